This design comes from an exercise in tuning for small area on the open sky130 flow, not from production work. At most, simulation tests tie the RTL to the original design; equivalence was not proved. Order is by start time. A run may have started before the one above it ended, and the first run may already hold edits. Some runs may be left out. An edit can pass the tests and still lose a function that they never use. The RTL of run 4 was laid out without a check of its function.

==> flow/design.v <==
`timescale 1ns / 1ps
module vga_sync(
  input  clk,
  input  reset,
  output oHS,
  output oVS,
  output visible,
  output p_tick,
  output [9:0] pixel_x,
  output [9:0] pixel_y
  );
localparam HD = 640, HF = 16, HS = 96, HB = 48;
localparam VD = 480, VF = 10, VS = 2,  VB = 33;
reg       mod2;
reg [9:0] h_count, v_count;
reg       h_sync_reg, v_sync_reg;
wire h_end = (h_count == HD + HF + HS + HB - 1);
wire v_end = (v_count == VD + VF + VS + VB - 1);
wire [9:0] h_next = ~mod2 ? h_count : (h_end ? 10'd0 : h_count + 10'd1);
wire [9:0] v_next = (~mod2 | ~h_end) ? v_count : (v_end ? 10'd0 : v_count + 10'd1);
wire h_sync_next = (h_next >= HD + HF) && (h_next <= HD + HF + HS - 1);
wire v_sync_next = (v_next >= VD + VF) && (v_next <= VD + VF + VS - 1);
always @(posedge clk) begin
  if (reset) begin
    mod2       <= 1'b0;
    h_count    <= 10'd0;
    v_count    <= 10'd0;
    h_sync_reg <= 1'b0;
    v_sync_reg <= 1'b0;
  end else begin
    mod2       <= ~mod2;
    h_count    <= h_next;
    v_count    <= v_next;
    h_sync_reg <= h_sync_next;
    v_sync_reg <= v_sync_next;
  end
end
assign p_tick  = mod2;
assign oHS     = ~h_sync_reg;
assign oVS     = ~v_sync_reg;
assign visible = (h_count < HD) && (v_count < VD);
assign pixel_x = h_count;
assign pixel_y = v_count;
endmodule
`timescale 1ns / 1ps
module Rotation_direction(
    input  CLK,
    input  reset,
    input  ROT_A,
    input  ROT_B,
    output reg rotary_event,
    output reg rotary_right
    );
reg [1:0] rot_in;
reg       rot_q1, rot_q2, rot_q1_d;
always @(posedge CLK) begin
  if (reset) begin
    rot_in <= 2'b00;
    rot_q1 <= 1'b0;
    rot_q2 <= 1'b0;
  end else begin
    rot_in <= {ROT_B, ROT_A};
    case (rot_in)
      2'b00: rot_q1 <= 1'b0;
      2'b01: rot_q2 <= 1'b0;
      2'b10: rot_q2 <= 1'b1;
      2'b11: rot_q1 <= 1'b1;
    endcase
  end
end
always @(posedge CLK) begin
  if (reset) begin
    rot_q1_d     <= 1'b0;
    rotary_event <= 1'b0;
    rotary_right <= 1'b0;
  end else begin
    rot_q1_d <= rot_q1;
    if (rot_q1 && !rot_q1_d) begin
      rotary_event <= 1'b1;
      rotary_right <= rot_q2;
    end else
      rotary_event <= 1'b0;
  end
end
endmodule
`timescale 1ns / 1ps
module GP(
	input clk,
	input reset,
	input [9:0]midx,
	input [9:0]midy,
	input [9:0]x,
	input [9:0]y,
	output reg [2:0]rgb,
	output reg gp_valid
    );
	wire [9:0] x_;
	wire [9:0] y_;
	reg [25:0] cnt;
	assign x_ = x > midx ? x - midx : midx - x;
	assign y_ = y > midy ? y - midy : midy - y;
	localparam MOUTH = 25000, PERIOD = 50000;
	always@(*)begin
		rgb <= 3'b110;
		gp_valid <= 0;
		if(  ((x_*x_) + (y_*y_) <= 16*16))begin
			gp_valid <= 1;
			if(cnt <= MOUTH)begin
				if((x+y > midx+midy) ||(x+midy < y+midx))begin
					rgb <= 3'b110;
					gp_valid <= 1;
				end
				else
					gp_valid <= 0;
			end
			else if(cnt <= PERIOD)begin
				rgb <= 3'b110;
				gp_valid <= 1;
			end
		end
		else 
			gp_valid <= 0;
	end
	always@(posedge clk)begin
		if(reset)
			cnt <= 0;
		else if(cnt >=PERIOD)
			cnt <= 0;
		else
			cnt <= cnt + 1 ;
	end
endmodule
`timescale 1ns / 1ps
module TP(
	input clk,
	input show,
	input [1:0]id,
	input [9:0]midx,
	input [9:0]midy,
	input [9:0]x,
	input [9:0]y,
	output reg [2:0]rgb,
	output reg tp_valid
    );
	wire [9:0] x_;
	wire [9:0] y_;
	assign x_ = x > midx ? x - midx : midx - x;
	assign y_ = y > midy ? y - midy : midy - y;
	always@(*)begin
		rgb <= 3'b000;
		tp_valid <= 0;
		if(show)begin
			case(id)
			0:begin
				if(x <= midx+8 && x >= midx-8 && y <= midy+8 && y >= midy-8)begin
					rgb <= 3'b001;
					tp_valid <= 1;
				end
				else tp_valid <=0;
			end
			1:begin
				if(y <= midy+20 && 2*x+midy < y+2*midx && 2*x+y > 2*midx+midy)begin
					rgb <= 3'b010;
					tp_valid <= 1;
				end
				else tp_valid <=0;
			end
			2:begin
				if( x_*x_ + y_*y_ <= 10*10)begin
					rgb <= 3'b100;
					tp_valid <= 1;
				end
				else tp_valid <=0;
			end
			3:begin
				if( x_*x_ + y_*y_ <= 10*10)begin
					rgb <= 3'b101;
					tp_valid <= 1;
				end
				else tp_valid <=0;
			end
			default:
				tp_valid <= 0;
         endcase
		end
		else
			tp_valid <= 0;
	end
endmodule
`timescale 1ns / 1ps
module status_board(
	input [9:0]x,
	input [9:0]y,
	input [3:0]id,
	output reg [2:0]rgb,
	output reg stbd_valid
	 );
	always@(*)begin
		rgb <= 3'b000;
		stbd_valid <= 0;
		if(x > 520 && y < 75)begin
			case(id)
			10:
				if((x > 555 && x < 565 && y > 10 && y < 60 ) || ((x >580 && x < 610 && y> 10 && y <60) && !( x >590 && x < 600 && y > 20 && y<50)))begin
					rgb <= 3'b110;
					stbd_valid <= 1;
				end
				else begin
					rgb <= 3'b011;
					stbd_valid <= 1;
				end
			9:
				if( ((x > 580 && x <610 && y >10  && y <40) && !( x >590 &&  x <600 && y >20  && y < 30)) || (x >580 && x <610 && y >50 && y <60) || (x >600 && x<610 && y >=40 && y<60))begin
					rgb <= 3'b110;
					stbd_valid <= 1;
				end
				else begin
					rgb <= 3'b011;
					stbd_valid <= 1;
				end
			8:
				if( (x > 580 && x <610 && y >10 && y <60) && !(x >590 && x < 600 && ( (y> 20 && y <30) || (y> 40 && y <50))) )begin
					rgb <= 3'b110;
					stbd_valid <= 1;
				end
				else begin
					rgb <= 3'b011;
					stbd_valid <= 1;
				end
			7:
				if(  (x>580 && x <590 && y >10 && y<35) || (x >=590 && x <600 &&y>10 && y <20) || (x >=600 && x <610 && y >10 && y<60))begin
					rgb <= 3'b110;
					stbd_valid <= 1;
				end
				else begin
					rgb <= 3'b011;
					stbd_valid <= 1;
				end
			6:
				if( ((x > 580 && x <610 && y >10 && y <60) && !(x >590 && x < 600 && ( (y> 20 && y <30) || (y> 40 && y <50)))) && !(x >= 600 && x <610 && y>20 && y <30) )begin
					rgb <= 3'b110;
					stbd_valid <= 1;
				end
				else begin
					rgb <= 3'b011;
					stbd_valid <= 1;
				end
			5:
				if( ((x > 580 && x <610 && y >10 && y <60) && !(x >590 && x < 600 && ( (y> 20 && y <30) || (y> 40 && y <50)))) && !((x >= 600 && x <610 && y>20 && y <30) || (x >580 && x <=590 &&y >40 && y <50)) )begin
					rgb <= 3'b110;
					stbd_valid <= 1;
				end
				else begin
					rgb <= 3'b011;
					stbd_valid <= 1;
				end
			4:
				if( (x >580 && x < 590 && y >10 && y < 40) || ( x >= 590 && x <= 600 && y > 30 && y <40) || ( x > 600 && x <610 && y >10 && y <60))begin
					rgb <= 3'b110;
					stbd_valid <= 1;
				end
				else begin
					rgb <= 3'b011;
					stbd_valid <= 1;
				end
			3:
				if( ((x > 580 && x <610 && y >10 && y <60) && !(x >590 && x < 600 && ( (y> 20 && y <30) || (y> 40 && y <50)))) && !( (x>580 && x <= 590) && ( (y >20 && y <30) || (y >40 && y <50)))  )begin
					rgb <= 3'b110;
					stbd_valid <= 1;
				end
				else begin
					rgb <= 3'b011;
					stbd_valid <= 1;
				end
			2:
				if( ((x > 580 && x <610 && y >10 && y <60) && !(x >590 && x < 600 && ( (y> 20 && y <30) || (y> 40 && y <50)))) && !( (x>580 && x <= 590 && y >20 && y <30) || (x>=600 && x <610 && y>40 && y <50)) )begin
					rgb <= 3'b110;
					stbd_valid <= 1;
				end
				else begin
					rgb <= 3'b011;
					stbd_valid <= 1;
				end
			1:
				if( x > 600 && x <610 && y >10 && y < 60)begin
					rgb <= 3'b110;
					stbd_valid <= 1;
				end
				else begin
					rgb <= 3'b011;
					stbd_valid <= 1;
				end
			0:
				if( (x > 580 && x <610 && y >10 && y <60) && !(x>590 && x <600 && y>20 && y <50))begin
					rgb <= 3'b110;
					stbd_valid <= 1;
				end
				else begin
					rgb <= 3'b011;
					stbd_valid <= 1;
				end
			endcase
		end
		else stbd_valid <= 0;
	end
endmodule
`timescale 1ns / 1ps
module final_pro(
    input  clk,
    input  reset,
    input start,
	 input ROT_A,
	 input ROT_B,
	 output reg [7:0] led,
    output HSYNC,
    output VSYNC,
    output VGA_RED,
    output VGA_GREEN,
    output VGA_BLUE
	);
wire video_on;       
wire pixel_tick;     
wire [9:0] pixel_x;  
wire [9:0] pixel_y;  
reg [2:0] rgb_reg;   
reg [2:0] rgb_next;  
wire [2:0] current_rgb;  
reg start_b;
reg [9:0]gp_pos_x;
reg [9:0]gp_pos_y;
reg [9:0]tp_pos_x;
reg [9:0]tp_pos_y;
reg tp_show;
reg [3:0]tp_cnt;
reg [1:0]tp_id;
reg fb_show;
reg [2:0]score;
wire [2:0] rgb_gp;
wire [2:0] rgb_stbd;
wire [2:0] rgb_tp;
wire [2:0] rgb_fb;
reg [3:0]score_0;
reg [3:0]score_1;
reg [3:0]score_2;
reg [3:0]score_3;
reg led_valid;
reg catch;
localparam init_s = 3'b000 , set_s = 3'b001,fall_s = 3'b010 , dsap_s = 3'b011 , over_s = 3'b100;
reg [2:0]S_cur,S_next;
localparam TICK = 5000;
reg [19:0] cnt;
reg [25:0]rand_cnt;
wire stbd_valid;
wire gp_valid;
wire tp_valid;
wire fb_valid;
wire ro_event;
wire ro_dir;
vga_sync vs0(
  .clk(clk), .reset(reset), .oHS(HSYNC), .oVS(VSYNC),
  .visible(video_on), .p_tick(pixel_tick),
  .pixel_x(pixel_x), .pixel_y(pixel_y)
  );
GP gp(
	.clk(clk),
	.reset(reset),
	.midx(gp_pos_x),
	.midy(gp_pos_y),
	.x(pixel_x),
	.y(pixel_y),
	.rgb(rgb_gp),
	.gp_valid(gp_valid)
    );
TP tp(
	.clk(clk),
	.show(tp_show),
	.id(tp_id),
	.midx(tp_pos_x),
	.midy(tp_pos_y),
	.x(pixel_x),
	.y(pixel_y),
	.rgb(rgb_tp),
	.tp_valid(tp_valid)
    );
status_board sta_bd(
	.x(pixel_x),
	.y(pixel_y),
	.id(tp_cnt),
	.rgb(rgb_stbd),
	.stbd_valid(stbd_valid)
    );
Rotation_direction rd(
    .CLK(clk),
    .reset(reset),
    .ROT_A(ROT_A),
    .ROT_B(ROT_B),
    .rotary_event(ro_event),
    .rotary_right(ro_dir)
    );
assign rgb_fb = 3'b000;
assign fb_valid = 1'b0;
assign {VGA_RED, VGA_GREEN, VGA_BLUE} = rgb_reg;
always@(posedge clk)begin
   if(reset)
      start_b <= 0;
   else if(start)
      start_b <= 1;
   else 
      start_b <= 0;
end
always@(posedge clk)begin
   if(reset || start_b)
      S_cur <= init_s;
   else begin
      S_cur <= S_next;
   end
end
always@(posedge clk)begin
   if(reset)
      S_next <= init_s;
   else
   case(S_cur)
   init_s:
      S_next <= set_s;
   set_s:
      S_next <= fall_s;
   fall_s:
      if(catch || tp_pos_y >= 470)
         S_next <= dsap_s;
      else
         S_next <= fall_s;
   dsap_s:
      if(tp_cnt == 0)
         S_next <= over_s;
      else 
         S_next <= set_s;
   over_s:
      S_next <= over_s;
   endcase
end
always @(posedge clk) begin
  if (reset)
    rgb_reg <= 3'b000;
  else if (pixel_tick)
    rgb_reg <= rgb_next;
  else
    rgb_reg <= rgb_reg;
end
always @(*) begin
  if (~video_on)
    rgb_next = 3'b000;  
  else
    rgb_next = current_rgb;  
end
assign current_rgb = stbd_valid ? rgb_stbd: gp_valid ? rgb_gp : tp_valid ? rgb_tp : fb_valid ? rgb_fb : 111;
always@(posedge clk)begin
	if(reset || S_cur == init_s)begin
		gp_pos_x <= 319;
		gp_pos_y <= 463;
	end
	else if(ro_event)begin
		if(ro_dir)begin			 
			if(gp_pos_x <= 619)
				gp_pos_x <= gp_pos_x + 20 ;
			else
				gp_pos_x <= 639;
		end
		else begin					 
			if(gp_pos_x >= 20)
				gp_pos_x <= gp_pos_x - 20;
			else
				gp_pos_x <= 0;
		end
	end 
end
always@(posedge clk)begin
	if(reset)begin
		tp_pos_x <= 319;
		tp_pos_y <= 10;
		tp_show <= 0;
		tp_id <= 0;
	end
	else if(S_cur == init_s || S_cur == set_s)begin
		tp_pos_x <= 0 + 30 *(rand_cnt % 16);
		tp_pos_y <= 10 + 10 * (rand_cnt % 8);
		tp_show <= 1;
		tp_id <= rand_cnt % 4;
	end
	else if(S_cur == fall_s)
      if(cnt == TICK)begin
         if(tp_pos_y < 479)begin
            tp_pos_y <= tp_pos_y + 4;
            tp_show <= 1;
         end
         else
            tp_show <= 0;
      end
end
always@(posedge clk)begin
	if(reset)
		tp_cnt <= 0;
	else if(S_cur == init_s)
		tp_cnt <= 10;
   else if(S_cur == set_s && S_next == fall_s)
      tp_cnt <= tp_cnt -1;
end
always@(posedge clk)begin
   if(reset)
		cnt <= 0;
   else if(cnt < TICK)  
		cnt <= cnt + 1;
	else
		cnt <=0;
end
always@(posedge clk)begin
   if(reset)
      rand_cnt <= 0;
   else if(rand_cnt < 1500000)
      rand_cnt <= rand_cnt + 1;
   else 
      rand_cnt <= 0;
end
always@(posedge clk)begin
	if(reset || S_cur == init_s)begin
      catch <=0;
	end
	else if(S_cur == fall_s)begin
				if(tp_pos_x <= gp_pos_x+10 && tp_pos_x >= gp_pos_x-10 && tp_pos_y <= gp_pos_y+10 && tp_pos_y >= gp_pos_y-10)begin
               catch <= 1;
				end		
			end
         else if(S_cur == dsap_s)
            catch <=0;
end
always@(posedge clk)begin
   if(reset || S_cur == init_s)begin
      led <= 0;
      score_0 <= 0;
      score_1 <= 0;
      score_2 <= 0;
      score_3 <= 0;
   end
   else if(catch && led_valid)
      led <= led + 1;
      case(tp_id)
      0:score_0 <= score_0+1;
      1:score_1 <= score_1+1;
      2:score_2 <= score_2+1;
      3:score_3 <= score_3+1;
      endcase
end
always@(posedge clk)begin
   if(reset)
      led_valid <= 0;
   else if(S_cur == set_s)begin
      led_valid <= 1;
   end
   else if(catch)
      led_valid <= 0;
end
always@(posedge clk)begin
   if(reset)
      fb_show <= 0;
   else if(S_cur == over_s)begin
      fb_show <= 1;
   end
   else
      fb_show <= 0;
end
endmodule
==> flow/run.sh <==
#!/bin/bash
# synth_recipe.tcl (not shown) runs the flow's synth.tcl, then flattens the netlist and writes it again
# the make line also repeats each setting of config.mk as NAME=value (left out here)
make -C /OpenROAD-flow-scripts/flow DESIGN_CONFIG=/design/flow/config.mk WORK_HOME=/design/flow/orfs CLKGATE_MAP_FILE= SYNTH_SCRIPT=/design/flow/synth_recipe.tcl finish
==> flow/config.mk <==
export PLATFORM = sky130hd
export DESIGN_NAME = final_pro
export DESIGN_NICKNAME = final_pro
export VERILOG_FILES = /design/flow/design.v
export SDC_FILE = /design/flow/constraint.sdc
export NUM_CORES = 4
export LEC_CHECK = 0
export CAP_MARGIN = 20
export CORE_MARGIN = 2
export CORE_UTILIZATION = 40
export SLEW_MARGIN = 20
==> flow/constraint.sdc <==
create_clock -name core_clock -period 12.0 [get_ports {clk}]
set_input_delay 2.4000 -clock core_clock [delete_from_list [all_inputs] [get_ports {clk}]]
set_output_delay 2.4000 -clock core_clock [all_outputs]
set_load 0.01 [all_outputs]
==> reports/metrics.csv, run 1 <==
stage;metric;value;unit
outcome;status;no timing/DRC/antenna violations;
cts;post-CTS setup buffers;0;
final_layout;Util after Layout;43.4;%
cts;CTS Sinks;156;
die;Die H;271;um
critical_path;CP max stage cell;dfxtp_1;
final_layout;register area;3120;um2
critical_path;Reg2Reg Setup Slack;0.95;ns
detailed_routing;DR WL/cell;16.7;um
die;I/O pin cnt;18;
synth;Syn Area/Cell;7.98;um2
critical_path;Worst R2R Start;vs0.h_count[0];
die;die extent in x;271;um
global_route;global route overflow;0;
cts;Clock transition at path regs;0.07;ns
detailed_routing;vias per cell;5.45;
timing;Period Utilization, post-route;92.1;%
timing;Setup Viol. Count Final;0;
final_layout;layout cells sized above 1;4.69;%
cts;post_cts resized;0;
final_layout;Largest regs;gp.cnt: 26 flops, rand_cnt: 26 flops, cnt: 20 flops;
global_route;initial antenna violation count;0;
die;Cell Rows;97;
final_layout;commonest non-fill, non-tap cell in the layout;ha_1;
cts;CTS tree;yes;
global_route;vias in the first global route;23600;
die;area of the die;73200;um2
placed_design;HPWL after DPL;60.0;mm
final_layout;# fillers;7208;
detailed_routing;antenna-violating nets left;0;
timing;Tightest Pin Transition;1.04;ns
critical_path;Most Frequent Cell on Critical Path;inv_1;
detailed_routing;drt first pass iters;6;
final_layout;Net count, final;4255;
timing;fmax;90.5;MHz
synth;Synth async-reset ratio;0;%
cts;H-tree depth;4;
global_route;global-route wire length before repair;124;mm
critical_path;CP Data Required Time;12.35;ns
detailed_routing;Routed WL;75.6;mm
cts;clock tree buffer depth;2;
cts;Num CTS Buffers;17;
critical_path;Worst setup EP type;flip-flop;
detailed_routing;drt drc;0;
synth;register bit total from synthesis;156;
synth;number of synthesized flops with an enable pin;0;
job;Max-Cap Viols;0;
die;initial core utilization;40.5;%
cts;Hold-fix buffers, CTS;0;
synth;synthesized area;28400;um2
synth;ys flop type;dfxtp_1;
global_route;pin count of the biggest net entering global routing;60;
final_layout;footprint of the multi-input gates;23300;um2
timing;RSZ-0062 raised after global routing;false;
timing;worst hold margin;0.420;ns
final_layout;n_diodes;0;
final_layout;Area Overhead vs Synth;7.05;%
die;Placeable Area;70100;um2
synth;sequential-to-total area share from yosys stat;11.0;%
critical_path;worst reg-to-reg path cell count;39;
critical_path;crit path max fanout;14;
critical_path;Critical Path Source Type;flip-flop;
critical_path;critical path type;reg -> reg;
final_layout;most frequent cells in the layout;ha_1 (472), inv_1 (427), nor2_1 (382), nand2_1 (231), xnor2_1 (210);
detailed_routing;Initial DRC Count;1944;
critical_path;beginning of the critical path;vs0.h_count[0];
cts;clock tree root buffer cell;clkbuf_16;
synth;Cells after Synth;3563;
timing;Clock Skews;0.0105;ns
global_route;Tot GR Track Use;20.6;%
timing;setup_tns;0;ns
placed_design;placer congestion estimate;0.922;
critical_path;Crit path largest cell delay;0.71;ns
critical_path;Critical Path Sink;rgb_reg[0];
hold_path;worst hold-check path type;reg -> reg;
placed_design;IO Port Bufs;17;
cts;clock network latency to the later pin of the worst-skew pair;0.46;ns
timing;Final Max Slew Viols;0;
critical_path;Worst EP arrival;11.40;ns
critical_path;Reg2Reg Capture Point;rgb_reg[0];
synth;yosys warns;6;
timing;slew margin rel.;29.9;%
timing;Fin. Hold Viols;0;
timing;Final Critical Period;11.05;ns
synth;Netlist cell types;103;
detailed_routing;DR vias;24700;
cell type report:
type	instances	share of cell area, %
Clock buffer	18	1.44
Clock inverter	12	0.465
Inverter	440	5.43
Multi-Input combinational cell	2879	76.5
Sequential cell	156	10.3
Tap cell	940	3.86
Timing Repair Buffer	76	2.00
worst min path at each step:
stage          cells past startpoint         endpoint   startpoint
3_3_place_gp                       1  rd.rotary_event  rd.rot_q1_d
5_1_grt                            1  rd.rotary_event  rd.rot_q1_d
4_1_cts                            1  rd.rotary_event  rd.rot_q1_d
3_5_place_dp                       1  rd.rotary_event  rd.rot_q1_d
6_report                           1  rd.rotary_event  rd.rot_q1_d
2_1_floorplan                      1  rd.rotary_event  rd.rot_q1_d
routing by layer:
layer,track usage (%),share of wire (%),wire length (um)
met1,29.3,49,36900
met2,33.0,44,33200
met3,1.96,4.8,3640
met4,6.37,2.6,1930
met5,0,0,0
cell usage after synthesis (22+ instances only):
cell type / count / area share, %
a211oi_1: 24 / 0.63
a21o_1: 70 / 1.8
a21oi_1: 198 / 3.5
a31oi_1: 32 / 0.70
and2_1: 29 / 0.64
and3_1: 29 / 0.64
clkbuf_1: 83 / 1.1
dfxtp_1: 156 / 11
fa_1: 208 / 15
ha_1: 472 / 21
inv_1: 427 / 5.6
nand2_1: 231 / 3.0
nand2b_1: 36 / 0.79
nand3_1: 91 / 1.6
nand4_1: 48 / 1.1
nor2_1: 382 / 5.0
nor2b_1: 42 / 0.92
nor3_1: 67 / 1.2
nor4_1: 38 / 0.84
o21a_1: 47 / 1.2
o21ai_0: 152 / 2.7
o21bai_1: 32 / 0.84
or2_2: 27 / 0.59
or3_1: 22 / 0.48
xnor2_1: 210 / 6.5
xor2_1: 75 / 2.3
through the flow:
stage | cell area, um2 | setup slack, ns | std cells
finish | 30400 | 0.949 | 4521
global route | 30400 | 0.0708 | 4521
CTS | 30400 | 1.05 | 4521
detailed placement | 29900 | 1.08 | 4491
global placement | 29900 | 1.17 | 4491
floorplan | 28500 | 2.11 | 3585
critical path, delay by kind of cell (launching register included):
family / cells / cell delay, ns
buffers and inverters: 7 / 0.87
flip-flops: 1 / 0.71
AO/OA/AOI/OAI: 15 / 3.85
XOR/XNOR: 1 / 0.54
adder cells (fa/ha/maj): 8 / 3.36
AND/OR/NAND/NOR: 8 / 1.60
kinds of logic after synthesis:
logic type	count (synthesis)	share of synthesized area (%)
adders and majority gates	680	35.4
AOI/OAI and AO/OA	760	17.6
other	1	0.0132
DFF	156	11.0
and+or+nand+nor	1104	18.8
xor gates and xnor gates	286	8.84
buffers and inverters	550	7.39
muxes	26	0.959
Power of run 1 is not shown: the default activity estimate is doubtful for this run.
==> inputs of run 2 (changes only) <==
==> flow/design.v (replaced) <==
`timescale 1ns / 1ps
module vga_sync(
  input  clk,
  input  reset,
  output oHS,
  output oVS,
  output visible,
  output p_tick,
  output reg [5:0] hq,
  output reg [4:0] hr,
  output reg [9:0] pixel_y
  );
reg mod2;
wire hr_end = hr[4] & hr[1] & hr[0];                     
wire hq_end = hq[5] & hq[2] & hq[1] & hq[0];             
wire v_end  = pixel_y[9] & pixel_y[3] & pixel_y[2];      
always @(posedge clk) begin
  if (reset) begin
    mod2    <= 1'b0;
    hr      <= 5'd0;
    hq      <= 6'd0;
    pixel_y <= 10'd0;
  end else begin
    mod2 <= ~mod2;
    if (mod2) begin
      hr <= hr_end ? 5'd0 : hr + 5'd1;
      if (hr_end) begin
        hq <= hq_end ? 6'd0 : hq + 6'd1;
        if (hq_end)
          pixel_y <= v_end ? 10'd0 : pixel_y + 10'd1;
      end
    end
  end
end
wire hs = (hq == 6'd32 && hr >= 5'd16) || (hq >= 6'd33 && hq <= 6'd36) ||
          (hq == 6'd37 && hr <= 5'd11);
wire vs = (pixel_y[9:1] == 9'd245);
assign p_tick  = mod2;
assign oHS     = ~hs;
assign oVS     = ~vs;
assign visible = (hq < 6'd32) && (pixel_y < 10'd480);
endmodule
`timescale 1ns / 1ps
module Rotation_direction(
    input  CLK,
    input  reset,
    input  ROT_A,
    input  ROT_B,
    output reg rotary_event,
    output reg rotary_right
    );
reg [1:0] rot_in;
reg       rot_q1, rot_q2, rot_q1_d;
always @(posedge CLK) begin
  if (reset) begin
    rot_in <= 2'b00;
    rot_q1 <= 1'b0;
    rot_q2 <= 1'b0;
  end else begin
    rot_in <= {ROT_B, ROT_A};
    case (rot_in)
      2'b00: rot_q1 <= 1'b0;
      2'b01: rot_q2 <= 1'b0;
      2'b10: rot_q2 <= 1'b1;
      2'b11: rot_q1 <= 1'b1;
    endcase
  end
end
always @(posedge CLK) begin
  if (reset) begin
    rot_q1_d     <= 1'b0;
    rotary_event <= 1'b0;
  end else begin
    rot_q1_d     <= rot_q1;
    rotary_event <= rot_q1 && !rot_q1_d;
  end
end
always @(posedge CLK)
  rotary_right <= rot_q2;
endmodule
`timescale 1ns / 1ps
module GP(
	input clk,
	input reset,
	input [4:0] m,
	input e,
	input [5:0] hq,
	input [4:0] hr,
	input [9:0] y,
	output gp_valid
    );
	localparam MOUTH = 25000, PERIOD = 50000;
	reg [15:0] cnt;
	wire cnt_end = cnt[15] & cnt[14] & cnt[9] & cnt[8] & cnt[6] & cnt[4];
	always@(posedge clk)begin
		if(reset || cnt_end)
			cnt <= 0;
		else
			cnt <= cnt + 1'b1;
	end
	wire mouth_en = (cnt <= MOUTH);
	wire q0 = (hq == {1'b0, m});
	wire qp = (hq == {1'b0, m} + 6'd1);
	wire qn = (hq + 6'd1 == {1'b0, m});
	reg hx;
	reg signed [5:0] dx;
	always @(*) begin
		hx = 1'b0;
		dx = 6'sd0;
		if (!e) begin
			if (q0 && hr <= 5'd16) begin hx = 1'b1; dx = {1'b0, hr}; end
			if (qn && hr >= 5'd4)  begin hx = 1'b1; dx = {1'b0, hr} - 6'sd20; end
		end else begin
			if (q0 && hr >= 5'd3)  begin hx = 1'b1; dx = {1'b0, hr} - 6'sd19; end
			if (qp && hr <= 5'd15) begin hx = 1'b1; dx = {1'b0, hr} + 6'sd1; end
		end
	end
	wire hy = (y >= 10'd447) && (y <= 10'd479);
	wire signed [5:0] dy = y[5:0] - 6'd15;       
	wire [4:0] ax = dx[5] ? -dx[4:0] : dx[4:0];
	wire [4:0] ay = dy[5] ? -dy[4:0] : dy[4:0];
	reg [4:0] w;
	always @(*) begin
		case (ay)
		5'd0: w = 16; 5'd1: w = 15; 5'd2: w = 15; 5'd3: w = 15;
		5'd4: w = 15; 5'd5: w = 15; 5'd6: w = 14; 5'd7: w = 14;
		5'd8: w = 13; 5'd9: w = 13; 5'd10: w = 12; 5'd11: w = 11;
		5'd12: w = 10; 5'd13: w = 9; 5'd14: w = 7; 5'd15: w = 5;
		5'd16: w = 0; default: w = 0;
		endcase
	end
	wire disc = hx && hy && (ax <= w);
	wire signed [6:0] t1 = dx + dy;
	wire lt = dx < dy;
	reg mouth;
	always @(*) begin
		case ({m, e})
		{5'd26, 1'b1}: mouth = (t1 > 0 && t1 < 22) || lt;            
		{5'd27, 1'b0}: mouth = (t1 > 0 && t1 < 21) || lt;            
		{5'd27, 1'b1}: mouth = (t1 == 1) ||                           
			(((dx >= 2) == (dy >= 2)) ? lt : (dx >= 2));
		{5'd28, 1'b0}: mouth =                                        
			(((dx >= 1) == (dy >= 1)) ? lt : (dx >= 1));
		{5'd28, 1'b1}: mouth = t1 > 0 || t1 < -18 || lt;             
		{5'd29, 1'b0}: mouth = t1 > 0 || t1 < -19 || lt;             
		default:       mouth = (dy > 0) || (ax > ay);
		endcase
	end
	assign gp_valid = disc && (!mouth_en || mouth);
endmodule
`timescale 1ns / 1ps
module TP(
	input show,
	input [1:0] id,
	input [3:0] k,
	input [7:0] ty2,
	input [5:0] hq,
	input [4:0] hr,
	input [9:0] y,
	output reg [2:0] rgb,
	output tp_valid
    );
	wire [5:0] qd = hq - ({2'b0, k} + {3'b0, k[3:1]});
	wire q0 = (qd == 6'd0);
	wire qp = (qd == 6'd1);
	wire qn = (qd == 6'h3f);
	reg hx;
	reg signed [4:0] dx;      
	always @(*) begin
		hx = 1'b0;
		dx = 5'sd0;
		if (!k[0]) begin
			if (q0 && hr <= 5'd10) begin hx = 1'b1; dx = hr; end
			if (qn && hr >= 5'd10) begin hx = 1'b1; dx = hr - 5'd20; end
		end else begin
			if (q0)                begin hx = 1'b1; dx = hr - 5'd10; end
			if (qp && hr == 5'd0)  begin hx = 1'b1; dx = 5'sd10; end
		end
	end
	wire signed [8:0] dh = y[9:1] - {1'b0, ty2};
	wire hy = (dh >= -9'sd5) && (dh <= 9'sd10);
	wire signed [5:0] dy = {dh[4:0], y[0]};
	wire [4:0] ax = dx[4] ? -dx : dx;
	wire [4:0] ay = dy[5] ? -dy[4:0] : dy[4:0];
	reg [3:0] w;
	reg wok;
	always @(*) begin
		wok = 1'b1;
		case (ay)
		5'd0: w = 10; 5'd1: w = 9; 5'd2: w = 9; 5'd3: w = 9;
		5'd4: w = 9; 5'd5: w = 8; 5'd6: w = 8; 5'd7: w = 7;
		5'd8: w = 6; 5'd9: w = 4; 5'd10: w = 0;
		default: begin w = 0; wok = 1'b0; end
		endcase
	end
	reg v;
	always @(*) begin
		case (id)
		2'd0: begin v = (k != 4'd0) && (ax <= 8) && (ay <= 8); rgb = 3'b001; end
		2'd1: begin v = !dy[5] && (dy <= 20) && ({ax, 1'b0} < dy); rgb = 3'b010; end
		2'd2: begin v = wok && (ax <= w); rgb = 3'b100; end
		default: begin v = wok && (ax <= w); rgb = 3'b101; end
		endcase
	end
	assign tp_valid = show && hx && hy && v;
endmodule
`timescale 1ns / 1ps
module status_board(
	input [5:0]hq,
	input [4:0]hr,
	input [9:0]y,
	input [3:0]id,
	output [2:0]rgb,
	output stbd_valid
	 );
	function xg(input [5:0] cq, input [4:0] cr);
		xg = (hq > cq) || (hq == cq && hr > cr);
	endfunction
	function xl(input [5:0] cq, input [4:0] cr);
		xl = (hq < cq) || (hq == cq && hr < cr);
	endfunction
	reg pix;
	always@(*)begin
		case(id)
		4'd10: pix = (xg(27,15) && xl(28,5) && y > 10 && y < 60 ) || ((xg(29,0) && xl(30,10) && y> 10 && y <60) && !( xg(29,10) && xl(30,0) && y > 20 && y<50));
		4'd9: pix = ((xg(29,0) && xl(30,10) && y >10  && y <40) && !( xg(29,10) &&  xl(30,0) && y >20  && y < 30)) || (xg(29,0) && xl(30,10) && y >50 && y <60) || (xg(30,0) && xl(30,10) && y >=40 && y<60);
		4'd8: pix = (xg(29,0) && xl(30,10) && y >10 && y <60) && !(xg(29,10) && xl(30,0) && ( (y> 20 && y <30) || (y> 40 && y <50)));
		4'd7: pix = (xg(29,0) && xl(29,10) && y >10 && y<35) || (!xl(29,10) && xl(30,0) &&y>10 && y <20) || (!xl(30,0) && xl(30,10) && y >10 && y<60);
		4'd6: pix = ((xg(29,0) && xl(30,10) && y >10 && y <60) && !(xg(29,10) && xl(30,0) && ( (y> 20 && y <30) || (y> 40 && y <50)))) && !(!xl(30,0) && xl(30,10) && y>20 && y <30);
		4'd5: pix = ((xg(29,0) && xl(30,10) && y >10 && y <60) && !(xg(29,10) && xl(30,0) && ( (y> 20 && y <30) || (y> 40 && y <50)))) && !((!xl(30,0) && xl(30,10) && y>20 && y <30) || (xg(29,0) && !xg(29,10) &&y >40 && y <50));
		4'd4: pix = (xg(29,0) && xl(29,10) && y >10 && y < 40) || ( !xl(29,10) && !xg(30,0) && y > 30 && y <40) || ( xg(30,0) && xl(30,10) && y >10 && y <60);
		4'd3: pix = ((xg(29,0) && xl(30,10) && y >10 && y <60) && !(xg(29,10) && xl(30,0) && ( (y> 20 && y <30) || (y> 40 && y <50)))) && !( (xg(29,0) && !xg(29,10)) && ( (y >20 && y <30) || (y >40 && y <50)));
		4'd2: pix = ((xg(29,0) && xl(30,10) && y >10 && y <60) && !(xg(29,10) && xl(30,0) && ( (y> 20 && y <30) || (y> 40 && y <50)))) && !( (xg(29,0) && !xg(29,10) && y >20 && y <30) || (!xl(30,0) && xl(30,10) && y>40 && y <50));
		4'd1: pix = xg(30,0) && xl(30,10) && y >10 && y < 60;
		4'd0: pix = (xg(29,0) && xl(30,10) && y >10 && y <60) && !(xg(29,10) && xl(30,0) && y>20 && y <50);
		default: pix = 1'b0;
		endcase
	end
	assign stbd_valid = xg(26,0) && y < 75 && id <= 4'd10;
	assign rgb = pix ? 3'b110 : 3'b011;
endmodule
`timescale 1ns / 1ps
module final_pro(
    input  clk,
    input  reset,
    input start,
	 input ROT_A,
	 input ROT_B,
	 output reg [7:0] led,
    output HSYNC,
    output VSYNC,
    output VGA_RED,
    output VGA_GREEN,
    output VGA_BLUE
	);
wire video_on;
wire pixel_tick;
wire [5:0] hq;
wire [4:0] hr;
wire [9:0] pixel_y;
reg [2:0] rgb_reg;
reg start_b;
reg [4:0] gm;
reg       ge;
reg [3:0] tk;
reg [7:0] ty2;
reg tp_show;
reg [3:0] tp_cnt;
reg [1:0] tp_id;
reg led_valid;
reg catch;
localparam init_s = 3'b000 , set_s = 3'b001,fall_s = 3'b010 , dsap_s = 3'b011 , over_s = 3'b100;
reg [2:0] S_cur, S_next;
localparam TICK = 5000;
reg [12:0] cnt;
reg [20:0] rand_cnt;
wire stbd_valid;
wire gp_valid;
wire tp_valid;
wire [2:0] rgb_stbd;
wire [2:0] rgb_tp;
wire ro_event;
wire ro_dir;
vga_sync vs0(
  .clk(clk), .reset(reset), .oHS(HSYNC), .oVS(VSYNC),
  .visible(video_on), .p_tick(pixel_tick),
  .hq(hq), .hr(hr), .pixel_y(pixel_y)
  );
GP gp(
	.clk(clk),
	.reset(reset),
	.m(gm),
	.e(ge),
	.hq(hq),
	.hr(hr),
	.y(pixel_y),
	.gp_valid(gp_valid)
    );
TP tp(
	.show(tp_show),
	.id(tp_id),
	.k(tk),
	.ty2(ty2),
	.hq(hq),
	.hr(hr),
	.y(pixel_y),
	.rgb(rgb_tp),
	.tp_valid(tp_valid)
    );
status_board sta_bd(
	.hq(hq),
	.hr(hr),
	.y(pixel_y),
	.id(tp_cnt),
	.rgb(rgb_stbd),
	.stbd_valid(stbd_valid)
    );
Rotation_direction rd(
    .CLK(clk),
    .reset(reset),
    .ROT_A(ROT_A),
    .ROT_B(ROT_B),
    .rotary_event(ro_event),
    .rotary_right(ro_dir)
    );
assign {VGA_RED, VGA_GREEN, VGA_BLUE} = rgb_reg;
always@(posedge clk)begin
   if(reset)
      start_b <= 0;
   else
      start_b <= start;
end
always@(posedge clk)begin
   if(reset || start_b)
      S_cur <= init_s;
   else
      S_cur <= S_next;
end
wire cnt_end = cnt[12] & cnt[9] & cnt[8] & cnt[7] & cnt[3];    
wire ty_ge470 = (ty2 >= 8'd235);
wire ty_lt479 = (ty2 < 8'd240);
always@(posedge clk)begin
   if(reset)
      S_next <= init_s;
   else
   case(S_cur)
   init_s:
      S_next <= set_s;
   set_s:
      S_next <= fall_s;
   fall_s:
      if(catch || ty_ge470)
         S_next <= dsap_s;
      else
         S_next <= fall_s;
   dsap_s:
      if(tp_cnt == 0)
         S_next <= over_s;
      else
         S_next <= set_s;
   over_s:
      S_next <= over_s;
   default:
      S_next <= S_next;
   endcase
end
wire [2:0] current_rgb = stbd_valid ? rgb_stbd : gp_valid ? 3'b110 : tp_valid ? rgb_tp : 3'b111;
always @(posedge clk) begin
  if (reset)
    rgb_reg <= 3'b000;
  else if (pixel_tick)
    rgb_reg <= video_on ? current_rgb : 3'b000;
end
always@(posedge clk)begin
	if(reset || S_cur == init_s)begin
		gm <= 5'd15;             
		ge <= 1'b1;
	end
	else if(ro_event)begin
		if(ro_dir)begin          
			if(gm != 5'd31)
				gm <= gm + 1'b1;     
			else
				ge <= 1'b1;          
		end
		else begin               
			if(gm != 5'd0)
				gm <= gm - 1'b1;     
			else
				ge <= 1'b0;          
		end
	end
end
always@(posedge clk)begin
	if(reset)
		tp_show <= 0;
	else if(S_cur == init_s || S_cur == set_s)
		tp_show <= 1;
	else if(S_cur == fall_s && cnt_end && !ty_lt479)
		tp_show <= 0;
end
always@(posedge clk)begin
	if(S_cur == init_s || S_cur == set_s)begin
		tk <= rand_cnt[3:0];
		ty2 <= 8'd5 + 8'd5 * rand_cnt[2:0];
		tp_id <= rand_cnt[1:0];
	end
	else if(S_cur == fall_s && cnt_end && ty_lt479)
		ty2 <= ty2 + 8'd2;
end
always@(posedge clk)begin
	if(reset)
		tp_cnt <= 0;
	else if(S_cur == init_s)
		tp_cnt <= 10;
	else if(S_cur == set_s && S_next == fall_s)
		tp_cnt <= tp_cnt - 1'b1;
end
always@(posedge clk)begin
	if(reset || cnt_end)
		cnt <= 0;
	else
		cnt <= cnt + 1'b1;
end
wire rand_end = rand_cnt[20] & rand_cnt[18] & rand_cnt[17] & rand_cnt[15] &
                rand_cnt[14] & rand_cnt[13] & rand_cnt[9] & rand_cnt[8] &
                rand_cnt[6] & rand_cnt[5];
always@(posedge clk)begin
	if(reset || rand_end)
		rand_cnt <= 0;
	else
		rand_cnt <= rand_cnt + 1'b1;
end
wire signed [7:0] j = {2'b0, tk, 1'b0} + {4'b0, tk} - {2'b0, gm, 1'b0};
wire hit_x = ge ? (j == 8'sd1 || j == 8'sd2)
                : ((j == 8'sd0 || j == 8'sd1 || j == -8'sd1) && gm != 5'd0);
wire hit_y = (ty2 >= 8'd227) && (ty2 <= 8'd236);
always@(posedge clk)begin
	if(reset || S_cur == init_s)
		catch <= 0;
	else if(S_cur == fall_s)begin
		if(hit_x && hit_y)
			catch <= 1;
	end
	else if(S_cur == dsap_s)
		catch <= 0;
end
always@(posedge clk)begin
   if(reset || S_cur == init_s)
      led <= 0;
   else if(catch && led_valid)
      led <= led + 1'b1;
end
always@(posedge clk)begin
   if(reset)
      led_valid <= 0;
   else if(S_cur == set_s)
      led_valid <= 1;
   else if(catch)
      led_valid <= 0;
end
endmodule
==> reports/metrics.csv, run 2 <==
stage;metric;value;unit
outcome;status;no timing/DRC/antenna violations;
final_layout;Largest Register;rand_cnt;
critical_path;Worst R2R Start;vs0.hr[4];
global_route;vias in the first global route;8460;
timing;fmax;163;MHz
global_route;initial antenna violation count;0;
synth;ys flop type;dfxtp_1;
cts;CTS tree;yes;
synth;number of synthesized flops with an enable pin;12;
cts;clock tree root buffer cell;clkbuf_16;
global_route;pin count of the biggest net entering global routing;36;
global_route;global route overflow;0;
detailed_routing;DR WL/cell;16.0;um
synth;top cells by area, synth;dfxtp_1 (21%), ha_1 (13%), xnor2_1 (5.0%);
detailed_routing;drt drc;0;
detailed_routing;Routed WL;26.6;mm
timing;RSZ-0062 raised after global routing;false;
synth;yosys warns;6;
die;Placeable Area;25800;um2
synth;Cells after Synth;1326;
timing;Period Utilization, post-route;51.1;%
critical_path;CP max stage cell;dfxtp_1;
synth;register bit total from synthesis;122;
timing;Tightest Pin Transition;1.12;ns
final_layout;commonest non-fill, non-tap cell in the layout;nor2_1;
synth;Synth area leader;dfxtp_1;
cts;clock tree buffer depth;2;
cts;post_cts resized;0;
synth;Syn Area/Cell;7.85;um2
critical_path;CP Data Required Time;12.30;ns
detailed_routing;drt first pass iters;5;
final_layout;Net count, final;1435;
timing;slew margin rel.;23.1;%
job;Max-Cap Viols;0;
critical_path;Worst EP arrival;6.43;ns
timing;setup_tns;0;ns
detailed_routing;Initial DRC Count;794;
die;initial core utilization;40.3;%
die;die extent in x;165;um
final_layout;Area Overhead vs Synth;9.47;%
final_layout;# fillers;2600;
detailed_routing;DR vias;9381;
detailed_routing;antenna-violating nets left;0;
hold_path;Hold Path Sink;rd.rotary_right;
final_layout;most frequent cells in the layout;nor2_1 (136), dfxtp_1 (110), ha_1 (109), nand2_1 (98), inv_1 (83);
final_layout;n_diodes;0;
cts;Hold-fix buffers, CTS;0;
synth;top-count cell post-synth;nor2_1;
placed_design;placer congestion estimate;0.915;
timing;Fin. Hold Viols;0;
synth;Yosys top cell area share;21.1;%
final_layout;max reg flops;21;
critical_path;critical path buffer and inverter count;3;
synth;Netlist cell types;81;
hold_path;hold path depth;0;
synth;synthesized area;10400;um2
cts;CTS Sinks;122;
placed_design;HPWL after DPL;20.1;mm
synth;Synth top cells by count;nor2_1 (136), dfxtp_1 (110), ha_1 (109);
global_route;Tot GR Track Use;19.6;%
critical_path;crit path max fanout;21;
detailed_routing;vias per cell;5.65;
timing;Clock Skews;0.0209;ns
synth;sequential-to-total area share from yosys stat;24.6;%
die;area of the die;27300;um2
cts;H-tree depth;4;
die;I/O pin cnt;18;
synth;Synth async-reset ratio;0;%
timing;Final Max Slew Viols;0;
critical_path;worst-path cell chain;clkinv_1 > ha_1 > o2111a_1 > nand3_2 > o21ai_1 > and2_1 > mux2i_1 > inv_1 > ha_1 > inv_1 > fa_1 > nor2b_1 > o21a_1 > o21ai_0 > a211o_1 > o32a_1 > nand2_1 > or4_1 > a221o_1 > or4b_1 > a2bb2oi_1;
cts;Num CTS Buffers;17;
die;Die H;165;um
die;Cell Rows;59;
global_route;global-route wire length before repair;43.0;mm
cts;post-CTS setup buffers;0;
critical_path;worst reg-to-reg path cell count;21;
final_layout;Largest regs;rand_cnt: 21 flops, gp.cnt: 16 flops, cnt: 13 flops;
final_layout;layout cells sized above 1;4.68;%
critical_path;Critical Path Source Type;flip-flop;
critical_path;Reg2Reg Capture Point;rgb_reg[1];
hold_path;hold path startpoint;rd.rot_q2;
timing;Setup Viol. Count Final;0;
timing;Final Critical Period;6.13;ns
cts;clock network latency to the later pin of the worst-skew pair;0.43;ns
placed_design;IO Port Bufs;17;
cts;Clock transition at path regs;0.07;ns
hold_path;worst hold-check path type;reg -> reg;
critical_path;Reg2Reg Setup Slack;5.87;ns
critical_path;Worst setup EP type;flip-flop;
critical_path;critical path type;reg -> reg;
critical_path;kind of cell adding the most delay to the critical path;compound AO/OA/AOI/OAI gates;
critical_path;Crit path largest cell delay;0.77;ns
-- run 2: cell families (layout without fill, tap and decap cells) --
kind of cell	Yosys count	count (layout)	share of synthesized area, %
flops	122	122	24.6
buf+inv	143	142	5.33
mux	13	13	1.29
simple gates	495	495	24.0
fa+ha+maj	118	118	14.8
xor+xnor	115	115	9.82
compound gates	320	320	20.1
-- run 2: worst max-delay path by stage --
stage	slack, ns	from	to	depth (start not counted)
global placement	6.17	vs0.hr[4]	rgb_reg[1]	21
global route	5.43	vs0.hr[4]	rgb_reg[1]	21
CTS	5.94	vs0.hr[4]	rgb_reg[1]	21
floorplan	6.85	tk[0]	rgb_reg[0]	22
detailed placement	5.98	vs0.hr[4]	rgb_reg[1]	21
finish	5.87	vs0.hr[4]	rgb_reg[1]	21
-- run 2: cell type report --
| type | count | area [um2] | share of cell area, % |
|---|---|---|---|
| timing repair buffer | 26 | 238 | 2.09 |
| sequential | 122 | 2560 | 22.5 |
| clock buffer | 18 | 429 | 3.76 |
| tap | 335 | 419 | 3.68 |
| clock inverter | 14 | 136 | 1.20 |
| inverter | 84 | 315 | 2.77 |
| multi-input combinational | 1061 | 7300 | 64.0 |
-- run 2: per-layer routing --
| metal | global-route usage (%) | up-vias | wire length (um) | share of wire, % |
|---|---|---|---|---|
| met5 | 0 | - | 0 | 0 |
| met4 | 8.74 | 0 | 897 | 3.4 |
| met3 | 2.85 | 50 | 1220 | 4.6 |
| met2 | 29.8 | 238 | 11300 | 42 |
| met1 | 27.6 | 4381 | 13200 | 50 |
| li1 | - | 4712 | - | - |
-- run 2: metrics by stage --
stage	cell area (um2)	cells	util, %	hold WS (ns)	worst slack [ns]
after floorplan	10400	1326	-	0.331	6.85
after detailed placement	10800	1628	41.9	0.351	5.98
final	11400	1660	44.1	0.358	5.87
after CTS	11400	1660	44.1	0.360	5.94
after global routing	11400	1660	44.1	0.371	5.43
after global placement	10800	1627	41.9	0.351	6.17
Power of run 2 is not shown: the default activity estimate is doubtful for this run.
==> inputs of run 3 (changes only) <==
--- a/flow/config.mk
+++ b/flow/config.mk
@@ -8,4 +8,4 @@
 export CAP_MARGIN = 20
 export CORE_MARGIN = 2
-export CORE_UTILIZATION = 40
+export CORE_UTILIZATION = 70
 export SLEW_MARGIN = 20
==> reports/metrics.csv, run 3 <==
stage;metric;value;unit
final_layout;n_diodes;0;
detailed_routing;drt first pass iters;5;
synth;Synth async-reset ratio;0;%
die;Cell Rows;44;
synth;synthesized area;10400;um2
critical_path;Reg2Reg Capture Point;rgb_reg[1];
timing;Clock Skews;0.0162;ns
cts;CTS tree;yes;
synth;top cells by area, synth;dfxtp_1 (21%), ha_1 (13%), xnor2_1 (5.0%);
global_route;grt peak-use layer;met2;
outcome;status;no timing/DRC/antenna violations;
final_layout;Net count, final;1433;
synth;register bit total from synthesis;122;
hold_path;hold path startpoint;rd.rot_q2;
cts;CTS Sinks;122;
synth;Synth area leader;dfxtp_1;
cts;clock tree buffer depth;2;
die;initial core utilization;71.7;%
synth;Syn Area/Cell;7.85;um2
cts;clock tree root buffer cell;clkbuf_16;
die;die extent in x;126;um
final_layout;# fillers;1067;
cts;Num CTS Buffers;17;
job;Max-Cap Viols;0;
timing;fmax;164;MHz
detailed_routing;DR vias;9726;
timing;RSZ-0062 raised after global routing;false;
timing;Tightest Pin Transition;1.04;ns
cts;Clock transition at path regs;0.06;ns
critical_path;CP max stage cell;dfxtp_1;
detailed_routing;vias per cell;6.45;
critical_path;crit path max fanout;21;
critical_path;CP Data Required Time;12.31;ns
global_route;met3 usage;6.71;%
global_route;global-route wire length before repair;43.5;mm
cts;post-CTS setup buffers;0;
synth;Cells after Synth;1326;
critical_path;Worst EP arrival;6.39;ns
die;Die H;126;um
placed_design;IO Port Bufs;17;
synth;Synth top cells by count;nor2_1 (136), dfxtp_1 (110), ha_1 (109);
timing;Final Max Slew Viols;0;
cts;clock network latency to the later pin of the worst-skew pair;0.43;ns
critical_path;Crit path largest cell delay;0.76;ns
synth;number of synthesized flops with an enable pin;12;
global_route;Tot GR Track Use;33.2;%
hold_path;hold path depth;0;
cts;Hold-fix buffers, CTS;0;
critical_path;Critical Path Source Type;flip-flop;
final_layout;layout cells sized above 1;4.54;%
final_layout;Largest regs;rand_cnt: 21 flops, gp.cnt: 16 flops, cnt: 13 flops;
final_layout;Largest Register;rand_cnt;
critical_path;critical path type;reg -> reg;
detailed_routing;DR WL/cell;17.6;um
synth;yosys warns;6;
critical_path;Worst setup EP type;flip-flop;
hold_path;Hold Path Sink;rd.rotary_right;
die;Placeable Area;14500;um2
detailed_routing;antenna-violating nets left;0;
synth;top-count cell post-synth;nor2_1;
critical_path;worst-path cell chain;clkinv_1 > ha_1 > o2111a_1 > nand3_2 > o21ai_1 > and2_1 > mux2i_1 > inv_1 > ha_1 > inv_1 > fa_1 > nor2b_1 > o21a_1 > o21ai_0 > a211o_1 > o32a_1 > nand2_1 > or4_1 > a221o_1 > or4b_1 > a2bb2oi_1;
timing;Final Critical Period;6.08;ns
synth;ys flop type;dfxtp_1;
cts;post_cts resized;0;
placed_design;placer congestion estimate;0.989;
final_layout;commonest non-fill, non-tap cell in the layout;nor2_1;
global_route;grt met2 use;54.9;%
detailed_routing;Routed WL;26.5;mm
final_layout;max reg flops;21;
detailed_routing;Initial DRC Count;1001;
die;area of the die;15900;um2
global_route;vias in the first global route;9077;
cts;H-tree depth;4;
synth;Netlist cell types;81;
final_layout;most frequent cells in the layout;nor2_1 (136), dfxtp_1 (110), ha_1 (109), nand2_1 (98), inv_1 (83);
synth;sequential-to-total area share from yosys stat;24.6;%
critical_path;Reg2Reg Setup Slack;5.92;ns
hold_path;worst hold-check path type;reg -> reg;
global_route;GRT met1 Usage;43.1;%
placed_design;HPWL after DPL;19.5;mm
critical_path;worst reg-to-reg path cell count;21;
synth;Yosys top cell area share;21.1;%
final_layout;Area Overhead vs Synth;7.75;%
critical_path;Worst R2R Start;vs0.hr[4];
timing;slew margin rel.;28.8;%
global_route;pin count of the biggest net entering global routing;36;
die;I/O pin cnt;18;
detailed_routing;drt drc;0;
global_route;global route overflow;0;
global_route;initial antenna violation count;0;
timing;setup_tns;0;ns
timing;Fin. Hold Viols;0;
timing;Period Utilization, post-route;50.7;%
timing;Setup Viol. Count Final;0;
critical_path;beginning of the critical path;vs0.hr[4];
==> run 3: cell counts after synthesis <==
No cell type changed its count.
==> run 3: final cells by class <==
class / instances / area [um2] / area share, %
Clock buffer: 18 / 429 / 3.82
Inverter: 84 / 315 / 2.81
Clock inverter: 14 / 161 / 1.44
Multi-Input combinational cell: 1061 / 7300 / 65.1
Timing Repair Buffer: 24 / 223 / 1.98
Tap cell: 184 / 230 / 2.05
Sequential cell: 122 / 2560 / 22.8
==> run 3: worst max-delay path by stage <==
stage            endpoint  cells past startpoint
3_3_place_gp   rgb_reg[1]                     21
4_1_cts        rgb_reg[1]                     21
3_5_place_dp   rgb_reg[1]                     21
5_1_grt        rgb_reg[1]                     21
6_report       rgb_reg[1]                     21
2_1_floorplan  rgb_reg[0]                     22
==> run 3: cell families after synthesis <==
| family | synth area share, % |
|---|---|
| fa+ha+maj | 14.8 |
| flops | 24.6 |
| buf+inv | 5.33 |
| compound gates | 20.1 |
| simple gates | 24.0 |
| mux | 1.29 |
| xor+xnor | 9.82 |
==> run 3: metal layers <==
layer / wire length [um] / share of wire [%]
met1: 11300 / 43
met2: 12300 / 46
met3: 1990 / 7.5
met4: 874 / 3.3
met5: 0 / 0
==> run 3: per-stage QoR <==
step           hold slack (ns)  cells  util, %  worst slack (ns)  instance area (um2)
2_1_floorplan            0.331   1326        -              6.85                10400
3_3_place_gp             0.340   1475     73.1              6.27                10600
3_5_place_dp             0.356   1475     73.1              6.01                10600
4_1_cts                  0.359   1507     77.2              6.02                11200
5_1_grt                  0.367   1507     77.2              5.65                11200
6_report                 0.354   1507     77.2              5.92                11200
==> run 3: worst max-delay path: cells and delay by family (launching register included) <==
family	cells	cell delay [ns]
muxes	1	0.45
adders and majority gates	3	0.77
and+or+nand+nor	6	1.33
DFF	1	0.76
buffers and inverters	3	0.65
AOI/OAI and AO/OA	8	2.01
Power of run 3 is not shown: the default activity estimate is doubtful for this run.
==> inputs of run 4 (changes only) <==
--- a/flow/design.v
+++ b/flow/design.v
@@ -8,4 +8,5 @@
   output p_tick,
   output reg [5:0] hq,
+  output [5:0] hq_inc,
   output reg [4:0] hr,
   output reg [9:0] pixel_y
@@ -15,4 +16,5 @@
 wire hq_end = hq[5] & hq[2] & hq[1] & hq[0];             
 wire v_end  = pixel_y[9] & pixel_y[3] & pixel_y[2];      
+assign hq_inc = hq + 6'd1;
 always @(posedge clk) begin
   if (reset) begin
@@ -26,5 +28,5 @@
       hr <= hr_end ? 5'd0 : hr + 5'd1;
       if (hr_end) begin
-        hq <= hq_end ? 6'd0 : hq + 6'd1;
+        hq <= hq_end ? 6'd0 : hq_inc;
         if (hq_end)
           pixel_y <= v_end ? 10'd0 : pixel_y + 10'd1;
@@ -33,11 +35,11 @@
   end
 end
-wire hs = (hq == 6'd32 && hr >= 5'd16) || (hq >= 6'd33 && hq <= 6'd36) ||
-          (hq == 6'd37 && hr <= 5'd11);
+wire hs = (hq == 6'd32 && hr[4]) || (hq[5] && (hq[2:0] == 3'd1 || hq[2:1] == 2'd1 || hq[2:0] == 3'd4)) ||
+          (hq == 6'd37 && !(hr[4] || (hr[3] && hr[2])));
 wire vs = (pixel_y[9:1] == 9'd245);
 assign p_tick  = mod2;
 assign oHS     = ~hs;
 assign oVS     = ~vs;
-assign visible = (hq < 6'd32) && (pixel_y < 10'd480);
+assign visible = !hq[5] && !pixel_y[9] && !(pixel_y[8] && pixel_y[7] && pixel_y[6] && pixel_y[5]);
 endmodule
 `timescale 1ns / 1ps
@@ -83,7 +85,8 @@
 	input clk,
 	input reset,
-	input [4:0] m,
+	input [5:0] gc,
 	input e,
 	input [5:0] hq,
+	input [5:0] hq_inc,
 	input [4:0] hr,
 	input [9:0] y,
@@ -99,50 +102,263 @@
 			cnt <= cnt + 1'b1;
 	end
-	wire mouth_en = (cnt <= MOUTH);
-	wire q0 = (hq == {1'b0, m});
-	wire qp = (hq == {1'b0, m} + 6'd1);
-	wire qn = (hq + 6'd1 == {1'b0, m});
-	reg hx;
-	reg signed [5:0] dx;
-	always @(*) begin
-		hx = 1'b0;
-		dx = 6'sd0;
-		if (!e) begin
-			if (q0 && hr <= 5'd16) begin hx = 1'b1; dx = {1'b0, hr}; end
-			if (qn && hr >= 5'd4)  begin hx = 1'b1; dx = {1'b0, hr} - 6'sd20; end
-		end else begin
-			if (q0 && hr >= 5'd3)  begin hx = 1'b1; dx = {1'b0, hr} - 6'sd19; end
-			if (qp && hr <= 5'd15) begin hx = 1'b1; dx = {1'b0, hr} + 6'sd1; end
+	function lt5(input [4:0] a, input [4:0] b);
+		integer i;
+		reg r;
+		begin
+			r = 1'b0;
+			for (i = 0; i < 5; i = i + 1)
+				r = (~a[i] & b[i]) | (~(a[i] ^ b[i]) & r);
+			lt5 = r;
+		end
+	endfunction
+	function lt16(input [15:0] a, input [15:0] b);
+		integer i;
+		reg r;
+		begin
+			r = 1'b0;
+			for (i = 0; i < 16; i = i + 1)
+				r = (~a[i] & b[i]) | (~(a[i] ^ b[i]) & r);
+			lt16 = r;
 		end
+	endfunction
+	wire mouth_en = lt16(cnt, MOUTH + 1);
+	wire sel = (hq == gc);
+	wire qn = (hq_inc == gc);
+	reg hx, sx;
+	reg [4:0] ax;
+	always @(*) begin
+		case ({e, sel, hr})
+		7'd4: {hx, sx, ax} = {1'b1, 1'b1, 5'd16};
+		7'd5: {hx, sx, ax} = {1'b1, 1'b1, 5'd15};
+		7'd6: {hx, sx, ax} = {1'b1, 1'b1, 5'd14};
+		7'd7: {hx, sx, ax} = {1'b1, 1'b1, 5'd13};
+		7'd8: {hx, sx, ax} = {1'b1, 1'b1, 5'd12};
+		7'd9: {hx, sx, ax} = {1'b1, 1'b1, 5'd11};
+		7'd10: {hx, sx, ax} = {1'b1, 1'b1, 5'd10};
+		7'd11: {hx, sx, ax} = {1'b1, 1'b1, 5'd9};
+		7'd12: {hx, sx, ax} = {1'b1, 1'b1, 5'd8};
+		7'd13: {hx, sx, ax} = {1'b1, 1'b1, 5'd7};
+		7'd14: {hx, sx, ax} = {1'b1, 1'b1, 5'd6};
+		7'd15: {hx, sx, ax} = {1'b1, 1'b1, 5'd5};
+		7'd16: {hx, sx, ax} = {1'b1, 1'b1, 5'd4};
+		7'd17: {hx, sx, ax} = {1'b1, 1'b1, 5'd3};
+		7'd18: {hx, sx, ax} = {1'b1, 1'b1, 5'd2};
+		7'd19: {hx, sx, ax} = {1'b1, 1'b1, 5'd1};
+		7'd32: {hx, sx, ax} = {1'b1, 1'b0, 5'd0};
+		7'd33: {hx, sx, ax} = {1'b1, 1'b0, 5'd1};
+		7'd34: {hx, sx, ax} = {1'b1, 1'b0, 5'd2};
+		7'd35: {hx, sx, ax} = {1'b1, 1'b0, 5'd3};
+		7'd36: {hx, sx, ax} = {1'b1, 1'b0, 5'd4};
+		7'd37: {hx, sx, ax} = {1'b1, 1'b0, 5'd5};
+		7'd38: {hx, sx, ax} = {1'b1, 1'b0, 5'd6};
+		7'd39: {hx, sx, ax} = {1'b1, 1'b0, 5'd7};
+		7'd40: {hx, sx, ax} = {1'b1, 1'b0, 5'd8};
+		7'd41: {hx, sx, ax} = {1'b1, 1'b0, 5'd9};
+		7'd42: {hx, sx, ax} = {1'b1, 1'b0, 5'd10};
+		7'd43: {hx, sx, ax} = {1'b1, 1'b0, 5'd11};
+		7'd44: {hx, sx, ax} = {1'b1, 1'b0, 5'd12};
+		7'd45: {hx, sx, ax} = {1'b1, 1'b0, 5'd13};
+		7'd46: {hx, sx, ax} = {1'b1, 1'b0, 5'd14};
+		7'd47: {hx, sx, ax} = {1'b1, 1'b0, 5'd15};
+		7'd48: {hx, sx, ax} = {1'b1, 1'b0, 5'd16};
+		7'd67: {hx, sx, ax} = {1'b1, 1'b1, 5'd16};
+		7'd68: {hx, sx, ax} = {1'b1, 1'b1, 5'd15};
+		7'd69: {hx, sx, ax} = {1'b1, 1'b1, 5'd14};
+		7'd70: {hx, sx, ax} = {1'b1, 1'b1, 5'd13};
+		7'd71: {hx, sx, ax} = {1'b1, 1'b1, 5'd12};
+		7'd72: {hx, sx, ax} = {1'b1, 1'b1, 5'd11};
+		7'd73: {hx, sx, ax} = {1'b1, 1'b1, 5'd10};
+		7'd74: {hx, sx, ax} = {1'b1, 1'b1, 5'd9};
+		7'd75: {hx, sx, ax} = {1'b1, 1'b1, 5'd8};
+		7'd76: {hx, sx, ax} = {1'b1, 1'b1, 5'd7};
+		7'd77: {hx, sx, ax} = {1'b1, 1'b1, 5'd6};
+		7'd78: {hx, sx, ax} = {1'b1, 1'b1, 5'd5};
+		7'd79: {hx, sx, ax} = {1'b1, 1'b1, 5'd4};
+		7'd80: {hx, sx, ax} = {1'b1, 1'b1, 5'd3};
+		7'd81: {hx, sx, ax} = {1'b1, 1'b1, 5'd2};
+		7'd82: {hx, sx, ax} = {1'b1, 1'b1, 5'd1};
+		7'd83: {hx, sx, ax} = {1'b1, 1'b0, 5'd0};
+		7'd96: {hx, sx, ax} = {1'b1, 1'b0, 5'd1};
+		7'd97: {hx, sx, ax} = {1'b1, 1'b0, 5'd2};
+		7'd98: {hx, sx, ax} = {1'b1, 1'b0, 5'd3};
+		7'd99: {hx, sx, ax} = {1'b1, 1'b0, 5'd4};
+		7'd100: {hx, sx, ax} = {1'b1, 1'b0, 5'd5};
+		7'd101: {hx, sx, ax} = {1'b1, 1'b0, 5'd6};
+		7'd102: {hx, sx, ax} = {1'b1, 1'b0, 5'd7};
+		7'd103: {hx, sx, ax} = {1'b1, 1'b0, 5'd8};
+		7'd104: {hx, sx, ax} = {1'b1, 1'b0, 5'd9};
+		7'd105: {hx, sx, ax} = {1'b1, 1'b0, 5'd10};
+		7'd106: {hx, sx, ax} = {1'b1, 1'b0, 5'd11};
+		7'd107: {hx, sx, ax} = {1'b1, 1'b0, 5'd12};
+		7'd108: {hx, sx, ax} = {1'b1, 1'b0, 5'd13};
+		7'd109: {hx, sx, ax} = {1'b1, 1'b0, 5'd14};
+		7'd110: {hx, sx, ax} = {1'b1, 1'b0, 5'd15};
+		7'd111: {hx, sx, ax} = {1'b1, 1'b0, 5'd16};
+		default: {hx, sx, ax} = 7'd0;
+		endcase
+	end
+	wire hy = (y[9:6] == 4'b0110 && y[5:0] == 6'd63) || (y[9:5] == 5'b01110);
+	reg sy;
+	reg [4:0] ay;
+	always @(*) begin
+		case (y[5:0])
+		6'd0: {sy, ay} = {1'b1, 5'd15};
+		6'd1: {sy, ay} = {1'b1, 5'd14};
+		6'd2: {sy, ay} = {1'b1, 5'd13};
+		6'd3: {sy, ay} = {1'b1, 5'd12};
+		6'd4: {sy, ay} = {1'b1, 5'd11};
+		6'd5: {sy, ay} = {1'b1, 5'd10};
+		6'd6: {sy, ay} = {1'b1, 5'd9};
+		6'd7: {sy, ay} = {1'b1, 5'd8};
+		6'd8: {sy, ay} = {1'b1, 5'd7};
+		6'd9: {sy, ay} = {1'b1, 5'd6};
+		6'd10: {sy, ay} = {1'b1, 5'd5};
+		6'd11: {sy, ay} = {1'b1, 5'd4};
+		6'd12: {sy, ay} = {1'b1, 5'd3};
+		6'd13: {sy, ay} = {1'b1, 5'd2};
+		6'd14: {sy, ay} = {1'b1, 5'd1};
+		6'd15: {sy, ay} = {1'b0, 5'd0};
+		6'd16: {sy, ay} = {1'b0, 5'd1};
+		6'd17: {sy, ay} = {1'b0, 5'd2};
+		6'd18: {sy, ay} = {1'b0, 5'd3};
+		6'd19: {sy, ay} = {1'b0, 5'd4};
+		6'd20: {sy, ay} = {1'b0, 5'd5};
+		6'd21: {sy, ay} = {1'b0, 5'd6};
+		6'd22: {sy, ay} = {1'b0, 5'd7};
+		6'd23: {sy, ay} = {1'b0, 5'd8};
+		6'd24: {sy, ay} = {1'b0, 5'd9};
+		6'd25: {sy, ay} = {1'b0, 5'd10};
+		6'd26: {sy, ay} = {1'b0, 5'd11};
+		6'd27: {sy, ay} = {1'b0, 5'd12};
+		6'd28: {sy, ay} = {1'b0, 5'd13};
+		6'd29: {sy, ay} = {1'b0, 5'd14};
+		6'd30: {sy, ay} = {1'b0, 5'd15};
+		6'd31: {sy, ay} = {1'b0, 5'd16};
+		6'd63: {sy, ay} = {1'b1, 5'd16};
+		default: {sy, ay} = 6'd0;
+		endcase
 	end
-	wire hy = (y >= 10'd447) && (y <= 10'd479);
-	wire signed [5:0] dy = y[5:0] - 6'd15;       
-	wire [4:0] ax = dx[5] ? -dx[4:0] : dx[4:0];
-	wire [4:0] ay = dy[5] ? -dy[4:0] : dy[4:0];
 	reg [4:0] w;
 	always @(*) begin
 		case (ay)
-		5'd0: w = 16; 5'd1: w = 15; 5'd2: w = 15; 5'd3: w = 15;
-		5'd4: w = 15; 5'd5: w = 15; 5'd6: w = 14; 5'd7: w = 14;
-		5'd8: w = 13; 5'd9: w = 13; 5'd10: w = 12; 5'd11: w = 11;
-		5'd12: w = 10; 5'd13: w = 9; 5'd14: w = 7; 5'd15: w = 5;
-		5'd16: w = 0; default: w = 0;
+		5'd0: w = 5'd16;
+		5'd1: w = 5'd15;
+		5'd2: w = 5'd15;
+		5'd3: w = 5'd15;
+		5'd4: w = 5'd15;
+		5'd5: w = 5'd15;
+		5'd6: w = 5'd14;
+		5'd7: w = 5'd14;
+		5'd8: w = 5'd13;
+		5'd9: w = 5'd13;
+		5'd10: w = 5'd12;
+		5'd11: w = 5'd11;
+		5'd12: w = 5'd10;
+		5'd13: w = 5'd9;
+		5'd14: w = 5'd7;
+		5'd15: w = 5'd5;
+		5'd16: w = 5'd0;
+		default: w = 5'd0;
 		endcase
 	end
-	wire disc = hx && hy && (ax <= w);
-	wire signed [6:0] t1 = dx + dy;
-	wire lt = dx < dy;
+	wire disc = (sel || qn) && hx && hy && !lt5(w, ax);
+	function e539(input [4:0] a, input [4:0] b);
+		case ({a, b})
+		10'd363: e539 = 1'b1;
+		10'd394: e539 = 1'b1;
+		10'd425: e539 = 1'b1;
+		default: e539 = 1'b0;
+		endcase
+	endfunction
+	function e540(input [4:0] a, input [4:0] b);
+		case ({a, b})
+		10'd362: e540 = 1'b1;
+		10'd363: e540 = 1'b1;
+		10'd393: e540 = 1'b1;
+		10'd394: e540 = 1'b1;
+		10'd424: e540 = 1'b1;
+		10'd425: e540 = 1'b1;
+		10'd455: e540 = 1'b1;
+		default: e540 = 1'b0;
+		endcase
+	endfunction
+	function e579(input [4:0] a, input [4:0] b);
+		case ({a, b})
+		10'd143: e579 = 1'b1;
+		10'd174: e579 = 1'b1;
+		10'd175: e579 = 1'b1;
+		10'd205: e579 = 1'b1;
+		10'd206: e579 = 1'b1;
+		10'd236: e579 = 1'b1;
+		10'd237: e579 = 1'b1;
+		10'd238: e579 = 1'b1;
+		10'd267: e579 = 1'b1;
+		10'd268: e579 = 1'b1;
+		10'd269: e579 = 1'b1;
+		10'd298: e579 = 1'b1;
+		10'd299: e579 = 1'b1;
+		10'd300: e579 = 1'b1;
+		10'd301: e579 = 1'b1;
+		10'd330: e579 = 1'b1;
+		10'd331: e579 = 1'b1;
+		10'd332: e579 = 1'b1;
+		10'd363: e579 = 1'b1;
+		default: e579 = 1'b0;
+		endcase
+	endfunction
+	function e580(input [4:0] a, input [4:0] b);
+		case ({a, b})
+		10'd175: e580 = 1'b1;
+		10'd206: e580 = 1'b1;
+		10'd237: e580 = 1'b1;
+		10'd238: e580 = 1'b1;
+		10'd268: e580 = 1'b1;
+		10'd269: e580 = 1'b1;
+		10'd299: e580 = 1'b1;
+		10'd300: e580 = 1'b1;
+		10'd301: e580 = 1'b1;
+		10'd330: e580 = 1'b1;
+		10'd331: e580 = 1'b1;
+		10'd332: e580 = 1'b1;
+		10'd363: e580 = 1'b1;
+		default: e580 = 1'b0;
+		endcase
+	endfunction
+	function d559(input [4:0] a, input [4:0] b);
+		case ({a, b})
+		10'd34: d559 = 1'b1;
+		10'd67: d559 = 1'b1;
+		10'd100: d559 = 1'b1;
+		10'd133: d559 = 1'b1;
+		10'd166: d559 = 1'b1;
+		10'd199: d559 = 1'b1;
+		10'd232: d559 = 1'b1;
+		10'd265: d559 = 1'b1;
+		10'd298: d559 = 1'b1;
+		10'd331: d559 = 1'b1;
+		default: d559 = 1'b0;
+		endcase
+	endfunction
+	wire agt = lt5(ay, ax);
+	wire alt = lt5(ax, ay);
+	wire az = (ax == 5'd0), bz = (ay == 5'd0);
+	wire dpos = !sx && !az, ypos = !sy && !bz;      
+	wire a2 = !sx && (ax[4:1] != 4'd0);             
+	wire b2 = !sy && (ay[4:1] != 4'd0);             
+	wire mnorm = ypos || agt;
+	wire lts = (sx && !sy) || (!sx && !sy && alt) || (sx && sy && agt);
 	reg mouth;
 	always @(*) begin
-		case ({m, e})
-		{5'd26, 1'b1}: mouth = (t1 > 0 && t1 < 22) || lt;            
-		{5'd27, 1'b0}: mouth = (t1 > 0 && t1 < 21) || lt;            
-		{5'd27, 1'b1}: mouth = (t1 == 1) ||                           
-			(((dx >= 2) == (dy >= 2)) ? lt : (dx >= 2));
-		{5'd28, 1'b0}: mouth =                                        
-			(((dx >= 1) == (dy >= 1)) ? lt : (dx >= 1));
-		{5'd28, 1'b1}: mouth = t1 > 0 || t1 < -18 || lt;             
-		{5'd29, 1'b0}: mouth = t1 > 0 || t1 < -19 || lt;             
-		default:       mouth = (dy > 0) || (ax > ay);
+		case ({gc, e})
+		{6'd27, 1'b1}: mouth = mnorm && !(dpos && ypos && e539(ax, ay));   
+		{6'd27, 1'b0}: mouth = mnorm && !(dpos && ypos && e540(ax, ay));   
+		{6'd28, 1'b1}: mouth = (a2 && b2) ? alt :                            
+		                       (!a2 && !b2) ? (lts || (!sx && ax == 5'd1 && bz)) :
+		                       a2 ? 1'b1 : (sx && d559(ax, ay));
+		{6'd28, 1'b0}: mouth = (dpos && ypos) ? alt :                        
+		                       (!dpos && !ypos) ? agt : dpos;
+		{6'd29, 1'b1}: mouth = mnorm || (sx && sy && e579(ax, ay));        
+		{6'd29, 1'b0}: mouth = mnorm || (sx && sy && e580(ax, ay));        
+		default:       mouth = mnorm;
 		endcase
 	end
@@ -153,7 +369,8 @@
 	input show,
 	input [1:0] id,
-	input [3:0] k,
-	input [7:0] ty2,
+	input [4:0] c,
+	input [7:0] tb,
 	input [5:0] hq,
+	input [5:0] hq_inc,
 	input [4:0] hr,
 	input [9:0] y,
@@ -161,47 +378,515 @@
 	output tp_valid
     );
-	wire [5:0] qd = hq - ({2'b0, k} + {3'b0, k[3:1]});
-	wire q0 = (qd == 6'd0);
-	wire qp = (qd == 6'd1);
-	wire qn = (qd == 6'h3f);
+	wire k0 = id[0];
+	wire sel = (hq == {1'b0, c});
+	wire qn = (hq_inc == {1'b0, c});
 	reg hx;
-	reg signed [4:0] dx;      
+	reg [3:0] ax;      
 	always @(*) begin
-		hx = 1'b0;
-		dx = 5'sd0;
-		if (!k[0]) begin
-			if (q0 && hr <= 5'd10) begin hx = 1'b1; dx = hr; end
-			if (qn && hr >= 5'd10) begin hx = 1'b1; dx = hr - 5'd20; end
-		end else begin
-			if (q0)                begin hx = 1'b1; dx = hr - 5'd10; end
-			if (qp && hr == 5'd0)  begin hx = 1'b1; dx = 5'sd10; end
-		end
-	end
-	wire signed [8:0] dh = y[9:1] - {1'b0, ty2};
-	wire hy = (dh >= -9'sd5) && (dh <= 9'sd10);
-	wire signed [5:0] dy = {dh[4:0], y[0]};
-	wire [4:0] ax = dx[4] ? -dx : dx;
-	wire [4:0] ay = dy[5] ? -dy[4:0] : dy[4:0];
-	reg [3:0] w;
-	reg wok;
-	always @(*) begin
-		wok = 1'b1;
-		case (ay)
-		5'd0: w = 10; 5'd1: w = 9; 5'd2: w = 9; 5'd3: w = 9;
-		5'd4: w = 9; 5'd5: w = 8; 5'd6: w = 8; 5'd7: w = 7;
-		5'd8: w = 6; 5'd9: w = 4; 5'd10: w = 0;
-		default: begin w = 0; wok = 1'b0; end
+		case ({k0, sel, hr})
+		7'd10: {hx, ax} = {1'b1, 4'd10};
+		7'd11: {hx, ax} = {1'b1, 4'd9};
+		7'd12: {hx, ax} = {1'b1, 4'd8};
+		7'd13: {hx, ax} = {1'b1, 4'd7};
+		7'd14: {hx, ax} = {1'b1, 4'd6};
+		7'd15: {hx, ax} = {1'b1, 4'd5};
+		7'd16: {hx, ax} = {1'b1, 4'd4};
+		7'd17: {hx, ax} = {1'b1, 4'd3};
+		7'd18: {hx, ax} = {1'b1, 4'd2};
+		7'd19: {hx, ax} = {1'b1, 4'd1};
+		7'd32: {hx, ax} = {1'b1, 4'd0};
+		7'd33: {hx, ax} = {1'b1, 4'd1};
+		7'd34: {hx, ax} = {1'b1, 4'd2};
+		7'd35: {hx, ax} = {1'b1, 4'd3};
+		7'd36: {hx, ax} = {1'b1, 4'd4};
+		7'd37: {hx, ax} = {1'b1, 4'd5};
+		7'd38: {hx, ax} = {1'b1, 4'd6};
+		7'd39: {hx, ax} = {1'b1, 4'd7};
+		7'd40: {hx, ax} = {1'b1, 4'd8};
+		7'd41: {hx, ax} = {1'b1, 4'd9};
+		7'd42: {hx, ax} = {1'b1, 4'd10};
+		7'd64: {hx, ax} = {1'b1, 4'd10};
+		7'd65: {hx, ax} = {1'b1, 4'd9};
+		7'd66: {hx, ax} = {1'b1, 4'd8};
+		7'd67: {hx, ax} = {1'b1, 4'd7};
+		7'd68: {hx, ax} = {1'b1, 4'd6};
+		7'd69: {hx, ax} = {1'b1, 4'd5};
+		7'd70: {hx, ax} = {1'b1, 4'd4};
+		7'd71: {hx, ax} = {1'b1, 4'd3};
+		7'd72: {hx, ax} = {1'b1, 4'd2};
+		7'd73: {hx, ax} = {1'b1, 4'd1};
+		7'd74: {hx, ax} = {1'b1, 4'd0};
+		7'd75: {hx, ax} = {1'b1, 4'd1};
+		7'd76: {hx, ax} = {1'b1, 4'd2};
+		7'd77: {hx, ax} = {1'b1, 4'd3};
+		7'd78: {hx, ax} = {1'b1, 4'd4};
+		7'd79: {hx, ax} = {1'b1, 4'd5};
+		7'd80: {hx, ax} = {1'b1, 4'd6};
+		7'd81: {hx, ax} = {1'b1, 4'd7};
+		7'd82: {hx, ax} = {1'b1, 4'd8};
+		7'd83: {hx, ax} = {1'b1, 4'd9};
+		7'd96: {hx, ax} = {1'b1, 4'd10};
+		default: {hx, ax} = 5'd0;
 		endcase
 	end
+	wire [8:0] dh = y[9:1] - {1'b0, tb};
+	wire hy = (dh[8:4] == 5'd0);
 	reg v;
 	always @(*) begin
 		case (id)
-		2'd0: begin v = (k != 4'd0) && (ax <= 8) && (ay <= 8); rgb = 3'b001; end
-		2'd1: begin v = !dy[5] && (dy <= 20) && ({ax, 1'b0} < dy); rgb = 3'b010; end
-		2'd2: begin v = wok && (ax <= w); rgb = 3'b100; end
-		default: begin v = wok && (ax <= w); rgb = 3'b101; end
+		2'd0: begin
+			case ({ax, dh[3:0], y[0]})
+			9'd2: v = 1'b1;
+			9'd3: v = 1'b1;
+			9'd4: v = 1'b1;
+			9'd5: v = 1'b1;
+			9'd6: v = 1'b1;
+			9'd7: v = 1'b1;
+			9'd8: v = 1'b1;
+			9'd9: v = 1'b1;
+			9'd10: v = 1'b1;
+			9'd11: v = 1'b1;
+			9'd12: v = 1'b1;
+			9'd13: v = 1'b1;
+			9'd14: v = 1'b1;
+			9'd15: v = 1'b1;
+			9'd16: v = 1'b1;
+			9'd17: v = 1'b1;
+			9'd18: v = 1'b1;
+			9'd34: v = 1'b1;
+			9'd35: v = 1'b1;
+			9'd36: v = 1'b1;
+			9'd37: v = 1'b1;
+			9'd38: v = 1'b1;
+			9'd39: v = 1'b1;
+			9'd40: v = 1'b1;
+			9'd41: v = 1'b1;
+			9'd42: v = 1'b1;
+			9'd43: v = 1'b1;
+			9'd44: v = 1'b1;
+			9'd45: v = 1'b1;
+			9'd46: v = 1'b1;
+			9'd47: v = 1'b1;
+			9'd48: v = 1'b1;
+			9'd49: v = 1'b1;
+			9'd50: v = 1'b1;
+			9'd66: v = 1'b1;
+			9'd67: v = 1'b1;
+			9'd68: v = 1'b1;
+			9'd69: v = 1'b1;
+			9'd70: v = 1'b1;
+			9'd71: v = 1'b1;
+			9'd72: v = 1'b1;
+			9'd73: v = 1'b1;
+			9'd74: v = 1'b1;
+			9'd75: v = 1'b1;
+			9'd76: v = 1'b1;
+			9'd77: v = 1'b1;
+			9'd78: v = 1'b1;
+			9'd79: v = 1'b1;
+			9'd80: v = 1'b1;
+			9'd81: v = 1'b1;
+			9'd82: v = 1'b1;
+			9'd98: v = 1'b1;
+			9'd99: v = 1'b1;
+			9'd100: v = 1'b1;
+			9'd101: v = 1'b1;
+			9'd102: v = 1'b1;
+			9'd103: v = 1'b1;
+			9'd104: v = 1'b1;
+			9'd105: v = 1'b1;
+			9'd106: v = 1'b1;
+			9'd107: v = 1'b1;
+			9'd108: v = 1'b1;
+			9'd109: v = 1'b1;
+			9'd110: v = 1'b1;
+			9'd111: v = 1'b1;
+			9'd112: v = 1'b1;
+			9'd113: v = 1'b1;
+			9'd114: v = 1'b1;
+			9'd130: v = 1'b1;
+			9'd131: v = 1'b1;
+			9'd132: v = 1'b1;
+			9'd133: v = 1'b1;
+			9'd134: v = 1'b1;
+			9'd135: v = 1'b1;
+			9'd136: v = 1'b1;
+			9'd137: v = 1'b1;
+			9'd138: v = 1'b1;
+			9'd139: v = 1'b1;
+			9'd140: v = 1'b1;
+			9'd141: v = 1'b1;
+			9'd142: v = 1'b1;
+			9'd143: v = 1'b1;
+			9'd144: v = 1'b1;
+			9'd145: v = 1'b1;
+			9'd146: v = 1'b1;
+			9'd162: v = 1'b1;
+			9'd163: v = 1'b1;
+			9'd164: v = 1'b1;
+			9'd165: v = 1'b1;
+			9'd166: v = 1'b1;
+			9'd167: v = 1'b1;
+			9'd168: v = 1'b1;
+			9'd169: v = 1'b1;
+			9'd170: v = 1'b1;
+			9'd171: v = 1'b1;
+			9'd172: v = 1'b1;
+			9'd173: v = 1'b1;
+			9'd174: v = 1'b1;
+			9'd175: v = 1'b1;
+			9'd176: v = 1'b1;
+			9'd177: v = 1'b1;
+			9'd178: v = 1'b1;
+			9'd194: v = 1'b1;
+			9'd195: v = 1'b1;
+			9'd196: v = 1'b1;
+			9'd197: v = 1'b1;
+			9'd198: v = 1'b1;
+			9'd199: v = 1'b1;
+			9'd200: v = 1'b1;
+			9'd201: v = 1'b1;
+			9'd202: v = 1'b1;
+			9'd203: v = 1'b1;
+			9'd204: v = 1'b1;
+			9'd205: v = 1'b1;
+			9'd206: v = 1'b1;
+			9'd207: v = 1'b1;
+			9'd208: v = 1'b1;
+			9'd209: v = 1'b1;
+			9'd210: v = 1'b1;
+			9'd226: v = 1'b1;
+			9'd227: v = 1'b1;
+			9'd228: v = 1'b1;
+			9'd229: v = 1'b1;
+			9'd230: v = 1'b1;
+			9'd231: v = 1'b1;
+			9'd232: v = 1'b1;
+			9'd233: v = 1'b1;
+			9'd234: v = 1'b1;
+			9'd235: v = 1'b1;
+			9'd236: v = 1'b1;
+			9'd237: v = 1'b1;
+			9'd238: v = 1'b1;
+			9'd239: v = 1'b1;
+			9'd240: v = 1'b1;
+			9'd241: v = 1'b1;
+			9'd242: v = 1'b1;
+			9'd258: v = 1'b1;
+			9'd259: v = 1'b1;
+			9'd260: v = 1'b1;
+			9'd261: v = 1'b1;
+			9'd262: v = 1'b1;
+			9'd263: v = 1'b1;
+			9'd264: v = 1'b1;
+			9'd265: v = 1'b1;
+			9'd266: v = 1'b1;
+			9'd267: v = 1'b1;
+			9'd268: v = 1'b1;
+			9'd269: v = 1'b1;
+			9'd270: v = 1'b1;
+			9'd271: v = 1'b1;
+			9'd272: v = 1'b1;
+			9'd273: v = 1'b1;
+			9'd274: v = 1'b1;
+			default: v = 1'b0;
+			endcase
+			v = v && (c != 5'd0);
+			rgb = 3'b001;
+		end
+		2'd1: begin
+			case ({ax, dh[3:0], y[0]})
+			9'd11: v = 1'b1;
+			9'd12: v = 1'b1;
+			9'd13: v = 1'b1;
+			9'd14: v = 1'b1;
+			9'd15: v = 1'b1;
+			9'd16: v = 1'b1;
+			9'd17: v = 1'b1;
+			9'd18: v = 1'b1;
+			9'd19: v = 1'b1;
+			9'd20: v = 1'b1;
+			9'd21: v = 1'b1;
+			9'd22: v = 1'b1;
+			9'd23: v = 1'b1;
+			9'd24: v = 1'b1;
+			9'd25: v = 1'b1;
+			9'd26: v = 1'b1;
+			9'd27: v = 1'b1;
+			9'd28: v = 1'b1;
+			9'd29: v = 1'b1;
+			9'd30: v = 1'b1;
+			9'd45: v = 1'b1;
+			9'd46: v = 1'b1;
+			9'd47: v = 1'b1;
+			9'd48: v = 1'b1;
+			9'd49: v = 1'b1;
+			9'd50: v = 1'b1;
+			9'd51: v = 1'b1;
+			9'd52: v = 1'b1;
+			9'd53: v = 1'b1;
+			9'd54: v = 1'b1;
+			9'd55: v = 1'b1;
+			9'd56: v = 1'b1;
+			9'd57: v = 1'b1;
+			9'd58: v = 1'b1;
+			9'd59: v = 1'b1;
+			9'd60: v = 1'b1;
+			9'd61: v = 1'b1;
+			9'd62: v = 1'b1;
+			9'd79: v = 1'b1;
+			9'd80: v = 1'b1;
+			9'd81: v = 1'b1;
+			9'd82: v = 1'b1;
+			9'd83: v = 1'b1;
+			9'd84: v = 1'b1;
+			9'd85: v = 1'b1;
+			9'd86: v = 1'b1;
+			9'd87: v = 1'b1;
+			9'd88: v = 1'b1;
+			9'd89: v = 1'b1;
+			9'd90: v = 1'b1;
+			9'd91: v = 1'b1;
+			9'd92: v = 1'b1;
+			9'd93: v = 1'b1;
+			9'd94: v = 1'b1;
+			9'd113: v = 1'b1;
+			9'd114: v = 1'b1;
+			9'd115: v = 1'b1;
+			9'd116: v = 1'b1;
+			9'd117: v = 1'b1;
+			9'd118: v = 1'b1;
+			9'd119: v = 1'b1;
+			9'd120: v = 1'b1;
+			9'd121: v = 1'b1;
+			9'd122: v = 1'b1;
+			9'd123: v = 1'b1;
+			9'd124: v = 1'b1;
+			9'd125: v = 1'b1;
+			9'd126: v = 1'b1;
+			9'd147: v = 1'b1;
+			9'd148: v = 1'b1;
+			9'd149: v = 1'b1;
+			9'd150: v = 1'b1;
+			9'd151: v = 1'b1;
+			9'd152: v = 1'b1;
+			9'd153: v = 1'b1;
+			9'd154: v = 1'b1;
+			9'd155: v = 1'b1;
+			9'd156: v = 1'b1;
+			9'd157: v = 1'b1;
+			9'd158: v = 1'b1;
+			9'd181: v = 1'b1;
+			9'd182: v = 1'b1;
+			9'd183: v = 1'b1;
+			9'd184: v = 1'b1;
+			9'd185: v = 1'b1;
+			9'd186: v = 1'b1;
+			9'd187: v = 1'b1;
+			9'd188: v = 1'b1;
+			9'd189: v = 1'b1;
+			9'd190: v = 1'b1;
+			9'd215: v = 1'b1;
+			9'd216: v = 1'b1;
+			9'd217: v = 1'b1;
+			9'd218: v = 1'b1;
+			9'd219: v = 1'b1;
+			9'd220: v = 1'b1;
+			9'd221: v = 1'b1;
+			9'd222: v = 1'b1;
+			9'd249: v = 1'b1;
+			9'd250: v = 1'b1;
+			9'd251: v = 1'b1;
+			9'd252: v = 1'b1;
+			9'd253: v = 1'b1;
+			9'd254: v = 1'b1;
+			9'd283: v = 1'b1;
+			9'd284: v = 1'b1;
+			9'd285: v = 1'b1;
+			9'd286: v = 1'b1;
+			9'd317: v = 1'b1;
+			9'd318: v = 1'b1;
+			default: v = 1'b0;
+			endcase
+			rgb = 3'b010;
+		end
+		default: begin
+			case ({ax, dh[3:0], y[0]})
+			9'd0: v = 1'b1;
+			9'd1: v = 1'b1;
+			9'd2: v = 1'b1;
+			9'd3: v = 1'b1;
+			9'd4: v = 1'b1;
+			9'd5: v = 1'b1;
+			9'd6: v = 1'b1;
+			9'd7: v = 1'b1;
+			9'd8: v = 1'b1;
+			9'd9: v = 1'b1;
+			9'd10: v = 1'b1;
+			9'd11: v = 1'b1;
+			9'd12: v = 1'b1;
+			9'd13: v = 1'b1;
+			9'd14: v = 1'b1;
+			9'd15: v = 1'b1;
+			9'd16: v = 1'b1;
+			9'd17: v = 1'b1;
+			9'd18: v = 1'b1;
+			9'd19: v = 1'b1;
+			9'd20: v = 1'b1;
+			9'd33: v = 1'b1;
+			9'd34: v = 1'b1;
+			9'd35: v = 1'b1;
+			9'd36: v = 1'b1;
+			9'd37: v = 1'b1;
+			9'd38: v = 1'b1;
+			9'd39: v = 1'b1;
+			9'd40: v = 1'b1;
+			9'd41: v = 1'b1;
+			9'd42: v = 1'b1;
+			9'd43: v = 1'b1;
+			9'd44: v = 1'b1;
+			9'd45: v = 1'b1;
+			9'd46: v = 1'b1;
+			9'd47: v = 1'b1;
+			9'd48: v = 1'b1;
+			9'd49: v = 1'b1;
+			9'd50: v = 1'b1;
+			9'd51: v = 1'b1;
+			9'd65: v = 1'b1;
+			9'd66: v = 1'b1;
+			9'd67: v = 1'b1;
+			9'd68: v = 1'b1;
+			9'd69: v = 1'b1;
+			9'd70: v = 1'b1;
+			9'd71: v = 1'b1;
+			9'd72: v = 1'b1;
+			9'd73: v = 1'b1;
+			9'd74: v = 1'b1;
+			9'd75: v = 1'b1;
+			9'd76: v = 1'b1;
+			9'd77: v = 1'b1;
+			9'd78: v = 1'b1;
+			9'd79: v = 1'b1;
+			9'd80: v = 1'b1;
+			9'd81: v = 1'b1;
+			9'd82: v = 1'b1;
+			9'd83: v = 1'b1;
+			9'd97: v = 1'b1;
+			9'd98: v = 1'b1;
+			9'd99: v = 1'b1;
+			9'd100: v = 1'b1;
+			9'd101: v = 1'b1;
+			9'd102: v = 1'b1;
+			9'd103: v = 1'b1;
+			9'd104: v = 1'b1;
+			9'd105: v = 1'b1;
+			9'd106: v = 1'b1;
+			9'd107: v = 1'b1;
+			9'd108: v = 1'b1;
+			9'd109: v = 1'b1;
+			9'd110: v = 1'b1;
+			9'd111: v = 1'b1;
+			9'd112: v = 1'b1;
+			9'd113: v = 1'b1;
+			9'd114: v = 1'b1;
+			9'd115: v = 1'b1;
+			9'd129: v = 1'b1;
+			9'd130: v = 1'b1;
+			9'd131: v = 1'b1;
+			9'd132: v = 1'b1;
+			9'd133: v = 1'b1;
+			9'd134: v = 1'b1;
+			9'd135: v = 1'b1;
+			9'd136: v = 1'b1;
+			9'd137: v = 1'b1;
+			9'd138: v = 1'b1;
+			9'd139: v = 1'b1;
+			9'd140: v = 1'b1;
+			9'd141: v = 1'b1;
+			9'd142: v = 1'b1;
+			9'd143: v = 1'b1;
+			9'd144: v = 1'b1;
+			9'd145: v = 1'b1;
+			9'd146: v = 1'b1;
+			9'd147: v = 1'b1;
+			9'd162: v = 1'b1;
+			9'd163: v = 1'b1;
+			9'd164: v = 1'b1;
+			9'd165: v = 1'b1;
+			9'd166: v = 1'b1;
+			9'd167: v = 1'b1;
+			9'd168: v = 1'b1;
+			9'd169: v = 1'b1;
+			9'd170: v = 1'b1;
+			9'd171: v = 1'b1;
+			9'd172: v = 1'b1;
+			9'd173: v = 1'b1;
+			9'd174: v = 1'b1;
+			9'd175: v = 1'b1;
+			9'd176: v = 1'b1;
+			9'd177: v = 1'b1;
+			9'd178: v = 1'b1;
+			9'd194: v = 1'b1;
+			9'd195: v = 1'b1;
+			9'd196: v = 1'b1;
+			9'd197: v = 1'b1;
+			9'd198: v = 1'b1;
+			9'd199: v = 1'b1;
+			9'd200: v = 1'b1;
+			9'd201: v = 1'b1;
+			9'd202: v = 1'b1;
+			9'd203: v = 1'b1;
+			9'd204: v = 1'b1;
+			9'd205: v = 1'b1;
+			9'd206: v = 1'b1;
+			9'd207: v = 1'b1;
+			9'd208: v = 1'b1;
+			9'd209: v = 1'b1;
+			9'd210: v = 1'b1;
+			9'd227: v = 1'b1;
+			9'd228: v = 1'b1;
+			9'd229: v = 1'b1;
+			9'd230: v = 1'b1;
+			9'd231: v = 1'b1;
+			9'd232: v = 1'b1;
+			9'd233: v = 1'b1;
+			9'd234: v = 1'b1;
+			9'd235: v = 1'b1;
+			9'd236: v = 1'b1;
+			9'd237: v = 1'b1;
+			9'd238: v = 1'b1;
+			9'd239: v = 1'b1;
+			9'd240: v = 1'b1;
+			9'd241: v = 1'b1;
+			9'd260: v = 1'b1;
+			9'd261: v = 1'b1;
+			9'd262: v = 1'b1;
+			9'd263: v = 1'b1;
+			9'd264: v = 1'b1;
+			9'd265: v = 1'b1;
+			9'd266: v = 1'b1;
+			9'd267: v = 1'b1;
+			9'd268: v = 1'b1;
+			9'd269: v = 1'b1;
+			9'd270: v = 1'b1;
+			9'd271: v = 1'b1;
+			9'd272: v = 1'b1;
+			9'd294: v = 1'b1;
+			9'd295: v = 1'b1;
+			9'd296: v = 1'b1;
+			9'd297: v = 1'b1;
+			9'd298: v = 1'b1;
+			9'd299: v = 1'b1;
+			9'd300: v = 1'b1;
+			9'd301: v = 1'b1;
+			9'd302: v = 1'b1;
+			9'd330: v = 1'b1;
+			default: v = 1'b0;
+			endcase
+			rgb = id[0] ? 3'b101 : 3'b100;
+		end
 		endcase
 	end
-	assign tp_valid = show && hx && hy && v;
+	assign tp_valid = show && (sel || qn) && hx && hy && v;
 endmodule
 `timescale 1ns / 1ps
@@ -257,12 +942,13 @@
 wire pixel_tick;
 wire [5:0] hq;
+wire [5:0] hq_inc;
 wire [4:0] hr;
 wire [9:0] pixel_y;
 reg [2:0] rgb_reg;
 reg start_b;
-reg [4:0] gm;
+reg [5:0] gc;
 reg       ge;
-reg [3:0] tk;
-reg [7:0] ty2;
+reg [4:0] tc;
+reg [7:0] tb;
 reg tp_show;
 reg [3:0] tp_cnt;
@@ -285,12 +971,13 @@
   .clk(clk), .reset(reset), .oHS(HSYNC), .oVS(VSYNC),
   .visible(video_on), .p_tick(pixel_tick),
-  .hq(hq), .hr(hr), .pixel_y(pixel_y)
+  .hq(hq), .hq_inc(hq_inc), .hr(hr), .pixel_y(pixel_y)
   );
 GP gp(
 	.clk(clk),
 	.reset(reset),
-	.m(gm),
+	.gc(gc),
 	.e(ge),
 	.hq(hq),
+	.hq_inc(hq_inc),
 	.hr(hr),
 	.y(pixel_y),
@@ -300,7 +987,8 @@
 	.show(tp_show),
 	.id(tp_id),
-	.k(tk),
-	.ty2(ty2),
+	.c(tc),
+	.tb(tb),
 	.hq(hq),
+	.hq_inc(hq_inc),
 	.hr(hr),
 	.y(pixel_y),
@@ -338,6 +1026,16 @@
 end
 wire cnt_end = cnt[12] & cnt[9] & cnt[8] & cnt[7] & cnt[3];    
-wire ty_ge470 = (ty2 >= 8'd235);
-wire ty_lt479 = (ty2 < 8'd240);
+function lt8(input [7:0] a, input [7:0] b);
+   integer i;
+   reg r;
+   begin
+      r = 1'b0;
+      for (i = 0; i < 8; i = i + 1)
+         r = (~a[i] & b[i]) | (~(a[i] ^ b[i]) & r);
+      lt8 = r;
+   end
+endfunction
+wire ty_ge470 = !lt8(tb, 8'd230);      
+wire ty_lt479 = lt8(tb, 8'd235);       
 always@(posedge clk)begin
    if(reset)
@@ -372,21 +1070,29 @@
     rgb_reg <= video_on ? current_rgb : 3'b000;
 end
+wire [5:0] gc_inc = gc + 6'd1;
+wire [5:0] gc_dec = gc - 6'd1;
+wire m_max = ge ? (gc == 6'd32) : (gc == 6'd31);    
+wire m_zero = (gc == {5'd0, ge});                    
 always@(posedge clk)begin
 	if(reset || S_cur == init_s)begin
-		gm <= 5'd15;             
+		gc <= 6'd16;             
 		ge <= 1'b1;
 	end
 	else if(ro_event)begin
 		if(ro_dir)begin          
-			if(gm != 5'd31)
-				gm <= gm + 1'b1;     
-			else
-				ge <= 1'b1;          
+			if(!m_max)
+				gc <= gc_inc;        
+			else begin
+				gc <= 6'd32;         
+				ge <= 1'b1;
+			end
 		end
 		else begin               
-			if(gm != 5'd0)
-				gm <= gm - 1'b1;     
-			else
-				ge <= 1'b0;          
+			if(!m_zero)
+				gc <= gc_dec;        
+			else begin
+				gc <= 6'd0;          
+				ge <= 1'b0;
+			end
 		end
 	end
@@ -400,12 +1106,26 @@
 		tp_show <= 0;
 end
+reg [4:0] tc_load;
+always @(*)
+	case (rand_cnt[3:0])
+	4'd0: tc_load = 5'd0;   4'd1: tc_load = 5'd2;   4'd2: tc_load = 5'd3;   4'd3: tc_load = 5'd5;
+	4'd4: tc_load = 5'd6;   4'd5: tc_load = 5'd8;   4'd6: tc_load = 5'd9;   4'd7: tc_load = 5'd11;
+	4'd8: tc_load = 5'd12;  4'd9: tc_load = 5'd14;  4'd10: tc_load = 5'd15; 4'd11: tc_load = 5'd17;
+	4'd12: tc_load = 5'd18; 4'd13: tc_load = 5'd20; 4'd14: tc_load = 5'd21; default: tc_load = 5'd23;
+	endcase
+reg [7:0] tb_load;       
+always @(*)
+	case (rand_cnt[2:0])
+	3'd0: tb_load = 8'd0;   3'd1: tb_load = 8'd5;   3'd2: tb_load = 8'd10;  3'd3: tb_load = 8'd15;
+	3'd4: tb_load = 8'd20;  3'd5: tb_load = 8'd25;  3'd6: tb_load = 8'd30;  default: tb_load = 8'd35;
+	endcase
 always@(posedge clk)begin
 	if(S_cur == init_s || S_cur == set_s)begin
-		tk <= rand_cnt[3:0];
-		ty2 <= 8'd5 + 8'd5 * rand_cnt[2:0];
+		tc <= tc_load;
+		tb <= tb_load;
 		tp_id <= rand_cnt[1:0];
 	end
 	else if(S_cur == fall_s && cnt_end && ty_lt479)
-		ty2 <= ty2 + 8'd2;
+		tb <= tb + 8'd2;
 end
 always@(posedge clk)begin
@@ -432,8 +1152,7 @@
 		rand_cnt <= rand_cnt + 1'b1;
 end
-wire signed [7:0] j = {2'b0, tk, 1'b0} + {4'b0, tk} - {2'b0, gm, 1'b0};
-wire hit_x = ge ? (j == 8'sd1 || j == 8'sd2)
-                : ((j == 8'sd0 || j == 8'sd1 || j == -8'sd1) && gm != 5'd0);
-wire hit_y = (ty2 >= 8'd227) && (ty2 <= 8'd236);
+wire hit_x = ((gc == {1'b0, tc}) || (!ge && tp_id[0] && gc_inc == {1'b0, tc})) &&
+             !(gc == 6'd0 && !ge);
+wire hit_y = !lt8(tb, 8'd222) && lt8(tb, 8'd232);
 always@(posedge clk)begin
 	if(reset || S_cur == init_s)
==> flow/flow/run.sh (new file) <==
#!/bin/bash
# Standard layout, logged.
bash standard.sh > standard.log 2>&1
==> flow/standard.sh (new file) <==
#!/bin/bash
# synth_recipe.tcl (not shown) runs the flow's synth.tcl, then flattens the netlist and writes it again
# the make line also repeats each setting of config.mk as NAME=value (left out here)
make -C /OpenROAD-flow-scripts/flow DESIGN_CONFIG=/design/flow/config.mk WORK_HOME=/design/flow/orfs CLKGATE_MAP_FILE= SYNTH_SCRIPT=/design/flow/synth_recipe.tcl "${@:-finish}"
--- a/flow/config.mk
+++ b/flow/config.mk
@@ -8,4 +8,4 @@
 export CAP_MARGIN = 20
 export CORE_MARGIN = 2
-export CORE_UTILIZATION = 70
+export CORE_UTILIZATION = 40
 export SLEW_MARGIN = 20
removed: flow/run.sh
==> reports/metrics.csv, run 4 <==
stage;metric;value;unit
outcome;status;no timing/DRC/antenna violations;
die;Placeable Area;25200;um2
timing;Fin. Hold Viols;0;
timing;Final Max Slew Viols;0;
synth;Netlist cell types;86;
die;I/O pin cnt;18;
final_layout;register area;2760;um2
cts;Hold-fix buffers, CTS;0;
timing;slew margin rel.;28.7;%
final_layout;footprint of the multi-input gates;6910;um2
timing;setup_tns;0;ns
global_route;initial antenna violation count;0;
global_route;vias in the first global route;8855;
placed_design;IO Port Bufs;17;
critical_path;Worst setup EP type;output port;
cts;H-tree depth;4;
hold_path;worst hold-check path type;reg -> reg;
synth;Synth area leader;dfxtp_1;
final_layout;Largest Register;rand_cnt;
detailed_routing;Initial DRC Count;900;
timing;Tightest Pin Transition;1.07;ns
detailed_routing;drt drc;0;
cts;clock tree buffer depth;2;
cts;clock tree root buffer cell;clkbuf_16;
final_layout;layout cells sized above 1;5.47;%
timing;fmax;194;MHz
synth;top-count cell post-synth;nor2_1;
critical_path;crit path max fanout;33;
final_layout;n_diodes;0;
timing;Period Utilization, post-route;42.9;%
die;Die H;164;um
placed_design;placer congestion estimate;0.946;
synth;Yosys top cell area share;22.9;%
job;Max-Cap Viols;0;
detailed_routing;Routed WL;26.9;mm
placed_design;HPWL after DPL;19.9;mm
die;Cell Rows;58;
global_route;pin count of the biggest net entering global routing;39;
timing;Setup Viol. Count Final;0;
final_layout;Net count, final;1403;
detailed_routing;DR vias;9546;
cts;Clock transition at path regs;0.06;ns
synth;sequential-to-total area share from yosys stat;27.0;%
global_route;global route overflow;0;
final_layout;Largest regs;rand_cnt: 21 flops, gp.cnt: 16 flops, cnt: 13 flops;
cts;post_cts resized;0;
timing;setup slack after layout;6.85;ns
critical_path;Worst EP arrival;2.75;ns
detailed_routing;drt first pass iters;5;
critical_path;Critical Path Source Type;flip-flop;
timing;RSZ-0062 raised after global routing;false;
final_layout;Area Overhead vs Synth;9.17;%
synth;yosys warns;6;
cts;CTS Sinks;131;
synth;synthesized area;10200;um2
cts;clock network latency to the later pin of the worst-skew pair;0.42;ns
die;area of the die;26900;um2
die;initial core utilization;40.7;%
cts;CTS tree;yes;
placed_design;Setup WS pre-CTS;7.19;ns
synth;Synth top cells by count;nor2_1 (191), dfxtp_1 (117), nand2_1 (107);
cts;post-CTS setup buffers;0;
synth;Synth async-reset ratio;0;%
final_layout;# fillers;2510;
timing;Clock Skews;0.0105;ns
timing;Final Critical Period;5.15;ns
cts;Num CTS Buffers;17;
critical_path;critical path type;reg -> out;
synth;ys flop type;dfxtp_1;
global_route;Tot GR Track Use;20.5;%
detailed_routing;antenna-violating nets left;0;
global_route;global-route wire length before repair;44.5;mm
critical_path;CP Data Required Time;9.60;ns
synth;Syn Area/Cell;7.57;um2
final_layout;most frequent cells in the layout;nor2_1 (191), dfxtp_1 (117), nand2_1 (107), a21oi_1 (85), nand3_1 (77);
synth;number of synthesized flops with an enable pin;14;
detailed_routing;vias per cell;5.74;
synth;top cells by area, synth;dfxtp_1 (23%), ha_1 (9.3%), nor2_1 (7.0%);
detailed_routing;DR WL/cell;16.2;um
final_layout;max reg flops;21;
synth;register bit total from synthesis;131;
synth;Cells after Synth;1353;
final_layout;commonest non-fill, non-tap cell in the layout;nor2_1;
die;die extent in x;164;um
run 4: cell types whose count changed after synthesis, sizes merged, moves of 8 or more:
cell    before  now
nand2       99  107
ha         109   76
inv         83   71
clkbuf      41   54
fa           9    1
nor2       136  193
o21a        16    3
xnor2       59   50
a31oi       23   14
nor4        11   19
nand3       54   77
run 4: stage by stage:
stage	utilization [%]	instances	area [um2]	hold slack [ns]
after CTS	44.4	1664	11200	0.354
after global routing	44.4	1664	11200	0.361
final	44.4	1664	11200	0.353
after detailed placement	42.0	1632	10600	0.342
after floorplan	-	1353	10200	0.331
after global placement	42.0	1632	10600	0.342
run 4: per-layer routing:
metal,track usage (%),share of wire (%),wire length (um),vias to the layer above
met2,32.9,46,12400,259
met1,27.5,47,12600,4447
met3,3.21,4.6,1230,56
li1,-,-,-,4784
met4,8.17,2.8,753,0
met5,0,0,0,-
run 4: worst paths after layout:
| check | start | to | slack [ns] | depth (start not counted) |
|---|---|---|---|---|
| worst max-delay path | vs0.hr[2] | HSYNC | 6.85 | 6 |
| worst min-delay path | rd.rot_q2 | rd.rotary_right | 0.35 | 0 |
| worst max register to register | vs0.hr[2] | rgb_reg[1] | 7.07 | 15 |
| worst min register to register | rd.rot_q2 | rd.rotary_right | 0.35 | 0 |
run 4: logic make-up after synthesis:
family          share of synthesized area (%)
simple gates                             27.9
compound gates                           19.3
buf+inv                                  5.56
flops                                    27.0
xor+xnor                                 8.80
fa+ha+maj                                9.58
mux                                      1.91
run 4: critical path: stages, from the launching register on:
cell and delay, ns:
dfxtp_1 1.03, ha_1 0.31, nor2_1 0.05, a21oi_1 0.11, nor3_1 0.06, o21ai_0 0.18
clkdlybuf4s50_1 0.60
run 4: area by class of cell:
class	instances	area share, %
clock buffer	17	3.81
multi-input combinational	1075	61.8
clock inverter	15	1.65
timing repair buffer	21	1.79
tap	330	3.69
sequential	131	24.7
inverter	75	2.52
Power of run 4 is not shown: the default activity estimate is doubtful for this run.

## what the ideal ports hide
The flow's constraints put no driver on any port. The routed layouts listed below were extracted and timed again, unchanged, in two steps. Step 1, drivers: a clkbuf_16 drives clk and a buf_2 each remaining input, both assumed. Step 2 moves the port delays by t, midway between the first and last clock arrival at a register: inputs arrive t later, outputs are due t later. That takes back most of the time a late clock gives input paths. Slacks: ideal ports / drivers / drivers and shift; pairs: ideal ports / drivers.
run	t, ns	slack for setup (ns)	latest minus earliest clock arrival (ns)
run 1	0.505	0.949 / 0.949 / 0.949	0.015 / 0.016
run 2	0.462	5.871 / 5.871 / 5.871	0.020 / 0.021
run 3	0.465	5.920 / 5.920 / 5.920	0.017 / 0.017
run 4	0.465	6.851 / 6.805 / 7.072	0.010 / 0.010
After both steps setup and hold are still met in every run listed.
